Background: an optimization exercise with open tools, aiming at a short achievable clock period and few clock cycles. Do not read the settings as production practice.
At most, simulation tests tie the RTL to the original design; equivalence was not proved.
The runs stand in the order in which they began. Some may have run side by side, so a run need not build on the results above it, and the first need not be the original design.
The series may have gaps, and a smaller design here may also do less where the tests do not look.
Function not checked in run 1: the RTL went through the layout flow alone.
No activity file was given, so power comes from the tool's default toggle rates.

### config.mk
export PLATFORM = sky130hd
export DESIGN_NAME = main_proc
export DESIGN_NICKNAME = main_proc
export VERILOG_FILES = /design/flow/design.v
export SDC_FILE = /design/flow/constraint.sdc
export NUM_CORES = 4
export LEC_CHECK = 0
export CAP_MARGIN = 20
export CORE_MARGIN = 2
export CORE_UTILIZATION = 40
export PLACE_DENSITY = 0.6
export SLEW_MARGIN = 20
### constraint.sdc
create_clock -name core_clock -period 23.0 [get_ports {clock}]
set_input_delay 4.6000 -clock core_clock [delete_from_list [all_inputs] [get_ports {clock}]]
set_output_delay 4.6000 -clock core_clock [all_outputs]
set_load 0.01 [all_outputs]
### design.v
module main_controller(instr,ALUop,pc1,pc2,wr_rd,i_m,reg_wr,reg_rd,mem_alu,alu_src,final_rd);
input [31:0]instr;
output reg [2:0]mem_alu;
output reg [1:0]pc1,alu_src;
output reg [3:0]ALUop;
output reg wr_rd,i_m,reg_wr,reg_rd,pc2;
output reg final_rd;
always @*
begin
  ALUop = 4'd0; pc1 = 2'd0; pc2 = 1'd0; wr_rd = 1'd0; i_m = 1'd1;
  reg_rd = 1'd0; reg_wr = 1'd0; mem_alu = 3'd3; final_rd = 1'd1; alu_src = 2'd0;
  case(instr[6:0])
  7'b0110011: begin  
    reg_rd = 1'd1; reg_wr = 1'd1; alu_src = 2'd0;
    case({instr[30],instr[14:12]})
      4'b0000: ALUop = 4'd0;    
      4'b1000: ALUop = 4'd1;    
      4'b0001: ALUop = 4'd2;    
      4'b0010: ALUop = 4'd10;   
      4'b0100: ALUop = 4'd7;    
      4'b0101: ALUop = 4'd3;    
      4'b1101: ALUop = 4'd4;    
      4'b0110: ALUop = 4'd6;    
      4'b0111: ALUop = 4'd5;    
      default: begin reg_rd = 1'd0; reg_wr = 1'd0; end
    endcase
  end
  7'b0010011: begin  
    reg_rd = 1'd1; reg_wr = 1'd1; alu_src = 2'd1;
    case(instr[14:12])
      3'b000: ALUop = 4'd0;     
      3'b010: ALUop = 4'd10;    
      3'b100: ALUop = 4'd7;     
      3'b110: ALUop = 4'd6;     
      3'b111: ALUop = 4'd5;     
      3'b001: begin ALUop = 4'd2; alu_src = 2'd3; end                   
      3'b101: begin ALUop = instr[30] ? 4'd4 : 4'd3; alu_src = 2'd3; end  
      default: begin reg_rd = 1'd0; reg_wr = 1'd0; end
    endcase
  end
  7'b0000011: begin  
    if (instr[14:12] == 3'b010) begin
      ALUop = 4'd0; i_m = 1'd0; reg_rd = 1'd1; reg_wr = 1'd1; final_rd = 1'd0; alu_src = 2'd1;
    end
  end
  7'b1100111: begin  
    if (instr[14:12] == 3'b000) begin
      ALUop = 4'd0; pc1 = 2'd3; pc2 = 1'd1; reg_rd = 1'd1; reg_wr = 1'd1; mem_alu = 3'd0; alu_src = 2'd1;
    end
  end
  7'b0100011: begin  
    if (instr[14:12] == 3'b010) begin
      ALUop = 4'd0; wr_rd = 1'd1; i_m = 1'd0; reg_rd = 1'd1; alu_src = 2'd2;
    end
  end
  7'b1100011: begin  
    reg_rd = 1'd1; pc1 = 2'd2;
    case(instr[14:12])
      3'b000: ALUop = 4'd8;     
      3'b001: ALUop = 4'd11;    
      3'b100: ALUop = 4'd10;    
      3'b101: ALUop = 4'd9;     
      default: begin reg_rd = 1'd0; pc1 = 2'd0; end
    endcase
  end
  7'b1101111: begin pc1 = 2'd1; reg_wr = 1'd1; mem_alu = 3'd0; end  
  7'b0110111: begin reg_wr = 1'd1; mem_alu = 3'd2; end               
  7'b0010111: begin reg_wr = 1'd1; mem_alu = 3'd1; end               
  default: ;
  endcase
end
endmodule
module alu_control(B_INV,shift,sel,CIN,m,s,alu_op);
output reg B_INV,CIN;
output reg [1:0]m,s,shift,sel;
input [3:0]alu_op;
always @*
begin
B_INV = 1'b0; CIN = 1'b0; m = 2'd0; s = 2'd1; shift = 2'd0; sel = 2'd0;
case (alu_op)
4'd0:  begin B_INV = 1'b0; CIN = 1'b0; s = 2'd1; end             
4'd1:  begin B_INV = 1'b1; CIN = 1'b1; s = 2'd1; end             
4'd2:  begin shift = 2'd0; s = 2'd2; end                          
4'd3:  begin shift = 2'd1; s = 2'd2; end                          
4'd4:  begin shift = 2'd2; s = 2'd2; end                          
4'd5:  begin sel = 2'd0; s = 2'd0; end                            
4'd6:  begin sel = 2'd1; s = 2'd0; end                            
4'd7:  begin sel = 2'd2; s = 2'd0; end                            
4'd8:  begin B_INV = 1'b1; CIN = 1'b1; s = 2'd3; m = 2'd0; end   
4'd9:  begin B_INV = 1'b1; CIN = 1'b1; s = 2'd3; m = 2'd1; end   
4'd10: begin B_INV = 1'b1; CIN = 1'b1; s = 2'd3; m = 2'd2; end   
4'd11: begin B_INV = 1'b1; CIN = 1'b1; s = 2'd3; m = 2'd3; end   
default: ;
endcase
end
endmodule
module ALU(A,B,CIN,B_INV,s,m,shift,sel,result,comp,JLR);
input [31:0]A,B;
input [1:0]s,sel,m;
input CIN,B_INV;
input [1:0]shift;
output reg[31:0]result;
output [31:0] JLR;
output reg comp;
wire [31:0]i0,i2;
wire [32:0]i1;
wire [31:0]tempB;
wire bt;
assign  tempB = B_INV?(~B):B;
logical m1(A,tempB,sel,i0);             
sub_add m2(A,tempB,CIN,i1);             
shift   m3(A,B,shift,i2);               
comparison m4(A,tempB,m,bt);            
assign JLR = i1[31:0] & (~(32'd1)) ;
always @*
begin
comp = bt;
case (s)
2'd0: result = i0;
2'd1: result = i1[31:0];
2'd2: result = i2;
default: result = {31'd0, bt};
endcase
end
endmodule
module shift(rs,s_value,x,out);
input [31:0]rs,s_value;
input [1:0]x;
output reg[31:0]out;
always @*
begin
case(x)
2'd0: out = rs << s_value[4:0];
2'd1: out = rs >> s_value[4:0];
default: out = $signed(rs) >>> s_value[4:0];
endcase
end
endmodule
module comparison (A,B,m,bt);
input [31:0]A,B;
input [1:0]m;
output reg bt;
wire [32:0] out;
wire lt;
sub_add A1(A,B,1'b1,out);
assign lt = (A[31] == B[31]) ? A[31] : out[31];
always @*
begin
case (m)
2'd0: bt = (out[31:0] == 32'b0);
2'd1: bt = ~lt;
2'd2: bt = lt;
default: bt = (out[31:0] != 32'b0);
endcase
end
endmodule
module logical(x,y,sel,out);
input [31:0]x,y;
input [1:0]sel;
output reg[31:0]out;
always @*
begin
case (sel)
2'd0: out = (x&y);
2'd1: out = (x|y);
default: out = (x^y);
endcase
end
endmodule
module sub_add(a,b,flag,res);
parameter n = 32;
input [n-1:0]a,b;
input flag;
output [n:0]res;
wire c1,c2,c3,cin;
wire [n-1:n/2]out1,out2;
wire [n+1:0]out;
assign cin = flag;
adder A1(cin,a[((n/2)-1):0],b[((n/2)-1):0],out[((n/2)-1):0],c1);
adder A2(1'b0,a[n-1:n/2],b[n-1:n/2],out1[n-1:n/2],c2);
adder A3(1'b1,a[n-1:n/2],b[n-1:n/2],out2[n-1:n/2],c3);
assign out[n+1:n/2]=c1?{1'b0,c3,out2[n-1:n/2]}:{1'b0,c2,out1[n-1:n/2]};
assign res = flag?({out[n-1],out[n-1:0]}):(out[n:0]);
endmodule
module adder(carryin,x,y,sub_add,carryout);
parameter n = 16;
output [n-1:0]sub_add;
output carryout;
input [n-1:0]x,y;
input carryin;
 wire [n:0]w;
 genvar i;
 assign w[0] = carryin;
 generate
 for (i=0; i<n; i=i+1 )
 begin: nbit_adder
   full_adder fa(w[i],x[i],y[i],sub_add[i],w[i+1]);
 end
 endgenerate
assign carryout = w[n];
endmodule
module full_adder(cin,a,b,sum,cout);
output sum,cout;
input a,b,cin;
assign sum = a^b^cin;
assign cout = (a&b)|(b&cin)|(a&cin);
endmodule
module imm_gen(instr,imm_i,imm_u,imm_s,imm_b,imm_j,shmt_i);
output [31:0]imm_i,imm_u,imm_s,imm_b,imm_j,shmt_i;
input [31:0]instr;
assign imm_i  = {{20{instr[31]}},instr[31:20]};                                   
assign shmt_i = {27'b0,instr[24:20]};                                             
assign imm_s  = {{20{instr[31]}},instr[31:25],instr[11:7]};                       
assign imm_b  = {{19{instr[31]}},instr[31],instr[7],instr[30:25],instr[11:8],1'b0};   
assign imm_j  = {{11{instr[31]}},instr[31],instr[19:12],instr[20],instr[30:21],1'b0};  
assign imm_u  = {instr[31:12],12'b0};                                             
endmodule
module register_file(instr,wr_data,reg_wr,clock,rd1,rd2);
input [31:0]wr_data;
input clock,reg_wr;
output [31:0]rd1,rd2;
input [31:0]instr;
wire [4:0]rs1,rs2,rd;
reg [31:0]mem[1:31];
assign rs1 = instr[19:15];
assign rs2 = instr[24:20];
assign rd  = instr[11:7];
assign rd1 = (rs1 == 5'd0) ? 32'd0 : mem[rs1];
assign rd2 = (rs2 == 5'd0) ? 32'd0 : mem[rs2];
always @(posedge clock)
begin
if (reg_wr && rd != 5'd0)
  mem[rd] <= wr_data;
end
endmodule
module pc_generation(pc_in,pc_out,pc1,pc2,JLR,comp,imm_b,imm_j);
input [31:0]JLR,pc_in,imm_b,imm_j;
input [1:0]pc1;
input pc2,comp;
output [31:0]pc_out;
wire carryout;
wire [31:0] pc_B;
reg [31:0]pc_A;
always @*
begin
case(pc1)
2'd0: pc_A = 32'd4;
2'd1: pc_A = imm_j;
2'd2: pc_A = comp ? imm_b : 32'd4;
default: pc_A = 32'h0;
endcase
end
adder32 X1(1'b0,pc_in,pc_A,pc_B,carryout);
assign pc_out = pc2 ? JLR : pc_B ;
endmodule
module adder32(carryin,x,y,sub_add,carryout);
parameter n = 32;
output [n-1:0]sub_add;
output carryout;
input [n-1:0]x,y;
input carryin;
 wire [n:0]w;
 genvar i;
 assign w[0] = carryin;
 generate
 for (i=0; i<n; i=i+1 )
 begin: nbit_adder
   full_adder1 fa(w[i],x[i],y[i],sub_add[i],w[i+1]);
 end
 endgenerate
assign carryout = w[n];
endmodule
module full_adder1 (cin,a,b,sum,cout);
output sum,cout;
input a,b,cin;
assign sum = a^b^cin;
assign cout = (a&b)|(b&cin)|(a&cin);
endmodule
module main_proc(clock, reset, imem_addr, imem_rdata, dmem_addr, dmem_wdata, dmem_we, dmem_rdata);
input clock, reset;
output [31:0] imem_addr;
input  [31:0] imem_rdata;
output [31:0] dmem_addr;
output [31:0] dmem_wdata;
output        dmem_we;
input  [31:0] dmem_rdata;
localparam S_FETCH = 3'd0, S_DECODE = 3'd1, S_REG = 3'd2, S_EXEC = 3'd3, S_MEM = 3'd4, S_WB = 3'd5;
reg [2:0]  state;
reg [31:0] pc, instr;
wire [3:0] alu_op_d;
wire [1:0] pc1_d, alu_src_d;
wire [2:0] mem_alu_d;
wire pc2_d, wr_rd_d, i_m_d, reg_wr_d, reg_rd_d, final_rd_d;
reg  [3:0] alu_op;
reg  [1:0] pc1, alu_src;
reg  [2:0] mem_alu;
reg  pc2, wr_rd, i_m, reg_wr, final_rd;
wire [31:0] imm_i_d, imm_u_d, imm_s_d, imm_b_d, imm_j_d, shmt_i_d;
reg  [31:0] imm_i, imm_u, imm_s, imm_b, imm_j, shmt_i;
wire [31:0] rf_rd1, rf_rd2;
reg  [31:0] rd1, rd2;
wire B_INV, CIN;
wire [1:0] m, s, shift, sel;
reg  [31:0] alu_B;
wire [31:0] alu_result, JLR, next_pc;
wire comp;
reg  [31:0] result;
reg  [31:0] npc;
wire [31:0] out1, wb_data;
wire we_rf;
main_controller A2(instr, alu_op_d, pc1_d, pc2_d, wr_rd_d, i_m_d, reg_wr_d, reg_rd_d, mem_alu_d, alu_src_d, final_rd_d);
imm_gen A6(instr, imm_i_d, imm_u_d, imm_s_d, imm_b_d, imm_j_d, shmt_i_d);
assign we_rf = (state == S_WB) && reg_wr;
register_file AX(instr, wb_data, we_rf, clock, rf_rd1, rf_rd2);
alu_control A4(B_INV, shift, sel, CIN, m, s, alu_op);
always @*
begin
case (alu_src)
2'd0: alu_B = rd2;
2'd1: alu_B = imm_i;
2'd2: alu_B = imm_s;
default: alu_B = shmt_i;
endcase
end
ALU A5(rd1, alu_B, CIN, B_INV, s, m, shift, sel, alu_result, comp, JLR);
pc_generation A7(pc, next_pc, pc1, pc2, JLR, comp, imm_b, imm_j);
mux3 M3(mem_alu, pc, imm_u, result, out1);
mux1 M1(final_rd, out1, dmem_rdata, wb_data);
always @(posedge clock)
begin
  if (reset) begin
    state <= S_FETCH;
    pc    <= 32'd0;
    result <= 32'd0;
  end else begin
    case (state)
    S_FETCH:  state <= S_DECODE;
    S_DECODE: begin instr <= imem_rdata; state <= S_REG; end
    S_REG: begin
      alu_op <= alu_op_d; pc1 <= pc1_d; pc2 <= pc2_d; wr_rd <= wr_rd_d; i_m <= i_m_d;
      reg_wr <= reg_wr_d; mem_alu <= mem_alu_d; final_rd <= final_rd_d; alu_src <= alu_src_d;
      imm_i <= imm_i_d; imm_u <= imm_u_d; imm_s <= imm_s_d; imm_b <= imm_b_d; imm_j <= imm_j_d; shmt_i <= shmt_i_d;
      rd1 <= rf_rd1; rd2 <= rf_rd2;
      state <= S_EXEC;
    end
    S_EXEC: begin result <= alu_result; npc <= next_pc; state <= S_MEM; end
    S_MEM:  state <= S_WB;
    default: begin pc <= npc; state <= S_FETCH; end
    endcase
  end
end
assign imem_addr  = pc;
assign dmem_addr  = i_m ? 32'd0 : result;    
assign dmem_wdata = rd2;
assign dmem_we    = (state == S_MEM) && wr_rd;
endmodule
module mux1 (final_rd,out1,data_mem,rd);
input final_rd;
input [31:0]out1, data_mem;
output [31:0]rd;
assign rd = final_rd ? out1 : data_mem;
endmodule
module mux3 (mem_alu, pc_in, imm_u, result, out1);
output reg [31:0] out1;
input [2:0]mem_alu;
input [31:0] imm_u,pc_in;
input [31:0]result;
wire [31:0]x1,x2;
wire c1, c2;
adder32 A1(1'b0,pc_in,32'd4,x1,c1);
adder32 A2(1'b0,pc_in,imm_u,x2,c2);
always @*
begin
case(mem_alu)
3'd0: out1 = x1;
3'd1: out1 = x2;
3'd2: out1 = imm_u;
default: out1 = result;
endcase
end
endmodule
### run.sh
#!/bin/bash
# synth_recipe.tcl (not shown) runs the flow's synth.tcl, then flattens the netlist and writes it again
# the make line also repeats each setting of config.mk as NAME=value (left out here)
make -C /OpenROAD-flow-scripts/flow DESIGN_CONFIG=/design/flow/config.mk WORK_HOME=/design/flow/orfs CLKGATE_MAP_FILE= SYNTH_SCRIPT=/design/flow/synth_recipe.tcl finish
==> results of run 1 <==
==> flip-flops by register name (all words and copies together), names as in the netlist, 3 cells and up, named ones only <==
| signal | cells |
|---|---|
| imm_j | 8 |
| imm_i | 12 |
| AX.mem | 992 |
| alu_op | 4 |
| rd1 | 32 |
| state | 3 |
| npc | 32 |
| pc | 32 |
| rd2 | 32 |
| instr | 32 |
| imm_s | 5 |
| result | 32 |
==> what timing repair did <==
item	4_1_cts	5_1_grt
pin swaps	0	4
buffers inserted	0	5
gates resized for setup	1	25
endpoints found under the setup margin	1	3
==> how the worst max path moves through the flow <==
stage | to | cells after the start | from
2_1_floorplan | npc[31] | 63 | alu_src[1]
3_3_place_gp | npc[31] | 60 | alu_src[1]
3_5_place_dp | npc[31] | 60 | alu_src[1]
4_1_cts | npc[31] | 60 | alu_src[1]
5_1_grt | npc[31] | 60 | alu_src[0]
6_report | npc[31] | 60 | alu_src[0]
==> cells by family after synthesis <==
family / count (synthesis) / synth area share
DFF: 1241 / 0.551
buffers and inverters: 536 / 0.0344
AOI/OAI and AO/OA: 825 / 0.0835
adders and majority gates: 199 / 0.0494
xor gates and xnor gates: 44 / 0.00583
muxes: 947 / 0.229
and+or+nand+nor: 672 / 0.0468
==> per-stage QoR <==
step / cell area [sq um] / util / setup WS (ns) / hold slack, ns / power (uW)
3_3_place_gp: 70400 / 0.428 / 0.221 / 0.449 / 3150
5_1_grt: 74900 / 0.455 / 0.0221 / 0.455 / 5400
2_1_floorplan: 66100 / - / 0.422 / 0.400 / 2890
6_report: 74900 / 0.455 / 0.747 / 0.454 / 5270
3_5_place_dp: 70400 / 0.428 / 0.133 / 0.439 / 3150
4_1_cts: 74700 / 0.454 / 0.0204 / 0.453 / 5270
==> worst max-delay path: cells and delay by family (launching register included) <==
| kind | cells | cell delay, ns |
|---|---|---|
| simple gates | 3 | 0.66 |
| fa+ha+maj | 45 | 18.69 |
| xor+xnor | 3 | 0.44 |
| compound gates | 7 | 1.52 |
| buf+inv | 2 | 0.22 |
| flops | 1 | 0.44 |
==> synth_stat cells, drive strengths merged (122+ instances only) <==
| master | count | share of area |
|---|---|---|
| a21oi | 227 | 0.017 |
| a221oi | 122 | 0.016 |
| buf | 155 | 0.013 |
| clkbuf | 212 | 0.012 |
| edfxtp | 1160 | 0.53 |
| inv | 169 | 0.0096 |
| mux2 | 181 | 0.031 |
| mux2i | 334 | 0.051 |
| mux4 | 432 | 0.15 |
| nand2 | 216 | 0.012 |
| nor2 | 183 | 0.010 |
| o21ai | 175 | 0.013 |
==> power groups by stage <==
stage | clock network [uW] | registers, uW | logic (uW)
finish | 2150 | 2500 | 618
global route | 2250 | 2500 | 645
floorplan | 0 | 2540 | 358
CTS | 2170 | 2500 | 601
global placement | 0 | 2550 | 600
detailed placement | 0 | 2550 | 599
==> cell type report <==
cell class | count | area share
flip-flops and latches | 1241 | 0.487
multi-input cells | 2687 | 0.372
clock buffers | 183 | 0.0507
repair buffers | 314 | 0.0386
well taps | 2189 | 0.0366
inverters | 169 | 0.00847
clock inverters | 63 | 0.00655
diodes | 5 | 0.000167
==> cells in the final DEF (no fill, tap or decap), types with 91 or more instances in the layout <==
master and instances:
nor2_1 153, a221oi_1 122, nand2_1 213, a21oi_1 215
edfxtp_1 1160, mux2i_1 332, mux4_2 432, buf_4 139
inv_1 169, clkdlybuf4s50_1 161, o21ai_0 154, clkbuf_16 145
ha_1 94, mux2_2 179, nor3_1 91
==> layer usage <==
| metal | vias to the layer above | routed length (um) | global-route usage |
|---|---|---|---|
| met1 | 22900 | 93200 | 0.380 |
| met3 | 576 | 24100 | 0.0612 |
| met2 | 2672 | 109000 | 0.432 |
| met5 | - | 103 | 0 |
| li1 | 18000 | - | - |
| met4 | 14 | 12400 | 0.129 |
==> impl_metrics.toml, run 1 <==
[status]
outcome = "complete, no violations"

[worst_setup_path]
regToRegEndpoint = "npc[31]"
required_ns = 23.52
crit_path_frequent_cell = "fa_1"
worstSetupEndpointType = "flip-flop"
cp-start-kind = "flip-flop"
max_stage_delay_ns = 0.55
slowest_stage = "fa_1"
regToRegSetupSlack_ns = 0.75
path_class = "reg2reg"
crit_arrival_ns = 22.77
r2r_cells = 60
cp_max_fo = 4
r2r_start = "alu_src[0]"

[grt]
grt_pass1_vias = 43300
grt_pass1_wl_um = 333000
antenna_found_initial = 11
grt.total_usage = 0.280
grt_start_max_net_pins = 95
grt-ovfl-total = 0

[routing]
via_count = 44100
ant_nets = 0
drt-total-wl_um = 239000
drc = 0
dr.pass1.iters = 8
wl_per_cell_um = 34.8
avgViaCountPerCell = 6.44
drtIter0Drc = 6310

[sta]
skew_ns = 0.0319
hold_violations = 0
finalSetupViolations = 0
final-max-slew-violation-count = 0
tns_ns = 0
period_needed_ns = 22.25
worst_pin_slew_ns = 1.23
fmax_mhz = 44.9
rsz0062_at_grt = "no"
slew_headroom = 0.156
finalCritPeriodShare = 0.968

[pwr]
seq_power_share = 0.475
p_sw_uw = 1370
p_per_area_nw_per_um2 = 70.3
swShare = 0.260
worst_ir_drop_vdd_v = 0.0000535
p_int_uw = 3900
comb_power_share = 0.117
clockPowerShare = 0.408
leakagePower_uw = 0.0251

[cts]
clkSlewWorstSetupHoldPaths_ns = 0.06
cts.sinks = 1241
clock_path_buffers = 3
cts_tree = "yes"
clock-root-buffer = "clkbuf_16"
clock_latency_ns = 0.81
htreeDepth = 4
hold_buffers = 0
cts_buffers = 140

[place]
dp.cells = 6593
gp_congestion = 1.01
port-buffer-count = 162
dp_hpwl_um = 154000

[synthesis]
syn_nets = 4729
synthCells = 4464
synth.distinct_cells = 84
postSynthAreaPerCell_sq_um = 14.8
synthFlopType = "edfxtp_1"
synth.ff_latch_count = 1241
async_flop_share = 0
ys_warn_count = 10
ys_seq_area_frac = 0.551
synth_edf_count = 1160
synth_area_sq_um = 66100

[layout]
final_nets = 4818
multi_input_area_sq_um = 27900
fill_cells = 14300
instances_no_fill = 6851
area_delta_synth_final_pct = 13.3
seqCellArea_sq_um = 36500
drive_gt1_frac = 0.228

[hold_path]
hold_end = "imm_i[6]"
holdCritStartpoint = "instr[26]"
hold_path.class = "reg2reg"
holdPathStages = 0

[floorplanning]
die_h_um = 411
die_w_um = 411
rows = 149
die-area_sq_um = 169000
core_area_sq_um = 165000
io_pins = 163
initial_core_util = 0.402

[run]
drv_cap = 0
==> run 2: changes to the inputs <==
==> design.v (replaced) <==
module predecode(x, pd, oh1, oh2, ohd);
input  [31:0] x;
output [12:0] pd;
output [31:1] oh1, oh2, ohd;
wire [6:0] o = x[6:0];
wire [2:0] f = x[14:12];
wire nz    = (x[11:7] != 5'd0);
wire r     = (o == 7'b0110011);
wire i     = (o == 7'b0010011);
wire lw    = (o == 7'b0000011) && (f == 3'b010);
wire sw    = (o == 7'b0100011) && (f == 3'b010);
wire br    = (o == 7'b1100011) && (f == 3'b000 || f == 3'b001 || f == 3'b100 || f == 3'b101);
wire jal   = (o == 7'b1101111);
wire jalr  = (o == 7'b1100111) && (f == 3'b000);
wire lui   = (o == 7'b0110111);
wire auipc = (o == 7'b0010111);
wire r_ok  = r && ((x[31:25] == 7'h00) || (x[31:25] == 7'h20 && (f == 3'b000 || f == 3'b101)));
wire i_ok  = i && (f != 3'b011) && (f != 3'b001 || x[31:25] == 7'h00)
               && (f != 3'b101 || x[31:25] == 7'h00 || x[31:25] == 7'h20);
assign pd = {nz, r || sw || br, r || i || lw || sw || br || jalr,
             (r_ok || i_ok || jal || jalr || lui || auipc) && nz,
             auipc, lui, jalr, jal, br, sw, lw, i, r};
genvar n;
generate
for (n = 1; n < 32; n = n + 1) begin : oh
  assign oh1[n] = (x[19:15] == n);
  assign oh2[n] = (x[24:20] == n);
  assign ohd[n] = (x[11:7] == n);
end
endgenerate
endmodule
module ALU(a, b, f3, alt, rtype, y);
input  [31:0] a, b;
input  [2:0]  f3;
input         alt, rtype;
output reg [31:0] y;
wire        sub = rtype && alt;
wire [31:0] sum = sub ? (a - b) : (a + b);
wire        lt  = $signed(a) < $signed(b);
wire [31:0] sra = $signed(a) >>> b[4:0];
wire [31:0] srl = a >> b[4:0];
always @* begin
  case (f3)
  3'b000: y = sum;
  3'b001: y = a << b[4:0];
  3'b010: y = {31'd0, lt};
  3'b100: y = a ^ b;
  3'b101: y = alt ? sra : srl;
  3'b110: y = a | b;
  3'b111: y = a & b;
  default: y = {31'd0, lt};
  endcase
end
endmodule
module register_file(clock, sel1, sel2, rd1, rd2, we1, wa1, wd1, we2, wa2, wd2);
input         clock;
input  [31:1] sel1, sel2;
output reg [31:0] rd1, rd2;
input         we1, we2;
input  [31:1] wa1, wa2;        
input  [31:0] wd1, wd2;
reg [31:0] mem [1:31];
integer j;
always @* begin
  rd1 = 32'd0; rd2 = 32'd0;
  for (j = 1; j < 32; j = j + 1) begin
    rd1 = rd1 | ({32{sel1[j]}} & mem[j]);
    rd2 = rd2 | ({32{sel2[j]}} & mem[j]);
  end
end
genvar i;
generate
for (i = 1; i < 32; i = i + 1) begin : regs
  always @(posedge clock) begin
    if (we1 && wa1[i]) mem[i] <= wd1;
    else if (we2 && wa2[i]) mem[i] <= wd2;
  end
end
endgenerate
endmodule
module branch_unit(a, b, f3, taken);
input  [31:0] a, b;
input  [2:0]  f3;
output reg    taken;
wire eq = (a == b);
wire lt = $signed(a) < $signed(b);
always @* begin
  case (f3)
  3'b000: taken = eq;
  3'b001: taken = !eq;
  3'b100: taken = lt;
  default: taken = !lt;
  endcase
end
endmodule
module f2_predict(w, pc2, v2, hit2, np2, pc_e, redirect, f2_jal, np_in, pc_next);
input  [31:0] w, pc2, np2, pc_e;
input         v2, hit2, redirect;
output        f2_jal;
output [31:0] np_in, pc_next;
wire [11:0] imm = w[2] ? {w[20], w[30:21], 1'b0} : {w[7], w[30:25], w[11:8], 1'b0};
wire [11:0] lo  = pc2[11:0] + imm;
wire [31:0] jt  = {pc2[31:12], lo};
wire j4  = !w[31] && (w[30:21] == 10'd2) && !w[20] && (w[19:12] == 8'd0);   
wire isj = (w[6:0] == 7'b1101111) && !j4;
wire isb = (w[6:0] == 7'b1100011) && w[31];
assign f2_jal  = v2 && !hit2 && (isj || isb);
assign np_in   = f2_jal ? jt : np2;
assign pc_next = (f2_jal && !redirect) ? jt : pc_e;
endmodule
module main_proc(clock, reset, imem_addr, imem_rdata, dmem_addr, dmem_wdata, dmem_we, dmem_rdata);
input clock, reset;
output [31:0] imem_addr;
input  [31:0] imem_rdata;
output [31:0] dmem_addr;
output [31:0] dmem_wdata;
output        dmem_we;
input  [31:0] dmem_rdata;
reg [31:0] pc_f;             
reg        v2;               
reg [31:0] pc2;              
reg [31:0] np2;              
reg        hit2;             
reg        vI;               
reg [31:0] ir, pcI, npI;
reg        hitI, hitS;       
reg [31:1] oh1, oh2;         
reg        vS;               
reg [31:0] irS, pcS, npS;
reg        ld1_v, ld2_v;     
reg [4:0]  ld1_rd, ld2_rd;
reg [31:1] ld1_oh, ld2_oh;
reg [31:0] dm_addr, dm_wdata;
reg        dm_we;
reg        sf_v;             
reg [4:0]  sf_rs1;
reg [11:0] sf_imm;
reg [31:0] sf_data;
wire [6:0] op  = ir[6:0];
wire [2:0] f3  = ir[14:12];
wire [4:0] rs1 = ir[19:15];
wire [4:0] rs2 = ir[24:20];
wire [4:0] rd  = ir[11:7];
reg  [12:0] pd;
reg  [31:1] ohd;             
wire d_r     = pd[0];
wire d_i     = pd[1];
wire d_lw    = pd[2];
wire d_sw    = pd[3];
wire d_br    = pd[4];
wire d_jal   = pd[5];
wire d_jalr  = pd[6];
wire d_lui   = pd[7];
wire d_auipc = pd[8];
wire wr_base = pd[9];        
wire use1    = pd[10];
wire use2    = pd[11];
wire rd_nz   = pd[12];
wire fw   = d_lw && sf_v && (rs1 == sf_rs1) && (ir[31:20] == sf_imm);    
wire wr_e = wr_base || (fw && rd_nz);
wire [31:0] imm_i = {{20{ir[31]}}, ir[31:20]};
wire [31:0] imm_s = {{20{ir[31]}}, ir[31:25], ir[11:7]};
wire [31:0] imm_b = {{19{ir[31]}}, ir[31], ir[7], ir[30:25], ir[11:8], 1'b0};
wire [31:0] imm_j = {{11{ir[31]}}, ir[31], ir[19:12], ir[20], ir[30:21], 1'b0};
wire [31:0] imm_u = {ir[31:12], 12'b0};
reg  stall_r;
wire go  = vI && !stall_r;
wire [31:0] a, b;
wire [31:0] res_e;
register_file RF(.clock(clock), .sel1(oh1), .sel2(oh2), .rd1(a), .rd2(b),
                 .we1(go && wr_e), .wa1(ohd), .wd1(res_e),
                 .we2(ld2_v), .wa2(ld2_oh), .wd2(dmem_rdata));
wire [31:0] alu_y;
ALU AL(.a(a), .b(d_r ? b : imm_i), .f3(f3), .alt(ir[30]), .rtype(d_r), .y(alu_y));
wire [31:0] pc4 = pcI + 32'd4;
assign res_e = fw ? sf_data :
               d_lui ? imm_u :
               d_auipc ? (pcI + imm_u) :
               (d_jal || d_jalr) ? pc4 : alu_y;
wire taken;
branch_unit BU(.a(a), .b(b), .f3(f3), .taken(taken));
wire [31:0] br_t   = pcI + imm_b;
wire [31:0] jal_t  = pcI + imm_j;
wire [31:0] jalr_t = (a + imm_i) & ~32'd1;
wire ok_seq  = (pc4 == npI);
wire ok_br   = (br_t == npI);
wire ok_jal  = (jal_t == npI);
wire np_ok = d_jal ? ok_jal : (d_br && taken) ? ok_br : ok_seq;
wire redirect = go && (d_jalr || !np_ok);    
wire jump = d_jal || (d_br && taken);
wire [31:0] target = d_jalr ? jalr_t : d_jal ? jal_t : (d_br && taken) ? br_t : pc4;
localparam NB = 8;
reg          bt_v [0:NB-1];
reg  [9:0]   bt_tag [0:NB-1];
reg  [31:0]  bt_tgt [0:NB-1];
reg  [2:0]   bt_ptr;
reg          f_hit;
reg  [31:0]  f_tgt;
reg          e_hit;
reg  [2:0]   e_idx;
integer k;
always @* begin
  f_hit = 1'b0; f_tgt = 32'd0; e_hit = 1'b0; e_idx = 3'd0;
  for (k = 0; k < NB; k = k + 1) begin
    if (bt_v[k] && bt_tag[k] == pc_f[11:2]) begin f_hit = 1'b1; f_tgt = f_tgt | bt_tgt[k]; end
    if (bt_v[k] && bt_tag[k] == pcI[11:2]) begin e_hit = 1'b1; e_idx = k; end
  end
end
wire [31:0] f_next = f_hit ? f_tgt : (pc_f + 32'd4);
wire [31:0] w      = imem_rdata;
wire        f2_jal;
wire [31:0] np_in, pc_next;
wire [31:0] pc_keep  = issue ? f_next : pc_f;
wire        redir_t  = go && d_br && !ok_br;
wire        redir_n  = go && (d_jalr || (d_jal && !ok_jal) || (!d_jal && !ok_seq));
wire [31:0] pc_t     = redir_t ? br_t : pc_keep;
wire [31:0] pc_n     = !redir_n ? pc_keep : d_jalr ? jalr_t : d_jal ? jal_t : pc4;
wire        br_tk    = d_br && taken;
wire [31:0] pc_e     = br_tk ? pc_t : pc_n;
f2_predict FP(.w(w), .pc2(pc2), .v2(v2), .hit2(hit2), .np2(np2), .pc_e(pc_e), .redirect(redirect),
              .f2_jal(f2_jal), .np_in(np_in), .pc_next(pc_next));
reg         bu_v, bu_hit;
reg  [2:0]  bu_idx;
reg  [9:0]  bu_tag;
reg  [31:0] bu_tgt;
wire [2:0]  bt_wi = bu_hit ? bu_idx : bt_ptr;
always @(posedge clock) begin
  bu_hit <= e_hit; bu_idx <= e_idx; bu_tag <= pcI[11:2]; bu_tgt <= target;
  if (reset) begin
    bu_v <= 1'b0;
    bt_ptr <= 3'd0;
    for (k = 0; k < NB; k = k + 1) bt_v[k] <= 1'b0;
  end else begin
    bu_v <= go && jump && (redirect || !hitI);
    if (bu_v) begin
      bt_v[bt_wi] <= 1'b1;
      if (!bu_hit) bt_ptr <= bt_ptr + 3'd1;
    end
  end
  if (bu_v) begin bt_tag[bt_wi] <= bu_tag; bt_tgt[bt_wi] <= bu_tgt; end
end
wire [31:0] ls_addr = a + (d_sw ? imm_s : imm_i);
function hazard;
  input [31:0] x;
  input l1v; input [4:0] l1rd; input l2v; input [4:0] l2rd;
  reg [6:0] o;
  reg u1, u2;
  begin
    o = x[6:0];
    u1 = (o == 7'b0110011) || (o == 7'b0010011) || (o == 7'b0000011) || (o == 7'b0100011)
      || (o == 7'b1100011) || (o == 7'b1100111);
    u2 = (o == 7'b0110011) || (o == 7'b0100011) || (o == 7'b1100011);
    hazard = (u1 && x[19:15] != 5'd0 && ((l1v && x[19:15] == l1rd) || (l2v && x[19:15] == l2rd)))
          || (u2 && x[24:20] != 5'd0 && ((l1v && x[24:20] == l1rd) || (l2v && x[24:20] == l2rd)));
  end
endfunction
wire [1:0] occ = {1'b0, vI} + {1'b0, vS} + {1'b0, v2} - {1'b0, go};
wire issue = (occ <= 2'd1);
wire [12:0] nx_pd;
wire [31:1] nx_oh1, nx_oh2, nx_ohd;
predecode PDX(.x(vS ? irS : w), .pd(nx_pd), .oh1(nx_oh1), .oh2(nx_oh2), .ohd(nx_ohd));
wire       nl1_v  = go && d_lw && !fw && rd_nz;
wire       nl2_v  = ld1_v && !(go && wr_e && rd == ld1_rd);
wire       hz_ir  = hazard(ir,  nl1_v, rd, nl2_v, ld1_rd);
wire       hz_s   = hazard(irS, nl1_v, rd, nl2_v, ld1_rd);
wire       hz_w   = hazard(w,   nl1_v, rd, nl2_v, ld1_rd);
always @(posedge clock) begin
  if (reset) begin
    pc_f <= 32'd0; v2 <= 1'b0; vI <= 1'b0; vS <= 1'b0;
    ld1_v <= 1'b0; ld2_v <= 1'b0; dm_we <= 1'b0; sf_v <= 1'b0; stall_r <= 1'b0;
  end else begin
    v2 <= issue && !redirect && !f2_jal;
    pc_f <= pc_next;
    if (vS) begin
      if (go) vS <= v2 && !redirect;
      vI <= !redirect;
    end else if (vI && !go) begin
      vS <= v2 && !redirect;
      vI <= !redirect;
    end else begin
      vI <= v2 && !redirect;
    end
    dm_we  <= go && d_sw;
    ld1_v  <= nl1_v;
    stall_r <= vS ? (go ? hz_s : hz_ir) : (vI && !go) ? hz_ir : hz_w;
    if (go && d_sw) sf_v <= 1'b1;
    else if (go && (wr_e || d_lw) && rd == sf_rs1) sf_v <= 1'b0;
    ld2_v  <= nl2_v;
  end
end
always @(posedge clock) begin
  pc2 <= pc_f;
  np2 <= f_next;
  hit2 <= f_hit;
  if (vS) begin
    if (go) begin
      ir <= irS; pcI <= pcS; npI <= npS; oh1 <= nx_oh1; oh2 <= nx_oh2;
      pd <= nx_pd; ohd <= nx_ohd; hitI <= hitS;
      irS <= imem_rdata; pcS <= pc2; npS <= np_in; hitS <= hit2;
    end
  end else if (vI && !go) begin
    irS <= imem_rdata; pcS <= pc2; npS <= np_in; hitS <= hit2;
  end else begin
    ir <= imem_rdata; pcI <= pc2; npI <= np_in; oh1 <= nx_oh1; oh2 <= nx_oh2;
    pd <= nx_pd; ohd <= nx_ohd; hitI <= hit2;
  end
  dm_addr  <= (go && (d_sw || d_lw)) ? ls_addr : 32'd0;
  dm_wdata <= (go && d_sw) ? b : 32'd0;
  if (go && d_sw) begin sf_rs1 <= rs1; sf_imm <= {ir[31:25], ir[11:7]}; sf_data <= b; end
  ld1_rd <= rd;
  ld2_rd <= ld1_rd;
  ld1_oh <= ohd;
  ld2_oh <= ld1_oh;
end
assign imem_addr  = pc_f;
assign dmem_addr  = dm_addr;
assign dmem_wdata = dm_wdata;
assign dmem_we    = dm_we;
endmodule
==> flow/run.sh (new file) <==
#!/bin/bash
# The standard ORFS layout (standard.sh; the standard synthesis is unchanged) with:
#  - repair_timing aiming for more setup slack than the 23 ns constraint alone asks for,
#  - port buffers made with buf_4 rather than the delay cell buffer_ports picks by default,
#  - resizing free to change a cell's footprint.
# All output goes to standard_flow.log in the work folder (ORFS's own logs are under orfs/logs).
set -euo pipefail
bash standard.sh \
  SETUP_SLACK_MARGIN=17.5 TNS_END_PERCENT=20 MATCH_CELL_FOOTPRINT=0 \
  "BUFFER_PORTS_ARGS=-buffer_cell sky130_fd_sc_hd__buf_4" \
  finish > standard_flow.log 2>&1
==> standard.sh (new file) <==
#!/bin/bash
# synth_recipe.tcl (not shown) runs the flow's synth.tcl, then flattens the netlist and writes it again
# the make line also repeats each setting of config.mk as NAME=value (left out here)
make -C /OpenROAD-flow-scripts/flow DESIGN_CONFIG=/design/flow/config.mk WORK_HOME=/design/flow/orfs CLKGATE_MAP_FILE= SYNTH_SCRIPT=/design/flow/synth_recipe.tcl "${@:-finish}"
--- a/config.mk
+++ b/config.mk
@@ -5,8 +5,9 @@
 export SDC_FILE = /design/flow/constraint.sdc
 export NUM_CORES = 4
 export LEC_CHECK = 0
+export ABC_CLOCK_PERIOD_IN_PS = 4000
 export CAP_MARGIN = 20
 export CORE_MARGIN = 2
-export CORE_UTILIZATION = 40
-export PLACE_DENSITY = 0.6
+export CORE_UTILIZATION = 30
+export PLACE_DENSITY = 0.45
 export SLEW_MARGIN = 20
removed: run.sh
==> impl_metrics.toml, run 2 <==
[floorplanning]
io_pins = 163
core_area_sq_um = 369000
die-area_sq_um = 375000
rows = 223
initial_core_util = 0.301
die_h_um = 612
die_w_um = 612

[hold_path]
holdPathStages = 0
holdCritStartpoint = "ld1_oh[16]"
hold_end = "ld2_oh[16]"
hold_path.class = "reg2reg"

[sta]
finalSetupViolations = 0
final-max-slew-violation-count = 0
slew_headroom = 0.112
rsz0062_at_grt = "yes"
hold_violations = 0
worst_pin_slew_ns = 1.33
skew_ns = 0.162
fmax_mhz = 155
period_needed_ns = 6.44
finalCritPeriodShare = 0.280
tns_ns = 0

[cts]
clock-root-buffer = "clkbuf_16"
cts_buffers = 227
cts.sinks = 1968
clock_path_buffers = 4
hold_buffers = 0
cts_tree = "yes"
clock_latency_ns = 1.05
clkSlewWorstSetupHoldPaths_ns = 0.06
htreeDepth = 4

[worst_setup_path]
crit_path_frequent_cell = "o21ai_2"
cp_max_fo = 4
r2r_start = "oh2[31]"
worstSetupEndpointType = "flip-flop"
crit_arrival_ns = 7.15
regToRegSetupSlack_ns = 16.61
cp-start-kind = "primary input"
path_cells = "buf_12, mux2_4, ha_4, inv_2, fa_2, nor2b_2, o21ai_2, a21boi_2, o21ai_2, a21oi_2, o21ai_1, nand2b_1, a21o_1, a21o_1, xnor2_4, o21ai_2, mux2_4"
path_class = "in2reg"
required_ns = 23.72
regToRegEndpoint = "RF.mem[2][24]"
cp-startpoint = "imem_rdata[2]"
slowest_stage = "mux2_4"
r2r_cells = 23
max_stage_delay_ns = 0.31

[place]
port-buffer-count = 162
dp_hpwl_um = 421000
gp_congestion = 1.02
placed_cell_area_sq_um = 118000

[pwr]
p_per_area_nw_per_um2 = 73.9
leakagePower_uw = 0.0501
worst_ir_drop_vdd_v = 0.0000720

[layout]
drive_gt1_frac = 0.210
area_delta_synth_final_pct = 22.7
fin_util = 0.370
layout_common_cells = "edfxtp_1, nand2_1, a22oi_1"
top_register = "RF.mem"
final_nets = 11300
reg_top3 = "RF.mem x992, bt_tgt x256, bt_tag x80"
layout_commonest_cell = "edfxtp_1"
final_area_sq_um = 136000
largest_reg_flops = 992

[synthesis]
synth_area_sq_um = 111000
synth_edf_count = 1674
synthCells = 10800
ys_seq_area_frac = 0.506
yosysMostFrequentCell = "edfxtp_1"
synth_commonest_cells = "edfxtp_1, nand2_1, o21ai_0"
synthFlopType = "edfxtp_1"
yosys.area.top_type = "edfxtp_1"
synth.ff_latch_count = 1968
syn_nets = 11100
synth_top_area_frac = 0.453
async_flop_share = 0
postSynthAreaPerCell_sq_um = 10.3
netlist_top_cells_area = "edfxtp_1, a22oi_1, dfxtp_1"
synth.distinct_cells = 111
ys_warn_count = 5

[grt]
grt.total_usage = 0.344
grt_pass1_wl_um = 881000
grt-ovfl-total = 0
grt_pass1_vias = 96600
antenna_found_initial = 57
grt_start_max_net_pins = 83

[routing]
wl_met3_um = 86700
m1WireLength_um = 251000
drc = 0
ant_nets = 0
wl_per_cell_um = 41.8
met2_length_um = 282000
drt-total-wl_um = 678000
dr.pass1.iters = 13
via_count = 105000
drtIter0Drc = 18900
avgViaCountPerCell = 6.50
top_layer = "met5"

[run]
drv_cap = 0

[status]
outcome = "complete, no violations"
[run 2: cell type report]
cell class	instances	area [sq um]
multi-input combinational	7639	54700
antenna	41	103
timing repair buffer	960	10400
clock buffer	299	6300
inverter	237	968
clock inverter	126	1270
fill	36100	232000
tap	4950	6190
sequential	1968	56200
[run 2: what timing repair did]
item | CTS | global route
setup buffers | 184 | 187
setup endpoints to repair | 1670 | 1858
pin swaps | 244 | 257
hold endpoints to repair | 0 | 0
cloned | 37 | 27
gates resized for setup | 718 | 658
[run 2: routing by layer]
metal  up-vias  track usage
met5         -       0.0159
met4        44        0.226
met3      2705        0.120
met2      8731        0.506
met1     52300        0.423
li1      41600            -
[run 2: kinds of logic (layout without fill, tap and decap cells)]
kind of cell | count (synthesis) | count (layout) | synth area share
compound gates | 3337 | 3346 | 0.203
mux | 606 | 606 | 0.0581
buf+inv | 1223 | 1622 | 0.0436
xor+xnor | 525 | 525 | 0.0429
other cells | 0 | 41 | 0
flops | 1968 | 1968 | 0.506
fa+ha+maj | 240 | 240 | 0.0276
simple gates | 2916 | 2922 | 0.119
[run 2: critical path: cells and delay by family]
family,cells,cell delay [ns]
compound gates,8,1.11
xor+xnor,1,0.22
fa+ha+maj,2,0.37
buf+inv,2,0.16
mux,2,0.57
simple gates,2,0.14
[run 2: metrics by stage]
stage	worst slack (ns)	hold slack (ns)	total power, uW	cells
detailed placement	14.98	0.312	5800	15300
floorplan	15.80	0.310	5050	10800
global route	16.46	0.314	10300	16200
finish	16.56	0.323	10100	16200
CTS	16.48	0.287	9770	16000
global placement	15.05	0.312	5800	15300
[run 2: worst max-delay path by stage]
stage / slack (ns) / end / cells past startpoint
finish: 16.56 / npI[11] / 17
global route: 16.46 / npI[11] / 17
CTS: 16.48 / RF.mem[4][4] / 14
detailed placement: 14.98 / RF.mem[29][28] / 20
global placement: 15.05 / RF.mem[14][28] / 22
floorplan: 15.80 / npI[11] / 17
[run 2: power breakdown]
group          switching, uW  internal [uW]  leakage, uW  total, uW
Combinational           1500            795       0.0283       2290
Clock                   1650           2120      0.00371       3770
Sequential              78.3           3920       0.0181       4000
Total                   3220           6840       0.0501      10100
Testbench counts for the RTL of run 2, summed over its fixed seeds: cycles 32,562.
==> run 3: changes to the inputs <==
==> design.v (replaced) <==
module predecode(x, pd, oh1, oh2, ohd);
input  [31:0] x;
output [12:0] pd;
output [31:1] oh1, oh2, ohd;
wire [6:0] o = x[6:0];
wire [2:0] f = x[14:12];
wire nz    = (x[11:7] != 5'd0);
wire r     = (o == 7'b0110011);
wire i     = (o == 7'b0010011);
wire lw    = (o == 7'b0000011) && (f == 3'b010);
wire sw    = (o == 7'b0100011) && (f == 3'b010);
wire br    = (o == 7'b1100011) && (f == 3'b000 || f == 3'b001 || f == 3'b100 || f == 3'b101);
wire jal   = (o == 7'b1101111);
wire jalr  = (o == 7'b1100111) && (f == 3'b000);
wire lui   = (o == 7'b0110111);
wire auipc = (o == 7'b0010111);
wire r_ok  = r && ((x[31:25] == 7'h00) || (x[31:25] == 7'h20 && (f == 3'b000 || f == 3'b101)));
wire i_ok  = i && (f != 3'b011) && (f != 3'b001 || x[31:25] == 7'h00)
               && (f != 3'b101 || x[31:25] == 7'h00 || x[31:25] == 7'h20);
assign pd = {nz, r || sw || br, r || i || lw || sw || br || jalr,
             (r_ok || i_ok || jal || jalr || lui || auipc) && nz,
             auipc, lui, jalr, jal, br, sw, lw, i, r};
genvar n;
generate
for (n = 1; n < 32; n = n + 1) begin : oh
  assign oh1[n] = (x[19:15] == n);
  assign oh2[n] = (x[24:20] == n);
  assign ohd[n] = (x[11:7] == n);
end
endgenerate
endmodule
module f2_predict(reset, w, pc2, v2, hit2, pc_e, redirect, f2_jal, jt, pc_next);
input  [31:0] w, pc2, pc_e;
input         reset, v2, hit2, redirect;
output        f2_jal;
output [11:2] jt;             
output [31:0] pc_next;
wire [5:0] hi_up = pc2[11:6] + 6'd1;
wire [5:0] hi_dn = pc2[11:6] - 6'd1;
wire [4:0] js = {1'b0, pc2[5:2]} + {1'b0, w[25:22]};
wire [4:0] bs = {1'b0, pc2[5:2]} + {1'b0, w[25], w[11:9]};
wire [5:0] jh = w[31] ? (js[4] ? pc2[11:6] : hi_dn) : (js[4] ? hi_up : pc2[11:6]);
wire [5:0] bh = w[31] ? (bs[4] ? pc2[11:6] : hi_dn) : (bs[4] ? hi_up : pc2[11:6]);
wire [11:2] jt_j = {jh, js[3:0]};
wire [11:2] jt_b = {bh, bs[3:0]};
wire isj = (w[6:0] == 7'b1101111);
wire isb = (w[6:0] == 7'b1100011) && (w[31] || w[14:12] == 3'b001);
assign f2_jal  = v2 && !hit2 && (isj || isb);
wire   f2_take = f2_jal && !redirect && !reset;
assign jt = w[2] ? jt_j : jt_b;
assign pc_next = f2_take ? {pc2[31:12], jt, 2'b00} : pc_e;
endmodule
module main_proc(clock, reset, imem_addr, imem_rdata, dmem_addr, dmem_wdata, dmem_we, dmem_rdata);
input clock, reset;
output [31:0] imem_addr;
input  [31:0] imem_rdata;
output [31:0] dmem_addr;
output [31:0] dmem_wdata;
output        dmem_we;
input  [31:0] dmem_rdata;
reg [31:0] pc_f;             
reg [31:0] pc_o;             
reg        v2;               
reg [31:0] pc2;              
reg [31:0] np2;              
reg        hit2;             
wire [31:0] w = imem_rdata;
reg        vI;               
reg [31:0] ir, pcI, npI;
reg        hitI;             
reg [12:0] pd;               
reg [31:1] oh1, oh2, ohd;    
reg        vS;               
reg [31:0] irS, pcS, npS;
reg        hitS;
reg        vE;
reg [31:0] opA, opB, opBi;   
reg [31:0] pcE, npE, kE_res, brE_t, jalE_t, pc4E, immE_i, immE_ls;
reg [2:0]  f3E;
reg        altE, rE, lwE, swE, brE, jalE, jalrE, kE, wrE, nzE, hitE;
reg        okE_seq, okE_br, okE_jal;
reg [4:0]  rs1E, rdE;
reg [11:0] immE_lo;          
reg [31:1] ohdE;
reg        okE_jalr_pred;    
reg        ld1_v, ld2_v;     
reg [4:0]  ld1_rd, ld2_rd;
reg [31:1] ld1_oh, ld2_oh;
reg [31:0] dm_addr, dm_wdata;
reg        dm_we;
reg        sf_v;             
reg [4:0]  sf_rs1;
reg [11:0] sf_imm;
reg [31:0] sf_data;
reg  [31:0] alu_y;
wire        alu_sub = rE && altE;
wire [31:0] alu_sum = alu_sub ? (opA - opBi) : (opA + opBi);
wire        alu_lt  = $signed(opA) < $signed(opBi);
wire [31:0] alu_sra = $signed(opA) >>> opBi[4:0];
wire [31:0] alu_srl = opA >> opBi[4:0];
always @* begin
  case (f3E)
  3'b000: alu_y = alu_sum;
  3'b001: alu_y = opA << opBi[4:0];
  3'b010: alu_y = {31'd0, alu_lt};
  3'b100: alu_y = opA ^ opBi;
  3'b101: alu_y = altE ? alu_sra : alu_srl;
  3'b110: alu_y = opA | opBi;
  3'b111: alu_y = opA & opBi;
  default: alu_y = {31'd0, alu_lt};
  endcase
end
wire fwE  = lwE && sf_v && (rs1E == sf_rs1) && (immE_lo == sf_imm);    
wire e_wr = vE && (wrE || (fwE && nzE));
wire [31:0] res_e = kE ? kE_res : fwE ? sf_data : alu_y;
wire br_eq = (opA == opB);
wire br_lt = $signed(opA) < $signed(opB);
reg  taken;
always @* begin
  case (f3E)
  3'b000: taken = br_eq;
  3'b001: taken = !br_eq;
  3'b100: taken = br_lt;
  default: taken = !br_lt;
  endcase
end
wire br_tk = brE && taken;
wire [31:0] jalr_t = (opA + immE_i) & ~32'd1;
wire [31:0] ls_addr = opA + immE_ls;
wire redir_t  = vE && !okE_br;
wire ok_jalr  = (jalr_t == npE);
wire redir_n  = vE && (jalrE ? !ok_jalr : jalE ? !okE_jal : !okE_seq);
wire redirect = br_tk ? redir_t : redir_n;
wire jump     = jalE || br_tk;
wire [31:0] target = jalrE ? jalr_t : jalE ? jalE_t : br_tk ? brE_t : pc4E;
reg  [31:0] rf [1:31];
reg  [31:0] rf1, rf2;
integer j;
always @* begin
  rf1 = 32'd0; rf2 = 32'd0;
  for (j = 1; j < 32; j = j + 1) begin
    rf1 = rf1 | ({32{oh1[j]}} & rf[j]);
    rf2 = rf2 | ({32{oh2[j]}} & rf[j]);
  end
end
genvar gi;
generate
for (gi = 1; gi < 32; gi = gi + 1) begin : regs
  always @(posedge clock) begin
    if (e_wr && ohdE[gi]) rf[gi] <= res_e;
    else if (ld2_v && ld2_oh[gi]) rf[gi] <= dmem_rdata;
  end
end
endgenerate
wire [2:0] f3  = ir[14:12];
wire [4:0] rs1 = ir[19:15];
wire [4:0] rs2 = ir[24:20];
wire [4:0] rd  = ir[11:7];
wire d_r     = pd[0];
wire d_i     = pd[1];
wire d_lw    = pd[2];
wire d_sw    = pd[3];
wire d_br    = pd[4];
wire d_jal   = pd[5];
wire d_jalr  = pd[6];
wire d_lui   = pd[7];
wire d_auipc = pd[8];
wire wr_base = pd[9];        
wire use1    = pd[10];
wire use2    = pd[11];
wire rd_nz   = pd[12];
wire [31:0] imm_i = {{20{ir[31]}}, ir[31:20]};
wire [31:0] imm_s = {{20{ir[31]}}, ir[31:25], ir[11:7]};
wire [31:0] imm_b = {{19{ir[31]}}, ir[31], ir[7], ir[30:25], ir[11:8], 1'b0};
wire [31:0] imm_j = {{11{ir[31]}}, ir[31], ir[19:12], ir[20], ir[30:21], 1'b0};
wire [31:0] imm_u = {ir[31:12], 12'b0};
wire e1 = e_wr && (rdE == rs1);
wire e2 = e_wr && (rdE == rs2);
wire l1 = ld2_v && (ld2_rd == rs1);
wire l2 = ld2_v && (ld2_rd == rs2);
wire [31:0] fa_o = l1 ? dmem_rdata : rf1;
wire [31:0] fb_o = l2 ? dmem_rdata : rf2;
wire [31:0] fa = e1 ? res_e : fa_o;
wire [31:0] fb = e2 ? res_e : fb_o;
wire ldE = vE && lwE && !fwE && nzE;
wire hz  = (use1 && rs1 != 5'd0 && ((ldE && rdE == rs1) || (ld1_v && ld1_rd == rs1)))
        || (use2 && rs2 != 5'd0 && ((ldE && rdE == rs2) || (ld1_v && ld1_rd == rs2)));
wire go  = vI && !hz;        
wire [31:0] pc4   = pcI + 32'd4;
wire [31:0] br_t  = pcI + imm_b;
wire [31:0] jal_t = pcI + imm_j;
reg         tl_v, ta_v;
reg  [4:0]  tl_r, ta_r;
reg  [31:0] tl_val, ta_val;
reg         fpI, fpS;        
reg  [11:2] jtI, jtS;        
wire [31:0] jtD = {pcI[31:12], jtI, 2'b00};
wire [31:0] npD = fpI ? jtD : npI;    
wire        dm_l    = tl_v && (tl_r == rs1);
wire        dm_a    = ta_v && (ta_r == rs1);
wire [31:0] d_jt    = ((dm_l ? tl_val : ta_val) + imm_i) & ~32'd1;
wire        d_redir = go && d_jalr && !fpI && (dm_l || dm_a);    
wire        flush   = redirect || d_redir;   
localparam NB = 8;
reg          bt_v [0:NB-1];
reg  [9:0]   bt_tag [0:NB-1];
reg  [31:0]  bt_tgt [0:NB-1];
reg  [2:0]   bt_ptr;
reg          f_hit;
reg  [31:0]  f_tgt;
reg          e_hit;
reg  [2:0]   e_idx;
integer k;
always @* begin
  f_hit = 1'b0; f_tgt = 32'd0; e_hit = 1'b0; e_idx = 3'd0;
  for (k = 0; k < NB; k = k + 1) begin
    if (bt_v[k] && bt_tag[k] == pc_f[11:2]) begin f_hit = 1'b1; f_tgt = f_tgt | bt_tgt[k]; end
    if (bt_v[k] && bt_tag[k] == pcE[11:2]) begin e_hit = 1'b1; e_idx = k; end
  end
end
wire [31:0] f_next = f_hit ? f_tgt : (pc_f + 32'd4);
reg         bu_v, bu_hit;
reg  [2:0]  bu_idx;
reg  [9:0]  bu_tag;
reg  [31:0] bu_tgt;
wire [2:0]  bt_wi = bu_hit ? bu_idx : bt_ptr;
always @(posedge clock) begin
  bu_hit <= e_hit; bu_idx <= e_idx; bu_tag <= pcE[11:2]; bu_tgt <= target;
  if (reset) begin
    bu_v <= 1'b0;
    bt_ptr <= 3'd0;
    for (k = 0; k < NB; k = k + 1) bt_v[k] <= 1'b0;
  end else begin
    bu_v <= vE && jump && (redirect || !hitE);
    if (bu_v) begin
      bt_v[bt_wi] <= 1'b1;
      if (!bu_hit) bt_ptr <= bt_ptr + 3'd1;
    end
  end
  if (bu_v) begin bt_tag[bt_wi] <= bu_tag; bt_tgt[bt_wi] <= bu_tgt; end
end
wire [1:0] occ = {1'b0, vI} + {1'b0, vS} + {1'b0, v2} - {1'b0, go};
wire issue = (occ <= 2'd1);
wire [31:0] pc_keep = reset ? 32'd0 : d_redir ? d_jt : issue ? f_next : pc_f;
wire [31:0] e_tgt   = br_tk ? brE_t : jalrE ? jalr_t : jalE ? jalE_t : pc4E;
wire        e_take  = redirect && !reset;
wire        f2_jal;
wire [11:2] f2_jt;
wire [31:0] pc_next;
f2_predict FP(.reset(reset), .w(w), .pc2(pc2), .v2(v2), .hit2(hit2), .pc_e(pc_keep), .redirect(d_redir),
              .f2_jal(f2_jal), .jt(f2_jt), .pc_next(pc_next));
wire [12:0] nx_pd;
wire [31:1] nx_oh1, nx_oh2, nx_ohd;
predecode PDX(.x(vS ? irS : w), .pd(nx_pd), .oh1(nx_oh1), .oh2(nx_oh2), .ohd(nx_ohd));
always @(posedge clock) begin
  if (reset) begin
    v2 <= 1'b0; vI <= 1'b0; vS <= 1'b0; vE <= 1'b0;
    ld1_v <= 1'b0; ld2_v <= 1'b0; dm_we <= 1'b0; sf_v <= 1'b0;
    tl_v <= 1'b0; ta_v <= 1'b0;
  end else begin
    if (go) begin
      if ((d_jal || d_jalr) && rd_nz) tl_v <= 1'b1;
      else if ((wr_base || (d_lw && rd_nz)) && rd == tl_r) tl_v <= 1'b0;
      if (d_auipc && rd_nz) ta_v <= 1'b1;
      else if ((wr_base || (d_lw && rd_nz)) && rd == ta_r) ta_v <= 1'b0;
    end
    v2   <= issue && !flush && !f2_jal;
    if (vS) begin
      if (go) vS <= v2 && !flush;
      vI <= !flush;
    end else if (vI && !go) begin
      vS <= v2 && !flush;
      vI <= !redirect;
    end else begin
      vI <= v2 && !flush;
    end
    vE <= go && !redirect;
    dm_we <= vE && swE;
    ld1_v <= ldE;
    ld2_v <= ld1_v && !(e_wr && rdE == ld1_rd);
    if (vE && swE) sf_v <= 1'b1;
    else if (vE && (wrE || lwE) && rdE == sf_rs1) sf_v <= 1'b0;
  end
end
always @(posedge clock) begin
  pc_f <= e_take ? e_tgt : pc_next;    
  pc_o <= reset ? 32'd0 : e_take ? e_tgt : pc_next;
  pc2 <= pc_f;
  np2 <= f_next;
  hit2 <= f_hit;
  if (vS) begin
    if (go) begin
      ir <= irS; pcI <= pcS; npI <= npS; hitI <= hitS; fpI <= fpS; jtI <= jtS;
      pd <= nx_pd; oh1 <= nx_oh1; oh2 <= nx_oh2; ohd <= nx_ohd;
      irS <= w; pcS <= pc2; npS <= np2; hitS <= hit2; fpS <= f2_jal; jtS <= f2_jt;
    end
  end else if (vI && !go) begin
    irS <= w; pcS <= pc2; npS <= np2; hitS <= hit2; fpS <= f2_jal; jtS <= f2_jt;
  end else begin
    ir <= w; pcI <= pc2; npI <= np2; hitI <= hit2; fpI <= f2_jal; jtI <= f2_jt;
    pd <= nx_pd; oh1 <= nx_oh1; oh2 <= nx_oh2; ohd <= nx_ohd;
  end
  if (go && (d_jal || d_jalr)) begin tl_r <= rd; tl_val <= pc4; end
  if (go && d_auipc) begin ta_r <= rd; ta_val <= pcI + imm_u; end
  opA <= fa; opB <= fb; opBi <= (d_r && e2) ? res_e : d_r ? fb_o : imm_i;    
  pcE <= pcI; npE <= d_redir ? d_jt : npD; hitE <= hitI;
  kE_res <= d_lui ? imm_u : d_auipc ? (pcI + imm_u) : pc4;
  kE <= d_lui || d_auipc || d_jal || d_jalr;
  brE_t <= br_t; jalE_t <= jal_t; pc4E <= pc4;
  immE_i <= imm_i; immE_ls <= d_sw ? imm_s : imm_i; immE_lo <= ir[31:20];
  f3E <= f3; altE <= ir[30];
  rE <= d_r; lwE <= d_lw; swE <= d_sw; brE <= d_br; jalE <= d_jal; jalrE <= d_jalr;
  wrE <= wr_base; nzE <= rd_nz;
  okE_seq <= fpI ? (pc4 == jtD) : (pc4 == npI);
  okE_br  <= fpI ? (br_t == jtD) : (br_t == npI);
  okE_jal <= fpI ? (jal_t == jtD) : (jal_t == npI);
  rs1E <= rs1; rdE <= rd; ohdE <= ohd;
  dm_addr  <= (vE && (swE || lwE)) ? ls_addr : 32'd0;
  dm_wdata <= (vE && swE) ? opB : 32'd0;
  if (vE && swE) begin sf_rs1 <= rs1E; sf_imm <= {immE_ls[11:5], immE_ls[4:0]}; sf_data <= opB; end
  ld1_rd <= rdE;  ld1_oh <= ohdE;
  ld2_rd <= ld1_rd; ld2_oh <= ld1_oh;
end
assign imem_addr  = pc_o;
assign dmem_addr  = dm_addr;
assign dmem_wdata = dm_wdata;
assign dmem_we    = dm_we;
endmodule
--- a/flow/run.sh
+++ b/flow/run.sh
@@ -6,6 +6,6 @@
 # All output goes to standard_flow.log in the work folder (ORFS's own logs are under orfs/logs).
 set -euo pipefail
 bash standard.sh \
-  SETUP_SLACK_MARGIN=17.5 TNS_END_PERCENT=20 MATCH_CELL_FOOTPRINT=0 \
+  SETUP_SLACK_MARGIN=16.8 TNS_END_PERCENT=50 MATCH_CELL_FOOTPRINT=0 \
   "BUFFER_PORTS_ARGS=-buffer_cell sky130_fd_sc_hd__buf_4" \
   finish > standard_flow.log 2>&1
--- a/config.mk
+++ b/config.mk
@@ -5,9 +5,12 @@
 export SDC_FILE = /design/flow/constraint.sdc
 export NUM_CORES = 4
 export LEC_CHECK = 0
-export ABC_CLOCK_PERIOD_IN_PS = 4000
+export ABC_CLOCK_PERIOD_IN_PS = 100
 export CAP_MARGIN = 20
+export CELL_PAD_IN_SITES_DETAIL_PLACEMENT = 1
+export CELL_PAD_IN_SITES_GLOBAL_PLACEMENT = 1
 export CORE_MARGIN = 2
 export CORE_UTILIZATION = 30
 export PLACE_DENSITY = 0.45
 export SLEW_MARGIN = 20
+export SYNTH_HIERARCHICAL = 1
==> impl_metrics.toml, run 3 <==
[cts]
clock-root-buffer = "clkbuf_16"
htreeDepth = 5
cts.sinks = 2436
cts_buffers = 306
clkSlewWorstSetupHoldPaths_ns = 0.06
clock_path_buffers = 4
clock_latency_ns = 0.97
cts_tree = "yes"

[pwr]
worst_ir_drop_vdd_v = 0.0000587
leakagePower_uw = 0.0531
p_per_area_nw_per_um2 = 88.6

[grt]
grt_start_max_net_pins = 155
grt-ovfl-total = 0
top_usage_layer = "met2"
grtUsageMet1 = 0.492
grt_pass1_wl_um = 1000000
gr-usage-met3 = 0.0924
grt_pass1_vias = 107000
met2_usage = 0.501
grt.total_usage = 0.352
antenna_found_initial = 107

[worst_setup_path]
path_class = "in2reg"
cp-start-kind = "primary input"
worstSetupEndpointType = "flip-flop"
regToRegEndpoint = "rf[31][30]"
regToRegSetupSlack_ns = 16.83
endpoint = "pc_o[4]"
cp-startpoint = "imem_rdata[13]"
required_ns = 23.83
cp_max_fo = 29
path_cells = "buf_4, nor3b_1, o31ai_1, nor2_2, buf_4, mux2_2, mux2_1, and2_1"
path_buf_inv = 2
r2r_start = "immE_i[11]"
crit_path_frequent_cell = "buf_4"
crit_family = "simple AND/OR/NAND/NOR gates"
r2r_cells = 12
cp_num_cells = 8
max_stage_delay_ns = 0.63
crit_arrival_ns = 7.08
slowest_stage = "nor3b_1"

[routing]
via_count = 111000
avgViaCountPerCell = 6.31
drtIter0Drc = 17900
drc = 0
ant_nets = 0
drt-total-wl_um = 760000
dr.pass1.iters = 7
wl_per_cell_um = 43.1

[run]
drv_cap = 0

[sta]
hold_violations = 0
slew_headroom = 0.0933
rsz0062_at_grt = "yes"
worst_pin_slew_ns = 1.36
skew_ns = 0.0883
tns_ns = 0
finalSetupViolations = 0
fmax_mhz = 160
period_needed_ns = 6.26
finalCritPeriodShare = 0.272
final-max-slew-violation-count = 0

[layout]
drive_gt1_frac = 0.134
largest_reg_flops = 992
layout_commonest_cell = "nand2_1"
reg_top3 = "rf x992, bt_tgt x256, bt_tag x80"
layout_common_cells = "nand2_1, edfxtp_1, o21ai_0"
seqCellArea_sq_um = 66500
final_nets = 12200
top_register = "rf"
area_delta_synth_final_pct = 15.1
multi_input_area_sq_um = 53900
final_area_sq_um = 143000
fill_cells = 45200

[place]
port-buffer-count = 162
dp_hpwl_um = 482000
placed_cell_area_sq_um = 132000
gp_congestion = 0.934

[synthesis]
syn_nets = 12300
ys_warn_count = 8
postSynthAreaPerCell_sq_um = 10.4
synth_area_sq_um = 124000
synthCells = 11900

[floorplanning]
die_h_um = 647
initial_core_util = 0.301
die_w_um = 647
io_pins = 163
rows = 236
core_area_sq_um = 412000
die-area_sq_um = 418000

[hold_path]
hold_path.class = "reg2reg"
holdCritStartpoint = "ld1_oh[1]"

[status]
outcome = "complete, no violations"
==> run 3: layout make-up <==
cell class                      instances  area share
Clock inverter                        144     0.00988
Antenna cell                           75     0.00132
Timing Repair Buffer                  571      0.0319
Inverter                              226     0.00594
Sequential cell                      2436       0.466
Clock buffer                          414      0.0597
Multi-Input combinational cell       8292       0.377
Tap cell                             5474      0.0480
==> run 3: repair_timing <==
item / 4_1_cts / 5_1_grt
pin swaps: 4 / 1
cloned: 2 / 0
buffers inserted: 8 / 3
hold endpoints to repair: 0 / 0
endpoints found under the setup margin: 106 / 101
gates resized for setup: 20 / 11
hold buffers: 0 / 0
==> run 3: worst min-delay path by stage <==
stage                             to  cells past startpoint
after floorplan           ld2_oh[10]                      0
after global placement    ld2_oh[20]                      0
after detailed placement  ld2_oh[13]                      0
after CTS                  ld2_oh[1]                      0
after global routing      ld2_oh[23]                      0
final                      ld2_oh[1]                      0
==> run 3: metrics by stage <==
stage | cells | setup slack [ns] | utilization | hold slack [ns] | power (uW)
after CTS | 17600 | 16.69 | 0.345 | 0.318 | 12600
after detailed placement | 17000 | 15.85 | 0.321 | 0.313 | 7680
after global routing | 17600 | 16.77 | 0.346 | 0.322 | 12900
final | 17600 | 16.74 | 0.346 | 0.317 | 12600
after global placement | 17000 | 15.78 | 0.321 | 0.310 | 7660
after floorplan | 11900 | 16.44 | - | 0.310 | 6470
==> run 3: worst reg2reg max path, stage by stage (launching register included) <==
cell and delay, ns:
dfxtp_1 0.31, buf_4 0.31, xor2_1 0.13, nor4_1 0.42, nand3_1 0.20, nor4_2 0.24
buf_4 0.32, a21oi_1 0.17, nor2_4 0.64, buf_6 0.60, nand2_2 0.84, nand2_4 0.72
buf_4 0.81
==> run 3: per-layer routing <==
layer / share of wire / wire (um) / up-vias
li1: - / - / 44000
met1: 0.43 / 326000 / 57600
met2: 0.41 / 311000 / 7770
met3: 0.11 / 81500 / 1866
met4: 0.054 / 40900 / 48
met5: 0.00041 / 310 / -
==> run 3: power breakdown <==
group | leakage (uW) | internal (uW) | switching [uW]
sequential | 0.0219 | 4930 | 244
clock | 0.00486 | 2830 | 2110
combinational | 0.0263 | 735 | 1800
Testbench counts for the RTL of run 3, summed over its fixed seeds: cycles 33,471.
==> run 4: changes to the inputs <==
--- a/design.v
+++ b/design.v
@@ -76,6 +76,7 @@
 reg        vE;
 reg [31:0] opA, opB, opBi;   
 reg [31:0] pcE, npE, kE_res, brE_t, jalE_t, pc4E, immE_i, immE_ls;
+reg [31:0] negE_i;           
 reg [2:0]  f3E;
 reg        altE, rE, lwE, swE, brE, jalE, jalrE, kE, wrE, nzE, hitE;
 reg        okE_seq, okE_br, okE_jal;
@@ -199,7 +200,17 @@
 wire        dm_l    = tl_v && (tl_r == rs1);
 wire        dm_a    = ta_v && (ta_r == rs1);
 wire [31:0] d_jt    = ((dm_l ? tl_val : ta_val) + imm_i) & ~32'd1;
-wire        d_redir = go && d_jalr && !fpI && (dm_l || dm_a);    
+wire        d_jr    = go && d_jalr && !fpI && (dm_l || dm_a);
+wire d_ok_seq = fpI ? (pc4 == jtD) : (pc4 == npI);
+wire d_ok_br  = fpI ? (br_t == jtD) : (br_t == npI);
+wire d_ok_jal = fpI ? (jal_t == jtD) : (jal_t == npI);
+wire e_addi   = wrE && !rE && !kE && (f3E == 3'b000);
+wire e_zero   = (opA == negE_i);
+wire d_zloop  = !f3[2] && (rs2 == 5'd0) && e1 && e_addi;
+wire d_taken  = e_zero ^ f3[0];
+wire d_brr    = go && d_br && d_zloop && (d_taken ? !d_ok_br : !d_ok_seq);
+wire        d_redir = d_jr || d_brr;         
+wire [31:0] d_tgt   = d_jalr ? d_jt : d_taken ? br_t : pc4;
 wire        flush   = redirect || d_redir;   
 localparam NB = 8;
 reg          bt_v [0:NB-1];
@@ -241,7 +252,7 @@
 end
 wire [1:0] occ = {1'b0, vI} + {1'b0, vS} + {1'b0, v2} - {1'b0, go};
 wire issue = (occ <= 2'd1);
-wire [31:0] pc_keep = reset ? 32'd0 : d_redir ? d_jt : issue ? f_next : pc_f;
+wire [31:0] pc_keep = reset ? 32'd0 : d_redir ? d_tgt : issue ? f_next : pc_f;
 wire [31:0] e_tgt   = br_tk ? brE_t : jalrE ? jalr_t : jalE ? jalE_t : pc4E;
 wire        e_take  = redirect && !reset;
 wire        f2_jal;
@@ -303,17 +314,17 @@
   if (go && (d_jal || d_jalr)) begin tl_r <= rd; tl_val <= pc4; end
   if (go && d_auipc) begin ta_r <= rd; ta_val <= pcI + imm_u; end
   opA <= fa; opB <= fb; opBi <= (d_r && e2) ? res_e : d_r ? fb_o : imm_i;    
-  pcE <= pcI; npE <= d_redir ? d_jt : npD; hitE <= hitI;
+  pcE <= pcI; npE <= d_redir ? d_tgt : npD; hitE <= hitI;
   kE_res <= d_lui ? imm_u : d_auipc ? (pcI + imm_u) : pc4;
   kE <= d_lui || d_auipc || d_jal || d_jalr;
   brE_t <= br_t; jalE_t <= jal_t; pc4E <= pc4;
-  immE_i <= imm_i; immE_ls <= d_sw ? imm_s : imm_i; immE_lo <= ir[31:20];
+  immE_i <= imm_i; negE_i <= 32'd0 - imm_i; immE_ls <= d_sw ? imm_s : imm_i; immE_lo <= ir[31:20];
   f3E <= f3; altE <= ir[30];
   rE <= d_r; lwE <= d_lw; swE <= d_sw; brE <= d_br; jalE <= d_jal; jalrE <= d_jalr;
   wrE <= wr_base; nzE <= rd_nz;
-  okE_seq <= fpI ? (pc4 == jtD) : (pc4 == npI);
-  okE_br  <= fpI ? (br_t == jtD) : (br_t == npI);
-  okE_jal <= fpI ? (jal_t == jtD) : (jal_t == npI);
+  okE_seq <= d_brr || d_ok_seq;       
+  okE_br  <= d_brr || d_ok_br;
+  okE_jal <= d_ok_jal;
   rs1E <= rs1; rdE <= rd; ohdE <= ohd;
   dm_addr  <= (vE && (swE || lwE)) ? ls_addr : 32'd0;
   dm_wdata <= (vE && swE) ? opB : 32'd0;
==> flow/run.sh (replaced) <==
#!/bin/bash
# The standard ORFS layout (standard.sh; the standard synthesis is unchanged) with:
#  - repair_timing aiming for more setup slack than the 23 ns constraint alone asks for,
#  - port buffers made with buf_4 rather than the delay cell buffer_ports picks by default,
#  - resizing free to change a cell's footprint,
#  - after global placement, the flip-flops that drive output ports get the strongest
#    drive of their cell type (flow/upsize_out_flops.tcl).
# All output goes to standard_flow.log in the work folder (ORFS's own logs are under orfs/logs).
set -euo pipefail
bash standard.sh \
  SETUP_SLACK_MARGIN=16.8 TNS_END_PERCENT=50 MATCH_CELL_FOOTPRINT=0 \
  "BUFFER_PORTS_ARGS=-buffer_cell sky130_fd_sc_hd__buf_4" \
  "POST_GLOBAL_PLACE_TCL=$(pwd)/flow/upsize_out_flops.tcl" \
  finish > standard_flow.log 2>&1
==> flow/upsize_out_flops.tcl (new file) <==
# Run after global placement (POST_GLOBAL_PLACE hook): give the flip-flops that
# drive the output ports (imem_addr, dmem_addr, dmem_wdata, dmem_we) the
# strongest drive of their cell type. Same cell type, same register; only the
# drive strength changes. Detailed placement legalizes afterwards.
set db [ord::get_db]
set block [[$db getChip] getBlock]
set strong [$db findMaster sky130_fd_sc_hd__dfxtp_4]
set n 0
foreach inst [$block getInsts] {
  set name [$inst getName]
  if {[regexp {^(pc_o|dm_addr|dm_wdata|dm_we)(\\\[|\$)} $name]} {
    if {[[$inst getMaster] getName] eq "sky130_fd_sc_hd__dfxtp_1"} {
      $inst swapMaster $strong
      incr n
    }
  }
}
puts "upsize_out_flops: $n flip-flops set to dfxtp_4"
==> impl_metrics.toml, run 4 <==
[routing]
wl_per_cell_um = 43.6
avgViaCountPerCell = 6.28
via_count = 108000
drtIter0Drc = 15400
dr.pass1.iters = 12
ant_nets = 0
drc = 0
drt-total-wl_um = 752000

[grt]
grt_start_max_net_pins = 137
grt_pass1_wl_um = 995000
grt.total_usage = 0.343
antenna_found_initial = 85
grt_pass1_vias = 107000
grt-ovfl-total = 0

[cts]
cts_tree = "yes"
clock_path_buffers = 4
htreeDepth = 5
cts_buffers = 306
clock_latency_ns = 1.00
cts.sinks = 2448
hold_buffers = 0
clock-root-buffer = "clkbuf_16"
clkSlewWorstSetupHoldPaths_ns = 0.06

[hold_path]
holdCritStartpoint = "ld1_oh[25]"
hold_end = "ld2_oh[25]"
hold_path.class = "reg2reg"
holdPathStages = 0

[sta]
final-max-slew-violation-count = 0
tns_ns = 0
hold_violations = 0
fmax_mhz = 163
finalSetupViolations = 0
worst_pin_slew_ns = 1.28
rsz0062_at_grt = "no"
finalCritPeriodShare = 0.266
period_needed_ns = 6.12
fin_ws_ns = 16.88
slew_headroom = 0.149
skew_ns = 0.0729

[worst_setup_path]
crit_arrival_ns = 6.94
cp_max_fo = 30
worstSetupEndpointType = "flip-flop"
r2r_cells = 20
regToRegEndpoint = "pc_o[2]"
required_ns = 23.82
regToRegSetupSlack_ns = 16.88
path_class = "reg2reg"
r2r_start = "ir[31]"
cp-start-kind = "flip-flop"

[place]
port-buffer-count = 162
dp_slack_ns = 15.87
dp.cells = 16600
dp_hpwl_um = 493000

[layout]
layout_common_cells = "edfxtp_1, nand2_1, o21ai_0"
largest_reg_flops = 992
instances_no_fill = 17300
layout_commonest_cell = "edfxtp_1"
final_nets = 11800
drive_gt1_frac = 0.177
top_register = "rf"
reg_top3 = "rf x992, bt_tgt x256, bt_tag x80"
area_delta_synth_final_pct = 15.5

[synthesis]
syn_nets = 11800
ys_warn_count = 8
synthCells = 11500
postSynthAreaPerCell_sq_um = 10.9
synth_area_sq_um = 126000

[floorplanning]
core_area_sq_um = 417000
initial_core_util = 0.301
die_w_um = 651
rows = 237
die-area_sq_um = 424000
io_pins = 163
die_h_um = 651

[pwr]
worst_ir_drop_vdd_v = 0.0000729
p_per_area_nw_per_um2 = 91.1
leakagePower_uw = 0.0524

[run]
drv_cap = 0

[status]
outcome = "complete, no violations"
==> run 4: area by class of cell <==
type,instances,area [sq um]
fill,44900,272000
sequential,2448,67100
multi-input combinational,7856,55800
clock buffer,425,8540
tap,5497,6880
timing repair buffer,613,4730
clock inverter,127,1130
inverter,208,785
antenna,76,190
==> run 4: power by group <==
part           internal [uW]  switching (uW)
combinational            916            2170
clock                   2780            2080
sequential              4990             288
==> run 4: worst max-delay path, stage by stage, from the launching register on <==
cell,delay (ns)
edfxtp_1,0.43
clkbuf_16,0.25
ha_1,0.49
a21o_1,0.35
a211o_1,0.38
a2111o_1,0.39
a21oi_1,0.22
o21ai_0,0.18
a31oi_1,0.23
o21ai_1,0.26
nor4_2,0.28
nand4_1,0.26
a21boi_4,0.25
inv_2,0.11
nor2_1,0.16
or4b_1,0.50
nor2_2,0.15
buf_12,0.24
mux2_2,0.36
mux2_2,0.27
and2_1,0.16
==> run 4: worst max-delay path by stage <==
stage / cells past startpoint / endpoint / startpoint / slack [ns]
floorplan: 10 / pc_o[9] / imem_rdata[22] / 16.47
global placement: 9 / pc_o[8] / imem_rdata[12] / 15.84
detailed placement: 9 / pc_o[1] / reset / 15.87
CTS: 20 / pc_o[4] / pcI[1] / 16.80
global route: 22 / pc_o[4] / ir[10] / 16.74
finish: 20 / pc_o[2] / ir[31] / 16.88
==> run 4: per-stage QoR <==
step | hold WS, ns | cell area [sq um] | utilization | power, uW
2_1_floorplan | 0.310 | 126000 | - | 6810
3_3_place_gp | 0.310 | 134000 | 0.322 | 8310
3_5_place_dp | 0.313 | 134000 | 0.323 | 8310
4_1_cts | 0.314 | 145000 | 0.347 | 13200
5_1_grt | 0.321 | 145000 | 0.348 | 13500
6_report | 0.274 | 145000 | 0.348 | 13200
==> run 4: metal layers <==
layer | wire length (um) | global-route usage | vias to the layer above | part of all wire
met5 | 281 | 0.000905 | - | 0.00037
met4 | 46800 | 0.185 | 36 | 0.062
met3 | 62400 | 0.0684 | 1683 | 0.083
met2 | 335000 | 0.534 | 6433 | 0.45
met1 | 308000 | 0.448 | 56600 | 0.41
li1 | - | - | 43500 | -
==> run 4: repair_timing <==
action / CTS / global route
endpoints found under the setup margin: 69 / 276
setup buffers: 23 / 13
cloned: 1 / 0
pin swaps: 4 / 12
resized for setup: 56 / 48
Testbench counts for the RTL of run 4, summed over its fixed seeds: cycles 32,913.
==> run 5: changes to the inputs <==
--- a/design.v
+++ b/design.v
@@ -208,7 +208,7 @@
 wire e_zero   = (opA == negE_i);
 wire d_zloop  = !f3[2] && (rs2 == 5'd0) && e1 && e_addi;
 wire d_taken  = e_zero ^ f3[0];
-wire d_brr    = go && d_br && d_zloop && (d_taken ? !d_ok_br : !d_ok_seq);
+wire d_brr    = go && d_br && d_zloop && (d_taken ^ (fpI || hitI));
 wire        d_redir = d_jr || d_brr;         
 wire [31:0] d_tgt   = d_jalr ? d_jt : d_taken ? br_t : pc4;
 wire        flush   = redirect || d_redir;   
@@ -252,13 +252,14 @@
 end
 wire [1:0] occ = {1'b0, vI} + {1'b0, vS} + {1'b0, v2} - {1'b0, go};
 wire issue = (occ <= 2'd1);
-wire [31:0] pc_keep = reset ? 32'd0 : d_redir ? d_tgt : issue ? f_next : pc_f;
+wire [31:0] pc_keep = reset ? 32'd0 : issue ? f_next : pc_f;
+wire        d_take  = d_redir && !reset;
 wire [31:0] e_tgt   = br_tk ? brE_t : jalrE ? jalr_t : jalE ? jalE_t : pc4E;
 wire        e_take  = redirect && !reset;
 wire        f2_jal;
 wire [11:2] f2_jt;
 wire [31:0] pc_next;
-f2_predict FP(.reset(reset), .w(w), .pc2(pc2), .v2(v2), .hit2(hit2), .pc_e(pc_keep), .redirect(d_redir),
+f2_predict FP(.reset(reset), .w(w), .pc2(pc2), .v2(v2), .hit2(hit2), .pc_e(pc_keep), .redirect(1'b0),
               .f2_jal(f2_jal), .jt(f2_jt), .pc_next(pc_next));
 wire [12:0] nx_pd;
 wire [31:1] nx_oh1, nx_oh2, nx_ohd;
@@ -294,8 +295,8 @@
   end
 end
 always @(posedge clock) begin
-  pc_f <= e_take ? e_tgt : pc_next;    
-  pc_o <= reset ? 32'd0 : e_take ? e_tgt : pc_next;
+  pc_f <= e_take ? e_tgt : d_take ? d_tgt : pc_next;    
+  pc_o <= reset ? 32'd0 : e_take ? e_tgt : d_take ? d_tgt : pc_next;
   pc2 <= pc_f;
   np2 <= f_next;
   hit2 <= f_hit;
==> impl_metrics.toml, run 5 <==
[layout]
area_delta_synth_final_pct = 15.4
final_nets = 11900
drive_gt1_frac = 0.171
largest_reg_flops = 992
reg_top3 = "rf x992, bt_tgt x256, bt_tag x80"
layout_common_cells = "edfxtp_1, nand2_1, o21ai_0"
fin_util = 0.348
top_register = "rf"
layout_commonest_cell = "edfxtp_1"

[sta]
slew_headroom = 0.0414
finalCritPeriodShare = 0.270
hold_violations = 0
period_needed_ns = 6.22
skew_ns = 0.0773
rsz0062_at_grt = "yes"
tns_ns = 0
final-max-slew-violation-count = 0
whs_ns = 0.260
fmax_mhz = 161
finalSetupViolations = 0
worst_pin_slew_ns = 1.44

[worst_setup_path]
regToRegSetupSlack_ns = 16.78
r2r_start = "ir[18]"
cp-start-kind = "flip-flop"
path_buf_inv = 1
max_stage_delay_ns = 0.72
crit_path_frequent_cell = "nand4_1"
worstSetupEndpointType = "flip-flop"
cp_num_cells = 17
required_ns = 23.83
crit_arrival_ns = 7.05
r2r_cells = 17
path_cells = "xnor2_1, nand4_1, nor2_4, buf_12, mux2_2, ha_1, and3_1, nand4_1, or3_1, a31oi_1, o2111ai_1, a211oi_2, o21ai_0, and4b_1, nor3_1, o31a_1, o31ai_1"
crit_family = "simple AND/OR/NAND/NOR gates"
regToRegEndpoint = "pc_o[29]"
path_class = "reg2reg"
cp_max_fo = 9
slowest_stage = "edfxtp_1"

[floorplanning]
die_h_um = 652
initial_core_util = 0.302
io_pins = 163
rows = 237
core_area_sq_um = 417000
die_w_um = 652
die-area_sq_um = 424000

[routing]
top_layer = "met5"
ant_nets = 0
via_count = 110000
m1WireLength_um = 313000
met2_length_um = 327000
drc = 0
drt-total-wl_um = 752000
wl_per_cell_um = 43.2
drtIter0Drc = 17100
avgViaCountPerCell = 6.32
wl_met3_um = 68000
dr.pass1.iters = 15

[cts]
clock-root-buffer = "clkbuf_16"
clkSlewWorstSetupHoldPaths_ns = 0.06
cts.sinks = 2448
clock_path_buffers = 4
clock_latency_ns = 1.01
cts_tree = "yes"
htreeDepth = 5
cts_buffers = 306
hold_buffers = 0

[grt]
grt_start_max_net_pins = 81
antenna_found_initial = 87
grt_pass1_wl_um = 993000
grt_pass1_vias = 106000
grt.total_usage = 0.342
grt-ovfl-total = 0

[hold_path]
holdPathStages = 0
hold_path.class = "reg2reg"
hold_end = "ld2_oh[2]"
holdCritStartpoint = "ld1_oh[2]"

[status]
outcome = "complete, no violations"

[synthesis]
synth_area_sq_um = 126000
postSynthAreaPerCell_sq_um = 10.8
synthCells = 11600
ys_warn_count = 8
syn_nets = 11900

[pwr]
p_per_area_nw_per_um2 = 89.6
worst_ir_drop_vdd_v = 0.0000533
leakagePower_uw = 0.0527

[place]
dp_hpwl_um = 489000
port-buffer-count = 162

[run]
drv_cap = 0
[run 5: timing repair]
item                       4_1_cts  5_1_grt
setup endpoints to repair      110      140
resized for setup                6       22
pin swaps                        0        3
setup buffers                    0       10
[run 5: power breakdown]
group / leakage (uW) / switching (uW) / internal (uW)
Clock: 0.00485 / 2110 / 2860
Sequential: 0.0221 / 233 / 4970
Combinational: 0.0257 / 2030 / 810
Total: 0.0527 / 4380 / 8630
[run 5: routing by layer]
metal,GRT usage,vias up
met4,0.173,38
met3,0.0652,1675
met2,0.518,6895
met5,0.00136,-
li1,-,43900
met1,0.464,57500
[run 5: layout make-up]
cell class              count  area (sq um)
well taps                5497          6880
inverters                 231           867
repair buffers            615          4730
diodes                    101           253
fillers                 45200        272000
multi-input cells        7945         55400
flip-flops and latches   2448         67100
clock inverters           153          1560
clock buffers             403          8410
[run 5: per-stage QoR]
| stage | setup WS [ns] | std cells | instance area (sq um) | total power (uW) |
|---|---|---|---|---|
| final | 16.78 | 17400 | 145000 | 13000 |
| after global routing | 16.78 | 17400 | 145000 | 13300 |
| after CTS | 16.65 | 17300 | 145000 | 13000 |
| after detailed placement | 15.70 | 16700 | 135000 | 8020 |
| after global placement | 15.68 | 16700 | 134000 | 8010 |
| after floorplan | 16.25 | 11600 | 126000 | 6630 |
[run 5: worst max-delay path by stage]
| stage | startpoint | endpoint |
|---|---|---|
| global route | fpI | okE_br |
| floorplan | imem_rdata[22] | pc_o[6] |
| CTS | ir[19] | pc_f[28] |
| global placement | reset | pc_o[6] |
| finish | ir[18] | pc_o[29] |
| detailed placement | imem_rdata[22] | pc_o[6] |
Testbench counts for the RTL of run 5, summed over its fixed seeds: cycles 32,913.
==> run 6: changes to the inputs <==
--- a/design.v
+++ b/design.v
@@ -199,7 +199,9 @@
 wire [31:0] npD = fpI ? jtD : npI;    
 wire        dm_l    = tl_v && (tl_r == rs1);
 wire        dm_a    = ta_v && (ta_r == rs1);
-wire [31:0] d_jt    = ((dm_l ? tl_val : ta_val) + imm_i) & ~32'd1;
+wire [31:0] d_jt_l  = (tl_val + imm_i) & ~32'd1;
+wire [31:0] d_jt_a  = (ta_val + imm_i) & ~32'd1;
+wire [31:0] d_jt    = dm_l ? d_jt_l : d_jt_a;
 wire        d_jr    = go && d_jalr && !fpI && (dm_l || dm_a);
 wire d_ok_seq = fpI ? (pc4 == jtD) : (pc4 == npI);
 wire d_ok_br  = fpI ? (br_t == jtD) : (br_t == npI);
==> impl_metrics.toml, run 6 <==
[status]
outcome = "failed layout checks"
so.violations = "max-capacitance violations, max-slew violations"

[sta]
skew_ns = 0.0964
finalSetupViolations = 0
finalCritPeriodShare = 0.272
fmax_mhz = 160
final-max-slew-violation-count = 3
whs_ns = 0.262
hold_violations = 0
worst_pin_slew_ns = 1.84
slew_headroom = -0.237
tns_ns = 0
period_needed_ns = 6.25
rsz0062_at_grt = "yes"

[synthesis]
synthCells = 11700
ys_warn_count = 8
postSynthAreaPerCell_sq_um = 10.7
syn_nets = 12100
synth_area_sq_um = 125000

[cts]
cts.sinks = 2448
clkSlewWorstSetupHoldPaths_ns = 0.06
clock_path_buffers = 4
clock-root-buffer = "clkbuf_16"
htreeDepth = 5
cts_buffers = 306
hold_buffers = 0
clock_latency_ns = 0.99
cts_tree = "yes"

[grt]
grt_start_max_net_pins = 157
antenna_found_initial = 77
grt_pass1_vias = 107000
grt.total_usage = 0.338
grt_pass1_wl_um = 985000
grt-ovfl-total = 0

[worst_setup_path]
r2r_start = "opA[14]"
worstSetupEndpointType = "flip-flop"
regToRegEndpoint = "pc_o[3]"
cp_max_fo = 8
cp-startpoint = "imem_rdata[9]"
required_ns = 23.86
slowest_stage = "o22ai_1"
max_stage_delay_ns = 0.57
path_class = "in2reg"
regToRegSetupSlack_ns = 16.91
cp-start-kind = "primary input"
crit_arrival_ns = 7.11
r2r_cells = 15
path_cells = "buf_4, ha_1, inv_1, fa_1, nor2b_1, o22ai_1, nand4_1, a211o_1, nand3_1, a21oi_1, and2_1, a211oi_1"

[floorplanning]
core_area_sq_um = 417000
rows = 237
die_h_um = 651
io_pins = 163
die-area_sq_um = 423000
initial_core_util = 0.301
die_w_um = 651

[routing]
drc = 0
drtIter0Drc = 15900
ant_nets = 0
wl_per_cell_um = 42.7
via_count = 110000
drt-total-wl_um = 743000
avgViaCountPerCell = 6.30
dr.pass1.iters = 10

[layout]
layout_common_cells = "edfxtp_1, nand2_1, o21ai_0"
largest_reg_flops = 992
drive_gt1_frac = 0.157
reg_top3 = "rf x992, bt_tgt x256, bt_tag x80"
final_nets = 11900
area_delta_synth_final_pct = 15.2
top_register = "rf"
layout_commonest_cell = "edfxtp_1"

[pwr]
worst_ir_drop_vdd_v = 0.0000671
clockPowerShare = 0.387
seq_power_share = 0.407
comb_power_share = 0.206
p_int_uw = 8490
p_per_area_nw_per_um2 = 87.5
p_sw_uw = 4160
swShare = 0.329
leakagePower_uw = 0.0526

[run]
drv_cap = 1

[hold_path]
holdCritStartpoint = "ld1_oh[27]"
hold_path.class = "reg2reg"
hold_end = "ld2_oh[27]"
holdPathStages = 0

[place]
dp_hpwl_um = 475000
port-buffer-count = 162
## run 6: area by class of cell
cell class              count  area [sq um]
clock buffers             408          8500
fillers                 45000        272000
well taps                5497          6880
clock inverters           155          1350
repair buffers            603          4790
inverters                 254           957
flip-flops and latches   2448         67100
multi-input cells        7986         54900
diodes                     36          90.1
## run 6: worst max-delay path by stage
stage	endpoint	cells past startpoint
global route	pc_o[10]	12
floorplan	pc_o[10]	11
finish	pc_o[10]	12
global placement	pc_f[5]	8
CTS	opBi[29]	15
detailed placement	pc_f[5]	8
## run 6: per-stage QoR
step | instances | instance area, sq um | total power, uW | util | setup WS [ns]
after floorplan | 11700 | 125000 | 6500 | - | 16.54
after global placement | 16800 | 134000 | 7720 | 0.321 | 15.35
after detailed placement | 16800 | 134000 | 7730 | 0.322 | 15.26
after CTS | 17300 | 144000 | 12600 | 0.346 | 16.76
after global routing | 17400 | 145000 | 13000 | 0.347 | 16.65
final | 17400 | 145000 | 12600 | 0.347 | 16.75
## run 6: power by group through the flow
stage	Clock, uW	Combinational, uW	Sequential (uW)
after floorplan	0	1360	5140
after global placement	0	2470	5250
after detailed placement	0	2490	5240
after CTS	4960	2500	5150
after global routing	5110	2690	5160
final	4900	2600	5150
## run 6: timing repair
action,in CTS,in global routing
cloned,0,1
buffers inserted,4,16
endpoints found under the hold margin,0,0
setup endpoints to repair,51,215
pin swaps,0,4
gates resized for setup,10,12
## run 6: per-layer routing
| metal | GRT usage | vias up | wire length [um] |
|---|---|---|---|
| met2 | 0.509 | 6750 | 318000 |
| met5 | 0 | - | 131 |
| met1 | 0.460 | 57100 | 313000 |
| met3 | 0.0710 | 1706 | 67800 |
| li1 | - | 44000 | - |
| met4 | 0.162 | 20 | 43500 |
## run 6: critical path: cells and delay by family
kind / cells / cell delay [ns]
simple gates: 4 / 0.65
fa+ha+maj: 2 / 0.43
buf+inv: 2 / 0.21
compound gates: 4 / 1.22
Testbench counts for the RTL of run 6, summed over its fixed seeds: cycles 32,913.

## separate check: timing with driven ports
How much do the figures lean on ideal ports? The routed layouts below were timed once more, with nothing changed but the port constraints. Step 1 (the two cells are an assumption about what drives the block):
set clk [get_ports {clock}]
set_driving_cell -lib_cell sky130_fd_sc_hd__clkbuf_16 $clk
set_driving_cell -lib_cell sky130_fd_sc_hd__buf_2 [delete_from_list [all_inputs] $clk]
Step 2 times the ports against the registers' clock, not the clock port: input delays grow and output delays shrink by t, the midpoint of the rising clock arrivals with the driver on. a / b / c = ideal / step 1 / step 2; a / b = the first two.
run	t, ns	setup WS [ns]	hold WS [ns]	clock arrival spread, ns	slew at the worst register clock pin (ns)
run 1	0.876	0.747 / 0.747 / 0.747	0.454 / 0.454 / 0.454	0.032 / 0.032	0.07 / 0.07
run 2	1.084	16.564 / 16.542 / 15.458	0.323 / 0.323 / 0.323	0.162 / 0.162	0.09 / 0.09
run 3	1.051	16.744 / 16.681 / 15.792	0.317 / 0.317 / 0.317	0.089 / 0.090	0.07 / 0.07
run 4	1.083	16.884 / 16.779 / 15.911	0.274 / 0.274 / 0.274	0.086 / 0.086	0.07 / 0.07
run 5	1.067	16.781 / 16.781 / 15.808	0.260 / 0.260 / 0.260	0.080 / 0.079	0.07 / 0.07
run 6	1.065	16.751 / 16.749 / 15.779	0.262 / 0.262 / 0.262	0.099 / 0.099	0.08 / 0.08
The setup slack of run 2, which loses most, moves by -0.022 ns with the drivers and by -1.106 ns with both steps.
